Background: an optimization exercise with open tools, aiming at small area, a short achievable clock period and few clock cycles. Do not read the settings as production practice. At most, simulation tests tie the RTL to the original design; equivalence was not proved. The runs stand in the order in which they began. Some may have run side by side, so a run need not build on the results above it, and the first need not be the original design. Not every run is shown, and edits may drop behaviour that the tests do not exercise. For run 2, only the layout was checked, not whether the RTL still works. Power is estimated from default activity; no workload was simulated.

<file path="flow/config.mk">
export PLATFORM = sky130hd
export DESIGN_NAME = SimpleCPU
export DESIGN_NICKNAME = SimpleCPU
export VERILOG_FILES = /design/flow/design.v
export SDC_FILE = /design/flow/constraint.sdc
export NUM_CORES = 4
export LEC_CHECK = 0
export CAP_MARGIN = 20
export CORE_MARGIN = 2
export CORE_UTILIZATION = 40
export PLACE_DENSITY = 0.6
export SLEW_MARGIN = 20
</file>
<file path="flow/constraint.sdc">
create_clock -name core_clock -period 10.0 [get_ports {clk}]
set_input_delay 2.0000 -clock core_clock [delete_from_list [all_inputs] [get_ports {clk}]]
set_output_delay 2.0000 -clock core_clock [all_outputs]
set_load 0.01 [all_outputs]
</file>
<file path="flow/design.v">
module ALU(Data1In,Data2In,OperatorIn,LessOut,ZeroOut,ResultOut);
  input[31:0] Data1In;         
  input[31:0] Data2In;         
  input[2:0] OperatorIn;       
  output LessOut;              
  output ZeroOut;              
  output reg[31:0] ResultOut;  
  always @(*) begin
    case (OperatorIn)
      3'b001: ResultOut<=Data1In+Data2In;  
      3'b010: ResultOut<=Data1In-Data2In;  
      3'b011: ResultOut<=Data1In&Data2In;  
      3'b100: ResultOut<=Data1In|Data2In;  
      3'b101: ResultOut<=Data1In^Data2In;  
      3'b110: if (Data2In>31) ResultOut<=32'h00000000;
              else if (Data2In>0) ResultOut<=Data1In<<Data2In;  
              else ResultOut<=Data1In;
      3'b111: if (Data2In>31) ResultOut<=32'h00000000;
              else if (Data2In>0) ResultOut<=Data1In>>Data2In;  
              else ResultOut<=Data1In;
     default: ResultOut<=32'h00000000;  
    endcase
  end  
  assign LessOut=(Data1In<Data2In)?1:0;
  assign ZeroOut=(ResultOut==0)?1:0;
endmodule
module ALUMUX(DataIn,Imm32In,SelectorIn,DataOut);
  input[31:0] DataIn;  
  input[31:0] Imm32In;     
  input SelectorIn;        
  output[31:0] DataOut;    
  assign DataOut=SelectorIn?DataIn:Imm32In;
endmodule
module AddrMUX(LessIn,ZeroIn,RegRelAddrIn,
               PCRelAddrIn,SeqAddrIn,SelectorIn,AddrOut);
  input LessIn;               
  input ZeroIn;               
  input[31:0] RegRelAddrIn;   
  input[31:0] PCRelAddrIn;    
  input[31:0] SeqAddrIn;      
  input[2:0] SelectorIn;      
  output reg[31:0] AddrOut;   
  always @(*) begin
    if (SelectorIn==0) AddrOut<=SeqAddrIn;
    else if (SelectorIn==1) begin              
      if (LessIn==1) AddrOut<=PCRelAddrIn; 
      else AddrOut<=SeqAddrIn;
    end
    else if (SelectorIn==2) begin              
      if (ZeroIn==1) AddrOut<=PCRelAddrIn; 
      else AddrOut<=SeqAddrIn;
    end
    else if (SelectorIn==3) AddrOut<=PCRelAddrIn;     
    else if (SelectorIn==4) AddrOut<=RegRelAddrIn;     
    else AddrOut<=0;   
  end
endmodule
module Controller(opcodeIn,ctrSignalsOut);
  input[4:0] opcodeIn;  
  output reg[11:0] ctrSignalsOut; 
  always @(*) begin
    case (opcodeIn)
      5'b00001: ctrSignalsOut<=12'b100000000011;  
      5'b00010: ctrSignalsOut<=12'b100000000010;  
      5'b00011: ctrSignalsOut<=12'b100000000101;  
      5'b00100: ctrSignalsOut<=12'b100000000111;  
      5'b00101: ctrSignalsOut<=12'b100000000110;  
      5'b00110: ctrSignalsOut<=12'b100000001001;  
      5'b00111: ctrSignalsOut<=12'b100000001000;  
      5'b01000: ctrSignalsOut<=12'b100000001011;  
      5'b01001: ctrSignalsOut<=12'b100000001010;  
      5'b01010: ctrSignalsOut<=12'b100000001101;  
      5'b01011: ctrSignalsOut<=12'b100000001100;  
      5'b01100: ctrSignalsOut<=12'b100000001111;  
      5'b01101: ctrSignalsOut<=12'b100000001110;  
      5'b01110: ctrSignalsOut<=12'b101000000000;  
      5'b01111: ctrSignalsOut<=12'b110100000010;  
      5'b10000: ctrSignalsOut<=12'b000010000010;  
      5'b10001: ctrSignalsOut<=12'b000000010101;  
      5'b10010: ctrSignalsOut<=12'b000000100101;  
      5'b10011: ctrSignalsOut<=12'b111000110000;  
      5'b10100: ctrSignalsOut<=12'b111001000010;  
       default: ctrSignalsOut<=12'b000000000000;  
    endcase
  end
endmodule
module DataMUX(ResultIn,Imm32In,DataIn,AddrIn,SelectorIn,DataOut);
  input[31:0] ResultIn;      
  input[31:0] Imm32In;       
  input[31:0] DataIn;        
  input[31:0] AddrIn;        
  input[1:0] SelectorIn;     
  output reg[31:0] DataOut;  
  always @(*) begin
    if (SelectorIn==0) DataOut<=ResultIn;
    else if (SelectorIn==1) DataOut<=Imm32In;
    else if (SelectorIn==2) DataOut<=DataIn;
    else DataOut<=AddrIn;
  end
endmodule
`timescale 1ns / 1ps
module EXMEMReg(clkIn,resetn,flushIn,rdIn,AddrIn,retAddrIn,ImmIn,Data2In,LessIn,ZeroIn,ResultIn,Ctrl_signalIn,rdOut,AddrOut,retAddrOut,ImmOut,Data2Out,LessOut,ZeroOut,ResultOut,ctrSignalsOut);
input clkIn;
input resetn;
input flushIn;
input[4:0] rdIn;
input[31:0] AddrIn;
input[31:0] retAddrIn;
input[31:0] ImmIn;
input[31:0] Data2In;
input LessIn;
input ZeroIn;
input[31:0] ResultIn;
input[11:0] Ctrl_signalIn;
output reg [4:0] rdOut;
output reg [31:0] AddrOut;
output reg [31:0] retAddrOut;
output reg [31:0] ImmOut;
output reg [31:0] Data2Out;
output reg LessOut;
output reg ZeroOut;
output reg [31:0] ResultOut;
output reg [11:0] ctrSignalsOut;
always @(posedge clkIn) begin
   if(~resetn)begin
      rdOut<=5'b0;
      AddrOut<=32'b0;
      retAddrOut<=32'b0;
      ImmOut<=32'b0;
      Data2Out<=32'b0;
      LessOut<=0;
      ZeroOut<=0;
      ResultOut<=32'b0;
      ctrSignalsOut<=12'b0;
   end
   else if(flushIn)begin
      rdOut<=5'b0;
      AddrOut<=32'b0;
      retAddrOut<=32'b0;
      ImmOut<=32'b0;
      Data2Out<=32'b0;
      LessOut<=0;
      ZeroOut<=0;
      ResultOut<=32'b0;
      ctrSignalsOut<=12'b0;
   end 
   else begin
      rdOut<=rdIn;
      AddrOut<=AddrIn;
      retAddrOut<=retAddrIn;
      ImmOut<=ImmIn;
      Data2Out<=Data2In;
      LessOut<=LessIn;
      ZeroOut<=ZeroIn;
      ResultOut<=ResultIn;
      ctrSignalsOut<=Ctrl_signalIn;
   end
end
endmodule
module FWD(
  input[4:0]      IDEXrs1In,     
  input[4:0]      IDEXrs2In,     
  input           EXMAwriteIn,   
  input[4:0]      EXMArdIn,      
  input[1:0]      EXMADataSelectorIn,      
  input           MAWBwriteIn,   
  input[4:0]      MAWBrdIn,      
  output reg[2:0] forward1Out,      
  output reg[2:0] forward2Out       
);
  always @(*) begin
    if ((EXMAwriteIn)&&(EXMArdIn==IDEXrs1In)) begin
      if      (EXMADataSelectorIn==0) forward1Out<=1;
      else if (EXMADataSelectorIn==1) forward1Out<=2;
      else if (EXMADataSelectorIn==3) forward1Out<=3;
      else                            forward1Out<=5;
    end
    else if ((MAWBwriteIn)&&(MAWBrdIn==IDEXrs1In)) forward1Out<=4;
    else forward1Out<=0;
  end
  always @(*) begin
    if ((EXMAwriteIn)&&(EXMArdIn==IDEXrs2In)) begin
      if      (EXMADataSelectorIn==0) forward2Out<=1;
      else if (EXMADataSelectorIn==1) forward2Out<=2;
      else if (EXMADataSelectorIn==3) forward2Out<=3;
      else                            forward2Out<=5;  
    end
    else if ((MAWBwriteIn)&&(MAWBrdIn==IDEXrs2In)) forward2Out<=4;
    else forward2Out<=0;
  end
endmodule
module FWDMUX(
  input[31:0]      IDEXdata1In,
  input[31:0]      IDEXdata2In,
  input[31:0]      EXMAresultIn,   
  input[31:0]      EXMAimm32In,
  input[31:0]      EXMAaddrIn,
  input[31:0]      MAWBdataIn,
  input[2:0]       forward1In,
  input[2:0]       forward2In,
  output reg[31:0] data1Out,
  output reg[31:0] data2Out
);
  always @(IDEXdata1In,EXMAresultIn,EXMAimm32In,EXMAaddrIn,MAWBdataIn,forward1In) begin
    if      (forward1In==0) data1Out<=IDEXdata1In;
    else if (forward1In==1) data1Out<=EXMAresultIn;
    else if (forward1In==2) data1Out<=EXMAimm32In;
    else if (forward1In==3) data1Out<=EXMAaddrIn;
    else if (forward1In==4) data1Out<=MAWBdataIn;
    else                    data1Out<=0;
  end                         
  always @(IDEXdata2In,EXMAresultIn,EXMAimm32In,EXMAaddrIn,MAWBdataIn,forward2In) begin
    if      (forward2In==0) data2Out<=IDEXdata2In;
    else if (forward2In==1) data2Out<=EXMAresultIn;
    else if (forward2In==2) data2Out<=EXMAimm32In;
    else if (forward2In==3) data2Out<=EXMAaddrIn;
    else if (forward2In==4) data2Out<=MAWBdataIn;
    else                    data2Out<=0;
  end
endmodule
module Flush(
  input lessIn,          
  input zeroIn,          
  input[2:0] AddrSelectorIn,   
  output reg flushOut    
);
  always @(*) begin
    if (AddrSelectorIn==1) begin   
      if (lessIn==1) flushOut<=1; 
      else flushOut<=0; 
    end
    else if (AddrSelectorIn==2) begin   
      if (zeroIn==1) flushOut<=1;
      else flushOut<=0;
    end
    else if (AddrSelectorIn==3) flushOut<=1;   
    else if (AddrSelectorIn==4) flushOut<=1;   
    else flushOut<=0;
  end
endmodule
`timescale 1ns / 1ps
module IDEXReg(clkIn,resetn,flushIn,stallIn,rs1In,rs2In,rdIn,AddrIn,ImmIn,
Data1In,Data2In,rdOut,rs1Out,rs2Out,AddrOut,ImmOut,Data1Out,Data2Out,ctrSignalsIn,ctrSignalsOut);
input clkIn;
input resetn;
input flushIn;       
input stallIn;
input[4:0] rs1In;
input[4:0] rs2In;        
input[4:0] rdIn;
input[31:0] AddrIn;
input[31:0] ImmIn;
input[31:0] Data1In;
input[31:0] Data2In;
input[11:0] ctrSignalsIn;
output reg [4:0] rdOut;
output reg [4:0] rs1Out;
output reg [4:0] rs2Out;
output reg [31:0] AddrOut;
output reg [31:0] ImmOut;
output reg [31:0] Data1Out;
output reg [31:0] Data2Out;
output reg [11:0] ctrSignalsOut;
always @(posedge clkIn) begin
   if(~resetn)begin
      rdOut<=5'b0;
      AddrOut<=32'b0;
      ImmOut<=32'b0;
      Data1Out<=32'b0;
      Data2Out<=32'b0;
      ctrSignalsOut<=12'b0;
      rs1Out<=5'b0;
      rs2Out<=5'b0;
   end
   else if(flushIn)begin
      rdOut<=5'b0;
      AddrOut<=32'b0;
      ImmOut<=32'b0;
      Data1Out<=32'b0;
      Data2Out<=32'b0;
      ctrSignalsOut<=12'b0;
      rs1Out<=5'b0;
      rs2Out<=5'b0;
   end
   else if(stallIn==0)begin
      rdOut<=rdIn;
      AddrOut<=AddrIn;
      ImmOut<=ImmIn;
      Data1Out<=Data1In;
      Data2Out<=Data2In;
      ctrSignalsOut<=ctrSignalsIn;
      rs1Out<=rs1In;
      rs2Out<=rs2In;
   end
   else begin
      rdOut<=5'b0;
      AddrOut<=32'b0;
      ImmOut<=32'b0;
      Data1Out<=32'b0;
      Data2Out<=32'b0;
      ctrSignalsOut<=12'b0;
      rs1Out<=5'b0;
      rs2Out<=5'b0;
   end
end
endmodule
`timescale 1ns / 1ps
module IFIDReg(clkIn,resetn,AddrIn,InsIn,flushIn,stallIn,AddrOut,InsOut);
input clkIn;
input resetn;
input [31:0]AddrIn;
input [31:0]InsIn;
input flushIn;
input stallIn;
output reg [31:0] AddrOut;
output reg [31:0] InsOut;
always @(posedge clkIn) begin
   if(~resetn)begin
      InsOut<=32'b0;
      AddrOut<=32'b0;
   end
   else if(flushIn) begin
       AddrOut<=32'b0;
       InsOut<=32'b0;
   end
   else if(stallIn==0)begin
      InsOut<=InsIn;
      AddrOut<=AddrIn;
   end
end
endmodule
module ImmGen(InsIn,Imm32Out);
  input[31:0] InsIn;          
  output reg[31:0] Imm32Out;  
  wire[4:0] opcode;
  assign opcode=InsIn[4:0];
  wire[4:0] imm5;
  assign imm5=InsIn[11:7];
  wire[5:0] imm6;
  assign imm6=InsIn[25:20];
  wire[6:0] imm7;
  assign imm7=InsIn[31:25];
  wire[11:0] imm12;
  assign imm12=InsIn[31:20];
  wire[19:0] imm20;
  assign imm20=InsIn[31:12];
  always @(InsIn) begin
    case (opcode)
      5'b00010: if (imm12[11]) Imm32Out<={20'hfffff,imm12[11:0]};
                else Imm32Out<={20'h00000,imm12[11:0]};
      5'b00101: Imm32Out<={20'h00000,imm12[11:0]};
      5'b00111: Imm32Out<={20'h00000,imm12[11:0]};
      5'b01001: Imm32Out<={20'h00000,imm12[11:0]};
      5'b01011: Imm32Out<={26'h0000000,imm6[5:0]};
      5'b01101: Imm32Out<={26'h0000000,imm6[5:0]};
      5'b01110: Imm32Out<={imm20,12'h000};
      5'b01111: if (imm12[11]) Imm32Out<={20'hfffff,imm12[11:0]};
                else Imm32Out<={20'h00000,imm12[11:0]};
      5'b10000: if (imm7[6]) Imm32Out<={20'hfffff,imm7[6:0],imm5[4:0]};
                else Imm32Out<={20'h00000,imm7[6:0],imm5[4:0]};
      5'b10001: if (imm7[6]) Imm32Out<={20'hfffff,imm7[6:0],imm5[4:0]};
                else Imm32Out<={20'h00000,imm7[6:0],imm5[4:0]};
      5'b10010: if (imm7[6]) Imm32Out<={20'hfffff,imm7[6:0],imm5[4:0]};
                else Imm32Out<={20'h00000,imm7[6:0],imm5[4:0]};
      5'b10011: if (imm20[19]) Imm32Out<={12'hfff,imm20[19:0]};
                else Imm32Out<={12'h000,imm20[19:0]};
      5'b10100: if (imm12[11]) Imm32Out<={20'hfffff,imm12[11:0]};
                else Imm32Out<={20'h00000,imm12[11:0]};
       default: Imm32Out<=32'h00000000;
    endcase
  end
endmodule
`timescale 1ns / 1ps
module MEMWBReg(clkIn,resetn,rdIn,retAddrIn,ImmIn,Data2In,ResultIn,Ctrl_signalIn,rdOut,retAddrOut,ImmOut,Data2Out,ResultOut,ctrSignalsOut);
input clkIn;
input resetn;
input[4:0] rdIn;
input[31:0] retAddrIn;
input[31:0] ImmIn;
input[31:0] Data2In;
input[31:0] ResultIn;
input[11:0] Ctrl_signalIn;
output reg [4:0] rdOut;
output reg [31:0] retAddrOut;
output reg [31:0] ImmOut;
output reg [31:0] Data2Out;
output reg [31:0] ResultOut;
output reg [11:0] ctrSignalsOut;
always @(posedge clkIn) begin
   if(~resetn)begin
      rdOut<=5'b0;
      retAddrOut<=32'b0;
      ImmOut<=32'b0;
      Data2Out<=32'b0;
      ResultOut<=32'b0;
      ctrSignalsOut<=12'b0;
   end
   else begin
      rdOut<=rdIn;
      retAddrOut<=retAddrIn;
      ImmOut<=ImmIn;
      Data2Out<=Data2In;
      ResultOut<=ResultIn;
      ctrSignalsOut<=Ctrl_signalIn;
   end
end
endmodule
module PC(clkIn,resetIn,AddrIn,flushIn,stallIn,AddrOut);
  input clkIn;
  input resetIn;
  input[31:0] AddrIn;
  input flushIn;
  input stallIn;
  output reg[31:0] AddrOut;
  always @(posedge clkIn) begin
    if (~resetIn) AddrOut<=0;
    else if (flushIn) AddrOut<=AddrIn;
    else if (stallIn==0) AddrOut<=AddrIn;
  end
endmodule
module PCRelAddrAdder(OffsetIn,AddrIn,AddrOut);
  input[31:0] OffsetIn;  
  input[31:0] AddrIn;    
  output[31:0] AddrOut;  
  assign AddrOut=AddrIn+OffsetIn;
endmodule
 module Reg(clkIn,resetIn,rs1In,rs2In,rdIn,DataIn,WriteIn,Data1Out,Data2Out,portOut);
  input clkIn;           
  input resetIn;
  input[4:0] rs1In;       
  input[4:0] rs2In;       
  input[4:0] rdIn;        
  input[31:0] DataIn;     
  input WriteIn;          
  output[31:0] Data1Out;  
  output[31:0] Data2Out;  
  output[15:0] portOut;   
  reg[31:0] RF[31:0];   
  integer k;
  assign Data1Out=RF[rs1In];
  assign Data2Out=RF[rs2In];
  assign portOut=RF[31][31:0];  
  always @(posedge clkIn) begin
    if (~resetIn) begin
      for (k=0;k<32;k=k+1) RF[k]<=0;
    end
    else if (WriteIn) RF[rdIn]<=DataIn;
  end
endmodule
module SeqAddrAdder(AddrIn,AddrOut);
  input[31:0] AddrIn;    
  output[31:0] AddrOut;  
  assign AddrOut=AddrIn+1;
endmodule
module Stall(
  input[4:0] IFIDrs1In,     
  input[4:0] IFIDrs2In,     
  input      IDEXIn,    
  input[4:0] IDEXrdIn,      
  input      MEMWBRegWriteIn,
  input[4:0] MEMWBrdIn,  
  output reg stallOut   
);
  always @(*) begin
    if ((IDEXIn)&&(IDEXrdIn==IFIDrs1In||IDEXrdIn==IFIDrs2In)) stallOut<=1;
    else if ((MEMWBRegWriteIn)&&(MEMWBrdIn==IFIDrs1In||MEMWBrdIn==IFIDrs2In)) stallOut<=1;
    else stallOut<=0;
  end
endmodule
`timescale 1ns / 1ps
module retAddrAdder(AddrIn,AddrOut);
  input[31:0] AddrIn;
  output[31:0] AddrOut;
  assign AddrOut=AddrIn+1;
endmodule
module SimpleCPU(clk,rstn,imem_addr,imem_data,dmem_addr,dmem_wdata,dmem_we,dmem_rdata);
  input clk;  
  input rstn;  
  output [31:0] imem_addr;   
  input  [31:0] imem_data;   
  output [31:0] dmem_addr;   
  output [31:0] dmem_wdata;  
  output        dmem_we;     
  input  [31:0] dmem_rdata;  
  wire clkIn;
  assign clkIn=clk;
  wire flush;
  wire stall;
  wire[31:0] AddrMUX_AddrOut; 
  wire[31:0] PC_AddrOut;
  PC myPC(clkIn,rstn,AddrMUX_AddrOut,flush,stall,PC_AddrOut);
  wire[31:0] IMem_InsOut;
  assign imem_addr=PC_AddrOut;
  assign IMem_InsOut=imem_data;
  wire [31:0] IFID_AddrOut;
  wire [31:0] IFID_InsOut;
  IFIDReg IFIDRegister(clkIn,rstn,PC_AddrOut,IMem_InsOut,flush,stall,IFID_AddrOut,IFID_InsOut);
  wire[31:0] SeqAddrAdder_AddrOut;
  SeqAddrAdder mySeqAddrAdder(PC_AddrOut,SeqAddrAdder_AddrOut);
  wire[11:0] Controller_ctrSignalsOut;
  Controller myController (IFID_InsOut[4:0],Controller_ctrSignalsOut);
  wire [11:0] MEMWB_ctrSignalsOut;
  wire [4:0] MEMWB_rdOut;
  wire [31:0] DataMUX_DataOut;
  wire [31:0] Reg_Data1Out;
  wire [31:0] Reg_Data2Out;
  wire [15:0] portOut;
  Reg myReg(clkIn,rstn,IFID_InsOut[19:15],IFID_InsOut[24:20],MEMWB_rdOut,DataMUX_DataOut,MEMWB_ctrSignalsOut[11],Reg_Data1Out,Reg_Data2Out,portOut);
  wire[31:0] ImmGen_Imm32Out;
  ImmGen myImmGen(IFID_InsOut,ImmGen_Imm32Out);
  wire[4:0] IDEX_rdOut;
  wire[11:0] IDEX_ctrSignalsOut;
  wire [4:0] EXMEM_rdOut;
  wire[11:0] EXMEM_ctrSignalsOut;
  Stall myStall(IFID_InsOut[19:15],IFID_InsOut[24:20],IDEX_ctrSignalsOut[8],IDEX_rdOut,MEMWB_ctrSignalsOut[11],MEMWB_rdOut,stall);
  wire[31:0] IDEX_AddrOut;
  wire[31:0] IDEX_Imm32Out;
  wire[31:0] IDEX_Data1Out;
  wire[31:0] IDEX_Data2Out;
  wire[4:0] IDEX_rs1Out;
  wire[4:0] IDEX_rs2Out;
  IDEXReg IDEXRegister(clkIn,rstn,flush,stall,IFID_InsOut[19:15],IFID_InsOut[24:20],IFID_InsOut[11:7],IFID_AddrOut,ImmGen_Imm32Out,Reg_Data1Out,
  Reg_Data2Out,IDEX_rdOut,IDEX_rs1Out,IDEX_rs2Out,IDEX_AddrOut,IDEX_Imm32Out,IDEX_Data1Out,IDEX_Data2Out,Controller_ctrSignalsOut,IDEX_ctrSignalsOut);
  wire [31:0] EXMEM_ResultOut;
  wire [31:0] EXMEM_Imm32Out;
  wire [31:0] EXMEM_AddrOut;
  wire [31:0] EXMEM_retAddrOut;
  wire[31:0] FWDMUX_Data1Out;
  wire[31:0] FWDMUX_Data2Out;
  wire [2:0]forward1;
  wire [2:0]forward2;
  FWDMUX myFWDMUX(IDEX_Data1Out,IDEX_Data2Out,EXMEM_ResultOut,EXMEM_Imm32Out,EXMEM_retAddrOut,
  DataMUX_DataOut,forward1,forward2,FWDMUX_Data1Out,FWDMUX_Data2Out);
  FWD myFWD(IDEX_rs1Out,IDEX_rs2Out,EXMEM_ctrSignalsOut[11],EXMEM_rdOut
  ,EXMEM_ctrSignalsOut[10:9],MEMWB_ctrSignalsOut[11],MEMWB_rdOut,forward1,forward2);
  wire[31:0] ALUMUX_DataOut; 
  ALUMUX myALUMUX(FWDMUX_Data2Out,IDEX_Imm32Out,IDEX_ctrSignalsOut[0],ALUMUX_DataOut);
  wire ALU_LessOut;
  wire ALU_ZeroOut;
  wire[31:0] ALU_ResultOut;
  ALU myALU(FWDMUX_Data1Out,ALUMUX_DataOut,IDEX_ctrSignalsOut[3:1],ALU_LessOut,ALU_ZeroOut,ALU_ResultOut);
  wire[31:0] PCRelAddrAdder_AddrOut;
  PCRelAddrAdder myPCRelAddrAdder(IDEX_Imm32Out,IDEX_AddrOut,PCRelAddrAdder_AddrOut);
  wire[31:0] retAddrAdder_retAddrOut;
  retAddrAdder myretAddrAdder(IDEX_AddrOut,retAddrAdder_retAddrOut);
  wire EXMEM_LessOut;
  wire EXMEM_ZeroOut;
  wire [31:0] EXMEM_Data2Out;
  EXMEMReg EXMEMRegister(clkIn,rstn,flush,IDEX_rdOut,PCRelAddrAdder_AddrOut,retAddrAdder_retAddrOut,IDEX_Imm32Out,FWDMUX_Data2Out,ALU_LessOut,ALU_ZeroOut,ALU_ResultOut,IDEX_ctrSignalsOut,
  EXMEM_rdOut,EXMEM_AddrOut,EXMEM_retAddrOut,EXMEM_Imm32Out,EXMEM_Data2Out,EXMEM_LessOut,EXMEM_ZeroOut,EXMEM_ResultOut,EXMEM_ctrSignalsOut);
  AddrMUX myAddrMUX(EXMEM_LessOut,EXMEM_ZeroOut,EXMEM_ResultOut,EXMEM_AddrOut,SeqAddrAdder_AddrOut,EXMEM_ctrSignalsOut[6:4],AddrMUX_AddrOut);
  Flush myFlush(EXMEM_LessOut,EXMEM_ZeroOut,EXMEM_ctrSignalsOut[6:4],flush);
  wire[31:0] DMem_DataOut;
  assign dmem_addr=EXMEM_ResultOut;
  assign dmem_wdata=EXMEM_Data2Out;
  assign dmem_we=EXMEM_ctrSignalsOut[7];
  assign DMem_DataOut=dmem_rdata;
  wire [31:0] MEMWB_ResultOut;
  wire [31:0] MEMWB_Data2Out;
  wire [31:0] MEMWB_Imm32Out;
  wire [31:0] MEMWB_retAddrOut;
  MEMWBReg MEMWBRegister(clkIn,rstn,EXMEM_rdOut,EXMEM_retAddrOut,EXMEM_Imm32Out,DMem_DataOut,EXMEM_ResultOut,EXMEM_ctrSignalsOut
  ,MEMWB_rdOut,MEMWB_retAddrOut,MEMWB_Imm32Out,MEMWB_Data2Out,MEMWB_ResultOut,MEMWB_ctrSignalsOut);
  DataMUX myDataMUX(MEMWB_ResultOut,MEMWB_Imm32Out,MEMWB_Data2Out,MEMWB_retAddrOut,MEMWB_ctrSignalsOut[10:9],DataMUX_DataOut);
endmodule
</file>
<file path="flow/run.sh">
#!/bin/bash
# synth_recipe.tcl (not shown) runs the flow's synth.tcl, then flattens the netlist and writes it again
# the make line also repeats each setting of config.mk as NAME=value (left out here)
make -C /OpenROAD-flow-scripts/flow DESIGN_CONFIG=/design/flow/config.mk WORK_HOME=/design/flow/orfs CLKGATE_MAP_FILE= SYNTH_SCRIPT=/design/flow/synth_recipe.tcl finish
</file>
==> results.py, run 1 <==
metrics = {
    "outcome": {
        "status": "finished clean",
    },
    "final_layout": {
        "drive_gt1_frac": 0.178,
        "fill_cells": 18900,
        "largest-register": "myReg.RF",
        "fin_nets": 7229,
        "area_growth_pct": 11.9,
        "largest_reg_flops": 1024,
        "layout_commonest_cell": "nor2_1",
        "layout_common_cells": "nor2_1 (1476), edfxtp_1 (1024), mux4_2 (641)",
    },
    "synthesis": {
        "syn_area_per_cell_um2": 11.7,
        "synth-main-ff-cell": "edfxtp_1",
        "async_reset_ff_frac": 0,
        "ys_seq_elements": 1583,
        "synth_edf_count": 1024,
        "syn_nets": 7352,
        "postSynthCellCount": 7147,
        "yosys.cell_types.count": 103,
        "yosysWarnings": 15,
        "syn_area_um2": 83700,
        "ys_seq_area_frac": 0.501,
    },
    "global_routing": {
        "grt_pass1_vias": 61400,
        "track_usage": 0.297,
        "grt_max_degree": 179,
        "antenna_found_initial": 16,
        "gr-total-overflow": 0,
        "grt_pass1_wl_um": 452000,
    },
    "routing": {
        "routed_via_density": 6.38,
        "finalWirelength_um": 322000,
        "ant_nets": 0,
        "drcViolationCount": 0,
        "dr_total_vias": 63400,
        "wl_per_cell_um": 32.3,
        "drt-pass1-iter-count": 7,
        "drt_iter0_drc": 9151,
    },
    "die": {
        "fp.dieW_um": 461,
        "io_pins": 163,
        "die_h_um": 461,
        "initial_core_util": 0.403,
        "die-area_um2": 213000,
        "fp-row-count": 167,
        "core_um2": 207000,
    },
    "clock_network": {
        "hold_buffers": 0,
        "clockBufferDepth": 3,
        "cts_buffers": 165,
        "cts_max_level": 4,
        "clkTransAtPathRegs_ps": 60,
        "clk_latency_ps": 840,
        "clkSinkCount": 1583,
        "cts_setup_buffers": 0,
        "cts_tree": "built",
        "ctsRootBufferMaster": "clkbuf_16",
        "postCtsResizedCells": 0,
    },
    "worst_setup_path": {
        "critPathTopFamily": "compound AO/OA/AOI/OAI gates",
        "rr_endpoint": "EXMEMRegister.ZeroOut$_SDFF_PP0_",
        "critical_path_class": "flip-flop to flip-flop",
        "startpoint": "MEMWBRegister.rdOut[4]$_SDFF_PN0_",
        "reg2reg_slack_ps": 1400,
        "crit_arrival_ps": 9350,
        "cp_cell_sequence": "xnor2_1 -> nand4_1 -> o22ai_1 -> o21ai_0 -> a31oi_1 -> a21oi_1 -> ha_1 -> a221oi_1 -> o211ai_1 -> a311oi_1 -> o41a_1 -> a221oi_1 -> a221oi_1 -> a21oi_1 -> a311o_1 -> a31oi_1 -> nand4_1 -> nor4_1 -> and4b_1 -> and4_1 -> and4_1",
        "startpoint_type": "flip-flop",
        "cp_num_buf_inv": 0,
        "slowest_stage": "o22ai_1",
        "crit_path_end_kind": "flip-flop",
        "max_stage_delay_ps": 930,
        "r2r-start": "MEMWBRegister.rdOut[4]$_SDFF_PN0_",
        "cpMostUsedCell": "a221oi_1",
        "crit_fanout": 13,
        "worstRegToRegCells": 21,
        "worstPathRequired_ps": 10750,
    },
    "worst_hold_path": {
        "min_from": "EXMEMRegister.ImmOut[4]$_SDFF_PP0_",
        "hold_path_class": "flip-flop to flip-flop",
        "hold_path_end": "MEMWBRegister.ImmOut[4]$_SDFF_PN0_",
        "worstHoldPathCells": 1,
    },
    "sta": {
        "slew_headroom": 0.139,
        "slew_violations": 0,
        "fin_skew_ps": 55.8,
        "finalHoldViolCount": 0,
        "tightest_slew_ps": 1290,
        "clock.fmax_ghz": 0.116,
        "grt_setup_unrepaired": "false",
        "fin_crit_sh": 0.860,
        "holdWs_ps": 445,
        "finalCriticalPeriod_ps": 8600,
        "tns_ps": 0,
        "setup_viol": 0,
    },
    "power": {
        "power.share.combinational": 0.175,
        "peakVddDrop_v": 0.000196,
        "power_frac_clock": 0.379,
        "powerDensity_nw_per_um2": 178,
        "p_sw_w": 0.00486,
        "sw_frac_of_total": 0.292,
        "power_leakage_nw": 32.0,
        "seqPwrFrac": 0.446,
        "p_int_w": 0.0118,
    },
    "placed_design": {
        "hpwl_um": 212000,
        "place_congestion": 1.01,
        "io_buffers": 160,
    },
    "job": {
        "maxCapViolations": 0,
    },
}
[through the flow]
step | util | power [W] | cells | worst slack, ps | cell area (um2)
after global placement | 0.425 | 0.0104 | 9645 | 1880 | 88100
after CTS | 0.451 | 0.0166 | 9941 | 1720 | 93600
after floorplan | - | 0.00916 | 7147 | 3700 | 83700
after detailed placement | 0.425 | 0.0104 | 9645 | 1750 | 88200
final | 0.451 | 0.0166 | 9949 | 1400 | 93600
after global routing | 0.451 | 0.0170 | 9944 | 955 | 93600
[power by group through the flow]
stage	registers, W	clock network (W)	logic [W]
global placement	0.00754	0	0.00283
global route	0.00744	0.00657	0.00302
detailed placement	0.00756	0	0.00282
finish	0.00742	0.00630	0.00292
CTS	0.00742	0.00633	0.00283
floorplan	0.00743	0	0.00173
[per-layer routing]
metal  vias to the layer above  share of wire  routed length, um  GRT usage
met5                         -        0.00023                 73          0
met4                        10          0.055              17700      0.145
met3                       817           0.11              35500     0.0708
met2                      4048           0.46             148000      0.470
met1                     32100           0.37             120000      0.383
li1                      26500              -                  -          -
[worst reg2reg max path, stage by stage, from the launching register on]
cell	delay (ps)
dfxtp_1	730
xnor2_1	230
nand4_1	490
o22ai_1	940
o21ai_0	180
a31oi_1	910
a21oi_1	470
ha_1	560
a221oi_1	500
o211ai_1	300
a311oi_1	510
o41a_1	340
a221oi_1	140
a221oi_1	250
a21oi_1	80
a311o_1	330
a31oi_1	260
nand4_1	160
nor4_1	470
and4b_1	260
and4_1	240
and4_1	190
[worst max-delay path by stage]
stage | end | slack, ps | depth (start not counted)
after floorplan | EXMEMRegister.ZeroOut$_SDFF_PP0_ | 3700 | 28
after global placement | EXMEMRegister.ZeroOut$_SDFF_PP0_ | 1880 | 22
after detailed placement | EXMEMRegister.ZeroOut$_SDFF_PP0_ | 1750 | 22
after CTS | EXMEMRegister.ZeroOut$_SDFF_PP0_ | 1720 | 22
after global routing | EXMEMRegister.ZeroOut$_SDFF_PP0_ | 960 | 22
final | EXMEMRegister.ZeroOut$_SDFF_PP0_ | 1400 | 21
[area by class of cell]
type | count | area [um2] | area share
Sequential cell | 1583 | 42000 | 0.448
Timing Repair Buffer | 356 | 3120 | 0.0334
Tap cell | 2788 | 3490 | 0.0373
Clock inverter | 77 | 945 | 0.0101
Clock buffer | 219 | 4480 | 0.0479
Multi-Input combinational cell | 4803 | 39100 | 0.418
Inverter | 115 | 432 | 0.00461
Antenna cell | 8 | 20.0 | 0.000214
[cells in the mapped netlist, types with 24 or more instances]
library cell	number	area [um2]
inv_1	109	409
nand2b_1	34	213
xnor2_1	56	490
and2_1	181	1130
mux2_2	36	405
or3_1	47	294
a221oi_1	42	368
a31oi_1	74	463
o21ai_0	212	1060
buf_2	41	205
o211ai_1	49	368
a21o_1	27	203
nor2_1	1483	5570
nand2_1	258	968
and3_1	126	788
o21ai_1	32	160
xor2_1	49	429
dfxtp_1	559	11200
edfxtp_1	1024	30700
clkbuf_1	523	1960
ha_1	136	1700
o31ai_1	24	180
a211oi_1	26	195
buf_1	70	263
mux4_2	641	14400
a22oi_1	42	315
o22ai_1	24	150
nor3_1	119	596
a21oi_1	260	1300
nand3_1	153	766
mux2i_1	268	2680
nor2b_1	33	206
[cell families (layout without fill, tap and decap cells)]
group	count (synthesis)	count (layout)	share of synthesized area
DFF	1583	1583	0.501
adders and majority gates	139	139	0.0211
buffers and inverters	761	767	0.0354
AOI/OAI and AO/OA	1079	1079	0.0864
xor gates and xnor gates	105	105	0.0110
and+or+nand+nor	2532	2532	0.135
muxes	948	948	0.210
other	0	8	0
Testbench counts, summed over its fixed seeds: cycles 83,322.
==> run 2: changes to the inputs <==
==> flow/design.v (replaced) <==
module SimpleCPU(clk,rstn,imem_addr,imem_data,dmem_addr,dmem_wdata,dmem_we,dmem_rdata);
  input clk;
  input rstn;
  output [31:0] imem_addr;
  input  [31:0] imem_data;
  output [31:0] dmem_addr;
  output [31:0] dmem_wdata;
  output        dmem_we;
  input  [31:0] dmem_rdata;
  reg  [31:0] pc;
  assign imem_addr = pc;
  reg  [31:0] ir;
  reg  [31:0] pcD;
  reg         vD;
  wire [4:0] op  = ir[4:0];
  wire [4:0] rd  = ir[11:7];
  wire [4:0] rs1 = ir[19:15];
  wire [4:0] rs2 = ir[24:20];
  wire opAdd  = op == 5'd1,  opAddi = op == 5'd2,  opSub  = op == 5'd3;
  wire opAnd  = op == 5'd4,  opAndi = op == 5'd5,  opOr   = op == 5'd6;
  wire opOri  = op == 5'd7,  opXor  = op == 5'd8,  opXori = op == 5'd9;
  wire opSll  = op == 5'd10, opSlli = op == 5'd11, opSrl  = op == 5'd12;
  wire opSrli = op == 5'd13, opLui  = op == 5'd14, opLw   = op == 5'd15;
  wire opSw   = op == 5'd16, opBlt  = op == 5'd17, opBeq  = op == 5'd18;
  wire opJal  = op == 5'd19, opJalr = op == 5'd20;
  wire isBr   = opBlt | opBeq;
  wire rType  = opAdd | opSub | opAnd | opOr | opXor | opSll | opSrl;
  wire iType  = opAddi | opAndi | opOri | opXori | opSlli | opSrli | opLw | opJalr;
  wire use1   = rType | iType | opSw | isBr;
  wire use2   = rType | opSw | isBr;
  wire wrD    = rType | iType | opLui | opJal;
  wire [31:0] immI  = {{20{ir[31]}}, ir[31:20]};
  wire [31:0] zimmI = {20'b0, ir[31:20]};
  wire [31:0] immSh = {26'b0, ir[25:20]};
  wire [31:0] immS  = {{20{ir[31]}}, ir[31:25], ir[11:7]};
  wire [31:0] immU  = {ir[31:12], 12'b0};
  wire [31:0] immJ  = {{12{ir[31]}}, ir[31:12]};
  wire predT  = isBr & ((opBeq & (rs1 == rs2)) | ir[31]);
  reg         vX;
  reg  [31:0] aX, bX, tX;
  reg  [4:0]  rdX;
  reg         wrX, ldX, stX, brX, bltX, jalrX, linkX, predX;
  reg  [2:0]  aluX;    
  reg  [31:0] resM, wdM;
  reg  [4:0]  rdM;
  reg         wrM, ldM, weM;
  assign dmem_addr  = resM;
  assign dmem_wdata = wdM;
  assign dmem_we    = weM;
  wire [31:0] wbM = ldM ? dmem_rdata : resM;
  reg  [31:0] RF [0:31];
  wire [31:0] rf1 = RF[rs1];
  wire [31:0] rf2 = RF[rs2];
  wire [31:0] sum   = aX + bX;
  wire [31:0] diff  = aX - bX;
  wire        big   = |bX[31:5];
  wire [31:0] shl   = big ? 32'b0 : aX << bX[4:0];
  wire [31:0] shr   = big ? 32'b0 : aX >> bX[4:0];
  reg  [31:0] alu;
  always @(*) begin
    case (aluX)
      3'd0: alu = sum;
      3'd1: alu = diff;
      3'd2: alu = aX & bX;
      3'd3: alu = aX | bX;
      3'd4: alu = aX ^ bX;
      3'd5: alu = shl;
      default: alu = shr;
    endcase
  end
  wire [31:0] resX  = linkX ? tX : alu;
  wire        taken = bltX ? (aX < bX) : (aX == bX);
  wire redirX = vX & ((brX & (taken != predX)) | jalrX);
  wire [31:0] tgtX = jalrX ? sum : tX;
  wire hitX1 = vX & wrX & (rdX == rs1);
  wire hitX2 = vX & wrX & (rdX == rs2);
  wire hitM1 = wrM & (rdM == rs1);
  wire hitM2 = wrM & (rdM == rs2);
  wire [31:0] r1 = hitX1 ? resX : hitM1 ? wbM : rf1;
  wire [31:0] r2 = hitX2 ? resX : hitM2 ? wbM : rf2;
  wire stall = vD & vX & ldX & ((hitX1 & use1) | (hitX2 & use2));
  wire off1 = opJal ? (ir[31:12] == 20'd1) : ({ir[31:25], ir[11:7]} == 12'd1);
  wire redirD = vD & ~stall & (opJal | predT) & ~off1;
  wire [31:0] brOff = opJal ? immJ : immS;
  wire [31:0] tgtD = pcD + brOff;
  wire [31:0] pcD1 = pcD + 32'd1;
  always @(posedge clk) begin
    if (!rstn) begin
      pc <= 32'b0;
      vD <= 1'b0;
    end else if (redirX) begin
      pc <= tgtX;
      vD <= 1'b0;
    end else if (!stall) begin
      if (redirD) begin
        pc <= tgtD;
        vD <= 1'b0;
      end else begin
        pc <= pc + 32'd1;
        vD <= 1'b1;
      end
    end
    if (!stall) begin
      ir  <= imem_data;
      pcD <= pc;
    end
  end
  always @(posedge clk) begin
    if (!rstn) vX <= 1'b0;
    else vX <= vD & ~stall & ~redirX;
    aX    <= r1;
    bX    <= (rType | isBr) ? r2 :
             (opSlli | opSrli) ? immSh :
             (opAndi | opOri | opXori) ? zimmI :
             opSw ? immS : immI;
    tX    <= opSw ? r2 : opLui ? immU : (opJal | opJalr | predT) ? pcD1 : tgtD;
    rdX   <= rd;
    wrX   <= wrD;
    ldX   <= opLw;
    stX   <= opSw;
    brX   <= isBr & ~off1;
    bltX  <= opBlt;
    jalrX <= opJalr;
    linkX <= opJal | opJalr | opLui;
    predX <= predT;
    aluX  <= (opSub | isBr) ? 3'd1 : (opAnd | opAndi) ? 3'd2 : (opOr | opOri) ? 3'd3 :
             (opXor | opXori) ? 3'd4 : (opSll | opSlli) ? 3'd5 : (opSrl | opSrli) ? 3'd6 : 3'd0;
  end
  always @(posedge clk) begin
    if (!rstn) begin
      wrM <= 1'b0;
      weM <= 1'b0;
    end else begin
      wrM <= vX & wrX;
      weM <= vX & stX;
    end
    ldM  <= ldX;
    rdM  <= rdX;
    resM <= resX;
    wdM  <= tX;
  end
  wire [31:0] wdata = rstn ? wbM : 32'b0;
  genvar g;
  generate for (g = 0; g < 32; g = g + 1) begin : rf
    always @(posedge clk)
      if (!rstn | (wrM & (rdM == g))) RF[g] <= wdata;
  end endgenerate
endmodule
==> flow/flow/run.sh (new file) <==
#!/bin/bash
# Standard ORFS layout, with repair_timing asked to leave extra setup slack
# (the clock and I/O constraints are the design's own; only the repair target moves).
set -euo pipefail
MARGIN=${MARGIN:-6.5}
bash standard.sh synth > synth.log 2>&1
bash standard.sh SETUP_SLACK_MARGIN=$MARGIN finish > layout.log 2>&1
==> flow/standard.sh (new file) <==
#!/bin/bash
# synth_recipe.tcl (not shown) runs the flow's synth.tcl, then flattens the netlist and writes it again
# the make line also repeats each setting of config.mk as NAME=value (left out here)
make -C /OpenROAD-flow-scripts/flow DESIGN_CONFIG=/design/flow/config.mk WORK_HOME=/design/flow/orfs CLKGATE_MAP_FILE= SYNTH_SCRIPT=/design/flow/synth_recipe.tcl "${@:-finish}"
removed: flow/run.sh
==> results.py, run 2 <==
metrics = {
    "worst_setup_path": {
        "worstPathRequired_ps": 10650,
        "cp_cell_sequence": "buf_6 -> nor3b_4 -> buf_6 -> nand3_4 -> nand2_2 -> nand2_2 -> ha_4 -> o211ai_1 -> o21a_2 -> a2111oi_4 -> o211ai_1 -> buf_4 -> o31ai_4 -> buf_6 -> a31oi_4 -> a21oi_2 -> xnor2_2 -> a21o_1 -> a22oi_1",
        "startpoint_type": "flip-flop",
        "crit_path_end_kind": "flip-flop",
        "critical_path_class": "flip-flop to flip-flop",
        "crit_fanout": 7,
        "max_stage_delay_ps": 430,
        "crit_arrival_ps": 4560,
        "slowest_stage": "edfxtp_1",
        "cpMostUsedCell": "buf_6",
    },
    "die": {
        "core_um2": 165000,
        "io_pins": 163,
        "die_h_um": 411,
        "initial_core_util": 0.402,
        "die-area_um2": 169000,
        "fp.dieW_um": 411,
        "fp-row-count": 149,
    },
    "outcome": {
        "status": "finished clean",
    },
    "clock_network": {
        "clockBufferDepth": 3,
        "cts_max_level": 4,
        "cts_tree": "built",
        "ctsRootBufferMaster": "clkbuf_16",
        "clk_latency_ps": 850,
        "cts_buffers": 144,
        "clkSinkCount": 1304,
        "hold_buffers": 0,
        "clkTransAtPathRegs_ps": 60,
    },
    "power": {
        "sw_frac_of_total": 0.357,
        "seqPwrFrac": 0.425,
        "power_frac_clock": 0.293,
        "peakVddDrop_v": 0.000176,
        "p_sw_w": 0.00668,
        "powerDensity_nw_per_um2": 226,
        "p_int_w": 0.0121,
        "power.share.combinational": 0.282,
        "power_leakage_nw": 29.9,
        "power.total_w": 0.0187,
    },
    "placed_design": {
        "hpwl_um": 210000,
        "place_area_um2": 71200,
        "place_congestion": 1.02,
        "io_buffers": 160,
    },
    "routing": {
        "ant_nets": 0,
        "drt-pass1-iter-count": 12,
        "finalWirelength_um": 358000,
        "dr_total_vias": 62500,
        "drt_iter0_drc": 12000,
        "drcViolationCount": 0,
        "routed_via_density": 7.32,
        "wl_per_cell_um": 42.0,
    },
    "synthesis": {
        "async_reset_ff_frac": 0,
        "synth_commonest_cells": "edfxtp_1 (1086), a22oi_1 (631), nand2_1 (465)",
        "yosys.cell_types.count": 97,
        "synth_largest_area_cell": "edfxtp_1",
        "yosysWarnings": 2,
        "synth.most_common_cell": "edfxtp_1",
        "postSynthCellCount": 5846,
        "ys_seq_area_frac": 0.559,
        "synth_top_area_frac": 0.493,
        "syn_area_um2": 66200,
        "syn_area_per_cell_um2": 11.3,
        "ys_seq_elements": 1304,
        "synth_edf_count": 1086,
        "syn_nets": 6045,
        "synth-main-ff-cell": "edfxtp_1",
        "synth_top_cells_by_area": "edfxtp_1 (49%), a22oi_1 (7.2%), dfxtp_1 (6.6%)",
    },
    "sta": {
        "clock.fmax_ghz": 0.256,
        "slew_headroom": 0.119,
        "fin_skew_ps": 55.8,
        "tightest_slew_ps": 1320,
        "holdWs_ps": 358,
        "finalCriticalPeriod_ps": 3910,
        "fin_crit_sh": 0.391,
        "grt_setup_unrepaired": "true",
        "tns_ps": 0,
        "slew_violations": 0,
        "finalHoldViolCount": 0,
        "setup_viol": 0,
    },
    "global_routing": {
        "track_usage": 0.409,
        "grt_pass1_wl_um": 478000,
        "grt_pass1_vias": 58300,
        "antenna_found_initial": 24,
        "grt_max_degree": 66,
        "grt-busiest-layer": "met2",
        "met1_usage": 0.471,
        "met3_usage": 0.182,
        "gr-total-overflow": 0,
        "use_met2": 0.590,
    },
    "final_layout": {
        "drive_gt1_frac": 0.236,
        "largest-register": "RF",
        "multi_input_area_um2": 31100,
        "layout_commonest_cell": "edfxtp_1",
        "fill_cells": 14300,
        "area_growth_pct": 25.2,
        "fin_nets": 6410,
        "final_area_um2": 82900,
        "seq_area_um2": 37200,
        "final_core_util": 0.503,
        "largest_reg_flops": 1024,
        "layout_common_cells": "edfxtp_1 (1086), a22oi_1 (629), nand2_1 (437)",
    },
    "job": {
        "maxCapViolations": 0,
    },
    "worst_hold_path": {
        "hold_path_class": "flip-flop to flip-flop",
    },
}
-- run 2: final timing paths --
| kind | slack (ps) | depth (start not counted) | endpoint | start |
|---|---|---|---|---|
| hold / removal | 360 | 0 | ldM$_DFF_P_ | ldX$_DFF_P_ |
| setup reg to reg | 6090 | 19 | tX[29]$_DFF_P_ | ir[3]$_DFFE_PN_ |
| setup / recovery | 6090 | 19 | tX[29]$_DFF_P_ | ir[3]$_DFFE_PN_ |
| hold reg to reg | 360 | 0 | ldM$_DFF_P_ | ldX$_DFF_P_ |
-- run 2: area by class of cell --
class,count,share of cell area
flip-flops and latches,1304,0.449
repair buffers,645,0.0756
inverters,166,0.00802
multi-input cells,3950,0.376
clock buffers,176,0.0454
diodes,19,0.000574
clock inverters,88,0.0127
well taps,2189,0.0331
-- run 2: power groups by stage --
stage | clock [W] | sequential, W | combinational, W
6_report | 0.00550 | 0.00795 | 0.00528
5_1_grt | 0.00568 | 0.00801 | 0.00537
4_1_cts | 0.00548 | 0.00792 | 0.00461
3_5_place_dp | 0 | 0.00801 | 0.00409
3_3_place_gp | 0 | 0.00800 | 0.00410
2_1_floorplan | 0 | 0.00767 | 0.00219
-- run 2: layer usage --
layer	up-vias	wire [um]
li1	23900	-
met1	30200	116000
met2	6306	147000
met3	2106	57000
met4	34	37200
met5	-	650
-- run 2: timing repair --
action,CTS,global route
resized for setup,759,334
setup buffers,170,112
setup endpoints to repair,1566,169
pin swaps,103,185
cloned,12,4
hold endpoints to repair,0,0
-- run 2: logic make-up (layout without fill, tap and decap cells) --
kind of cell    after synthesis  after routing  synth area share
simple gates               1413           1417             0.101
other cells                   0             19                 0
fa+ha+maj                   133            133            0.0255
mux                         189            189            0.0362
flops                      1304           1304             0.559
xor+xnor                    130            130            0.0172
compound gates             2080           2081             0.225
buf+inv                     597           1075            0.0369
-- run 2: stage by stage --
stage / setup WS [ps] / cells
3_3_place_gp: 3900 / 7954
3_5_place_dp: 3840 / 7955
4_1_cts: 6070 / 8401
2_1_floorplan: 6200 / 5846
5_1_grt: 5970 / 8518
6_report: 6090 / 8537
-- run 2: critical path: cells and delay by family (launching register included) --
| kind | cells | cell delay (ps) |
|---|---|---|
| DFF | 1 | 430 |
| adders and majority gates | 1 | 280 |
| and+or+nand+nor | 4 | 550 |
| AOI/OAI and AO/OA | 9 | 1670 |
| xor gates and xnor gates | 1 | 170 |
| buffers and inverters | 4 | 650 |
==> run 3: changes to the inputs <==
--- a/flow/design.v
+++ b/flow/design.v
@@ -79,5 +79,11 @@
   wire [31:0] r1 = hitX1 ? resX : hitM1 ? wbM : rf1;
   wire [31:0] r2 = hitX2 ? resX : hitM2 ? wbM : rf2;
-  wire stall = vD & vX & ldX & ((hitX1 & use1) | (hitX2 & use2));
+  reg  stall;
+  wire [4:0] fop = imem_data[4:0];
+  wire fUse1 = (fop >= 5'd1 && fop <= 5'd13) || (fop >= 5'd15 && fop <= 5'd18) || fop == 5'd20;
+  wire fUse2 = fop == 5'd1 || fop == 5'd3 || fop == 5'd4 || fop == 5'd6 || fop == 5'd8 ||
+               fop == 5'd10 || fop == 5'd12 || (fop >= 5'd16 && fop <= 5'd18);
+  wire stallN = vD & ~stall & ~redirX & opLw &
+                ((fUse1 & (imem_data[19:15] == rd)) | (fUse2 & (imem_data[24:20] == rd)));
   wire off1 = opJal ? (ir[31:12] == 20'd1) : ({ir[31:25], ir[11:7]} == 12'd1);
   wire redirD = vD & ~stall & (opJal | predT) & ~off1;
@@ -107,4 +113,6 @@
   end
   always @(posedge clk) begin
+    if (!rstn) stall <= 1'b0;
+    else stall <= stallN;
     if (!rstn) vX <= 1'b0;
     else vX <= vD & ~stall & ~redirX;
==> results.py, run 3 <==
metrics = {
    "outcome": {
        "status": "finished clean",
    },
    "sta": {
        "setup_viol": 0,
        "fin_skew_ps": 90.5,
        "grt_setup_unrepaired": "true",
        "slew_violations": 0,
        "finalCriticalPeriod_ps": 3850,
        "tightest_slew_ps": 1290,
        "fin_crit_sh": 0.385,
        "holdWs_ps": 330,
        "finalHoldViolCount": 0,
        "tns_ps": 0,
        "slew_headroom": 0.140,
        "clock.fmax_ghz": 0.260,
    },
    "worst_setup_path": {
        "slowest_stage": "edfxtp_1",
        "crit_arrival_ps": 4610,
        "max_stage_delay_ps": 440,
        "cp_cell_sequence": "nor3b_4 -> buf_4 -> and3_4 -> nand2_2 -> nand2_2 -> ha_4 -> inv_2 -> fa_2 -> nor2b_2 -> o2111ai_2 -> a21oi_2 -> o31a_1 -> o21ai_4 -> buf_6 -> o31ai_4 -> xor2_2 -> a211oi_2 -> o22ai_1",
        "reg2reg_slack_ps": 6150,
        "crit_fanout": 3,
        "cp_num_buf_inv": 3,
        "cpMostUsedCell": "nand2_2",
        "critical_path_class": "flip-flop to flip-flop",
        "crit_path_end_kind": "flip-flop",
        "worstPathRequired_ps": 10770,
        "startpoint_type": "flip-flop",
        "critPathTopFamily": "compound AO/OA/AOI/OAI gates",
    },
    "power": {
        "power_leakage_nw": 31.0,
        "power.total_w": 0.0191,
        "peakVddDrop_v": 0.000187,
        "powerDensity_nw_per_um2": 226,
    },
    "global_routing": {
        "antenna_found_initial": 27,
        "use_met2": 0.597,
        "track_usage": 0.412,
        "grt-busiest-layer": "met2",
        "met3_usage": 0.181,
        "met1_usage": 0.477,
        "grt_pass1_vias": 60600,
        "gr-total-overflow": 0,
        "grt_max_degree": 79,
        "grt_pass1_wl_um": 497000,
    },
    "job": {
        "maxCapViolations": 0,
    },
    "synthesis": {
        "synth_fa_ha_area_frac": 0.0269,
        "synth-simple-area-share": 0.126,
        "syn_area_per_cell_um2": 11.0,
        "async_reset_ff_frac": 0,
        "yosys.cell_types.count": 107,
        "ys_seq_area_frac": 0.543,
        "syn_nets": 6379,
        "synth_commonest_cells": "edfxtp_1 (1086), a22oi_1 (875), nand2_1 (512)",
        "synth-xor-area-share": 0.0165,
        "postSynthCellCount": 6169,
        "synth_largest_area_cell": "edfxtp_1",
        "synth_edf_count": 1086,
        "synth.most_common_cell": "edfxtp_1",
        "yosysWarnings": 2,
        "syn_area_um2": 68100,
        "synth_compound_gate_area_share": 0.212,
        "synth_top_area_frac": 0.479,
        "synth_top_cells_by_area": "edfxtp_1 (48%), a22oi_1 (9.6%), dfxtp_1 (6.4%)",
        "synth-main-ff-cell": "edfxtp_1",
        "ys_seq_elements": 1305,
        "muxShareOfSynthArea": 0.0398,
        "synth_top_family_by_area": "compound AO/OA/AOI/OAI gates",
    },
    "final_layout": {
        "largest-register": "RF",
        "fin_nets": 6702,
        "area_growth_pct": 24.0,
        "drive_gt1_frac": 0.226,
        "final_core_util": 0.499,
        "layout_commonest_cell": "edfxtp_1",
        "layout_common_cells": "edfxtp_1 (1086), a22oi_1 (873), nand2_1 (487)",
        "largest_reg_flops": 1024,
    },
    "clock_network": {
        "clkSinkCount": 1305,
        "clkTransAtPathRegs_ps": 60,
        "cts_max_level": 4,
        "ctsRootBufferMaster": "clkbuf_16",
        "cts_tree": "built",
        "clockBufferDepth": 3,
        "cts_buffers": 142,
        "clk_latency_ps": 870,
    },
    "routing": {
        "drt-pass1-iter-count": 10,
        "routed_via_density": 7.40,
        "drcViolationCount": 0,
        "drt_iter0_drc": 13100,
        "wl_per_cell_um": 42.0,
        "finalWirelength_um": 372000,
        "ant_nets": 0,
        "dr_total_vias": 65400,
    },
    "worst_hold_path": {
        "hold_path_class": "flip-flop to flip-flop",
    },
    "die": {
        "die_h_um": 417,
        "fp-row-count": 151,
        "initial_core_util": 0.402,
        "fp.dieW_um": 417,
        "core_um2": 169000,
        "die-area_um2": 174000,
        "io_pins": 163,
    },
    "placed_design": {
        "io_buffers": 160,
        "hpwl_um": 216000,
        "place_congestion": 1.03,
    },
}
-- run 3: changes by cell type after synthesis, moves of 31 or more --
cell | before | now
a22oi_1 | 631 | 875
a22o_1 | 182 | 25
a221oi_1 | 189 | 42
and3_1 | 33 | 106
o21ai_0 | 227 | 168
nand2_1 | 465 | 512
nor4_1 | 46 | 93
clkbuf_1 | 270 | 309
nor3_1 | 78 | 113
o32ai_1 | 44 | 9
nor2_1 | 355 | 388
nand3_1 | 122 | 153
-- run 3: cell families (layout without fill, tap and decap cells) --
group / after synthesis / count (layout)
flops: 1305 / 1305
buf+inv: 595 / 1029
fa+ha+maj: 145 / 145
simple gates: 1743 / 1744
mux: 202 / 202
other cells: 0 / 16
compound gates: 2051 / 2051
xor+xnor: 128 / 128
-- run 3: timing repair --
action	4_1_cts	5_1_grt
pin swaps	148	142
resized for setup	732	345
gates cloned	13	1
hold buffers	0	0
buffers inserted	166	84
setup endpoints to repair	770	242
-- run 3: path summary, 6_finish.rpt --
| kind | startpoint | end | depth (start not counted) |
|---|---|---|---|
| worst max-delay path | ir[3]$_DFFE_PN_ | tX[26]$_DFF_P_ | 18 |
| worst min-delay path | ldX$_DFF_P_ | ldM$_DFF_P_ | 0 |
| worst max register to register | ir[3]$_DFFE_PN_ | tX[26]$_DFF_P_ | 18 |
| worst min register to register | ldX$_DFF_P_ | ldM$_DFF_P_ | 0 |
-- run 3: per-layer routing --
layer	routed length [um]	vias up
met4	38300	26
met5	359	-
met1	120000	31600
met2	153000	6700
met3	59500	2134
li1	-	24900
-- run 3: area by class of cell --
cell class                 instances  area, um2
antenna                           16       40.0
clock buffer                     182       3840
clock inverter                    74        930
fill                           15000      84800
inverter                         141        553
multi-input combinational       4270      33000
sequential                      1305      37200
tap                             2218       2780
timing repair buffer             632       6090
-- run 3: power by group --
part / internal (W) / switching [W] / leakage [nW]
clock network: 0.00303 / 0.00243 / 2.30
logic: 0.00188 / 0.00383 / 15.7
registers: 0.00719 / 0.000725 / 13.0
total: 0.0121 / 0.00699 / 31.0
-- run 3: stage by stage --
step / setup slack [ps] / cell area (um2) / instances
global placement: 4570 / 73200 / 8301
detailed placement: 4540 / 73200 / 8301
floorplan: 6200 / 68300 / 6169
CTS: 6290 / 82200 / 8736
finish: 6150 / 84500 / 8838
global route: 6110 / 84400 / 8822
Testbench counts for the RTL of run 3, summed over its fixed seeds: cycles 68,763.
==> run 4: changes to the inputs <==
--- a/flow/design.v
+++ b/flow/design.v
@@ -10,6 +10,13 @@
   reg  [31:0] pc;
   assign imem_addr = pc;
+  wire        fJal  = imem_data[4:0] == 5'd19;
+  wire        fBr   = (imem_data[4:0] == 5'd17) | (imem_data[4:0] == 5'd18);
+  wire        fPred = fBr & (imem_data[31] | ((imem_data[4:0] == 5'd18) & (imem_data[19:15] == imem_data[24:20])));
+  wire [31:0] fTgtJ = pc + {{12{imem_data[31]}}, imem_data[31:12]};
+  wire [31:0] fTgtB = pc + {{20{imem_data[31]}}, imem_data[31:25], imem_data[11:7]};
+  wire [31:0] fSeq  = pc + 32'd1;
   reg  [31:0] ir;
-  reg  [31:0] pcD;
+  reg  [31:0] altD;
+  reg         predD;
   reg         vD;
   wire [4:0] op  = ir[4:0];
@@ -35,6 +42,5 @@
   wire [31:0] immS  = {{20{ir[31]}}, ir[31:25], ir[11:7]};
   wire [31:0] immU  = {ir[31:12], 12'b0};
-  wire [31:0] immJ  = {{12{ir[31]}}, ir[31:12]};
-  wire predT  = isBr & ((opBeq & (rs1 == rs2)) | ir[31]);
+  wire predT  = predD;
   reg         vX;
   reg  [31:0] aX, bX, tX;
@@ -86,28 +92,22 @@
   wire stallN = vD & ~stall & ~redirX & opLw &
                 ((fUse1 & (imem_data[19:15] == rd)) | (fUse2 & (imem_data[24:20] == rd)));
-  wire off1 = opJal ? (ir[31:12] == 20'd1) : ({ir[31:25], ir[11:7]} == 12'd1);
-  wire redirD = vD & ~stall & (opJal | predT) & ~off1;
-  wire [31:0] brOff = opJal ? immJ : immS;
-  wire [31:0] tgtD = pcD + brOff;
-  wire [31:0] pcD1 = pcD + 32'd1;
+  wire off1 = {ir[31:25], ir[11:7]} == 12'd1;
+  wire        goF   = rstn & ~redirX & ~stall;
+  wire        selJ  = goF & fJal;
+  wire        selB  = goF & ~fJal & fPred;
+  wire        selS  = goF & ~fJal & ~fPred;
+  wire        selX  = rstn & redirX;
+  wire        selH  = rstn & ~redirX & stall;
+  wire [31:0] pcN   = ({32{selJ}} & fTgtJ) | ({32{selB}} & fTgtB) | ({32{selS}} & fSeq) |
+                      ({32{selX}} & tgtX) | ({32{selH}} & pc);
   always @(posedge clk) begin
-    if (!rstn) begin
-      pc <= 32'b0;
-      vD <= 1'b0;
-    end else if (redirX) begin
-      pc <= tgtX;
-      vD <= 1'b0;
-    end else if (!stall) begin
-      if (redirD) begin
-        pc <= tgtD;
-        vD <= 1'b0;
-      end else begin
-        pc <= pc + 32'd1;
-        vD <= 1'b1;
-      end
-    end
+    pc <= pcN;
+    if (!rstn) vD <= 1'b0;
+    else if (redirX) vD <= 1'b0;
+    else if (!stall) vD <= 1'b1;
     if (!stall) begin
       ir  <= imem_data;
-      pcD <= pc;
+      altD <= (fBr & ~fPred) ? fTgtB : fSeq;
+      predD <= fPred;
     end
   end
@@ -122,5 +122,5 @@
              (opAndi | opOri | opXori) ? zimmI :
              opSw ? immS : immI;
-    tX    <= opSw ? r2 : opLui ? immU : (opJal | opJalr | predT) ? pcD1 : tgtD;
+    tX    <= opSw ? r2 : opLui ? immU : altD;
     rdX   <= rd;
     wrX   <= wrD;
==> flow/flow/run.sh (replaced) <==
#!/bin/bash
# Standard ORFS layout with two changes to how it is made (the clock and I/O
# constraints stay the design's own):
#  - repair_timing is asked to leave extra setup slack (SETUP_SLACK_MARGIN),
#  - the port buffers that buffer_ports inserts are buf_4 cells rather than the
#    delay cell it picks by default (every port still gets its own buffer).
set -euo pipefail
MARGIN=${MARGIN:-6.0}
bash standard.sh synth > synth.log 2>&1
bash standard.sh SETUP_SLACK_MARGIN=$MARGIN "BUFFER_PORTS_ARGS=-buffer_cell sky130_fd_sc_hd__buf_4" finish > layout.log 2>&1
==> results.py, run 4 <==
metrics = {
    "outcome": {
        "status": "finished clean",
    },
    "worst_setup_path": {
        "crit_fanout": 26,
        "crit_arrival_ps": 4890,
        "slowest_stage": "buf_4",
        "critical_path_class": "flip-flop to flip-flop",
        "crit_path_end_kind": "flip-flop",
        "cp_cell_sequence": "buf_4 -> and3b_2 -> and2_2 -> buf_4 -> a22oi_1 -> nand3_1 -> nor4_1 -> o221ai_2 -> a21boi_0 -> nor2_1 -> a31oi_2",
        "cpMostUsedCell": "buf_4",
        "worstPathRequired_ps": 10610,
        "max_stage_delay_ps": 710,
        "startpoint_type": "flip-flop",
    },
    "placed_design": {
        "place_ws_ps": 4800,
        "place_congestion": 1.03,
        "io_buffers": 160,
        "hpwl_um": 217000,
    },
    "routing": {
        "finalWirelength_um": 362000,
        "routed_via_density": 7.36,
        "drt_iter0_drc": 14000,
        "dr_total_vias": 63700,
        "wl_per_cell_um": 41.8,
        "drcViolationCount": 0,
        "drt-pass1-iter-count": 13,
        "ant_nets": 0,
    },
    "synthesis": {
        "synth_largest_area_cell": "edfxtp_1",
        "postSynthCellCount": 6160,
        "yosys.cell_types.count": 100,
        "ys_seq_area_frac": 0.544,
        "yosysWarnings": 2,
        "synth.most_common_cell": "edfxtp_1",
        "synth-main-ff-cell": "edfxtp_1",
        "syn_area_per_cell_um2": 11.1,
        "synth_commonest_cells": "edfxtp_1 (1087), a22oi_1 (877), nand2_1 (523)",
        "synth_top_area_frac": 0.479,
        "async_reset_ff_frac": 0,
        "synth_top_cells_by_area": "edfxtp_1 (48%), a22oi_1 (9.7%), dfxtp_1 (6.4%)",
        "synth_edf_count": 1087,
        "ys_seq_elements": 1306,
        "syn_nets": 6378,
        "syn_area_um2": 68100,
    },
    "global_routing": {
        "grt_pass1_vias": 58100,
        "track_usage": 0.401,
        "antenna_found_initial": 23,
        "grt_pass1_wl_um": 483000,
        "gr-total-overflow": 0,
        "grt_max_degree": 65,
    },
    "sta": {
        "finalHoldViolCount": 0,
        "slew_headroom": 0.202,
        "setup_viol": 0,
        "slew_violations": 0,
        "tns_ps": 0,
        "clock.fmax_ghz": 0.233,
        "grt_setup_unrepaired": "true",
        "fin_skew_ps": 91.1,
        "finalCriticalPeriod_ps": 4280,
        "fin_crit_sh": 0.428,
        "tightest_slew_ps": 1200,
        "timing.final.ws_setup_ps": 5720,
    },
    "final_layout": {
        "largest_reg_flops": 1024,
        "layout_commonest_cell": "edfxtp_1",
        "fill_cells": 15400,
        "largest-register": "RF",
        "area_growth_pct": 17.0,
        "layout_common_cells": "edfxtp_1 (1087), a22oi_1 (877), nand2_1 (520)",
        "drive_gt1_frac": 0.176,
        "fin_nets": 6530,
    },
    "die": {
        "fp.dieW_um": 417,
        "io_pins": 163,
        "die-area_um2": 174000,
        "core_um2": 169000,
        "initial_core_util": 0.402,
        "die_h_um": 417,
        "fp-row-count": 151,
    },
    "job": {
        "maxCapViolations": 0,
    },
    "clock_network": {
        "clkSinkCount": 1306,
        "cts_tree": "built",
        "ctsRootBufferMaster": "clkbuf_16",
        "hold_buffers": 0,
        "cts_buffers": 141,
        "cts_max_level": 4,
        "clkTransAtPathRegs_ps": 60,
        "clockBufferDepth": 3,
        "clk_latency_ps": 850,
    },
    "power": {
        "power_leakage_nw": 29.6,
        "powerDensity_nw_per_um2": 229,
        "peakVddDrop_v": 0.000176,
    },
    "worst_hold_path": {
        "hold_path_class": "flip-flop to flip-flop",
    },
}
run 4: cell types whose count changed after synthesis, moves of 15 or more:
cell      previous run  this run
clkbuf_1           309       341
mux2_2              42        67
inv_1              133       161
o21ai_1             34         9
a21oi_1            341       356
nor2b_1             42        57
a31oi_1             45        28
o21ai_0            168       205
a22o_1              25        50
nand3_1            153       128
and3_1             106        83
buf_2               85        28
or3_1               37        21
run 4: worst paths after layout:
path,startpoint,to,slack (ps),depth (start not counted)
worst max-delay path,ir[22]$_DFFE_PN_,bX[4]$_DFF_P_,5720,11
worst min-delay path,ldX$_DFF_P_,ldM$_DFF_P_,340,0
worst max register to register,ir[22]$_DFFE_PN_,bX[4]$_DFF_P_,5720,11
worst min register to register,ldX$_DFF_P_,ldM$_DFF_P_,340,0
run 4: cells by family (layout without fill, tap and decap cells):
logic type / Yosys count / in the layout / share of synthesized area
AO/OA/AOI/OAI: 2065 / 2065 / 0.213
XOR/XNOR: 146 / 146 / 0.0188
adder cells (fa/ha/maj): 153 / 153 / 0.0285
buffers and inverters: 594 / 854 / 0.0342
flip-flops: 1306 / 1306 / 0.544
multiplexers: 227 / 228 / 0.0435
other: 0 / 15 / 0
AND/OR/NAND/NOR: 1669 / 1670 / 0.118
run 4: through the flow:
step	util	instance area [um2]	hold WS (ps)	cells	power (W)
2_1_floorplan	-	68500	310	6160	0.0100
3_3_place_gp	0.431	73000	314	8308	0.0123
3_5_place_dp	0.431	73000	316	8308	0.0124
4_1_cts	0.465	78700	345	8604	0.0177
5_1_grt	0.471	79700	360	8641	0.0186
6_report	0.471	79700	341	8655	0.0183
run 4: final cells by class:
type                            count  area, um2  area share
Antenna cell                       15       37.5    0.000471
Clock buffer                      175       3730      0.0467
Clock inverter                     78        908      0.0114
Inverter                          165        623     0.00782
Multi-Input combinational cell   4262      30900       0.388
Sequential cell                  1306      37100       0.465
Tap cell                         2218       2780      0.0348
Timing Repair Buffer              436       3630      0.0455
run 4: critical path: cells and delay by family (launching register included):
kind	cells	cell delay (ps)
buf+inv	2	950
simple gates	5	1270
compound gates	4	1470
flops	1	350
run 4: where the power goes:
group | switching, W | internal [W] | total, W
registers | 0.000732 | 0.00716 | 0.00789
clock network | 0.00238 | 0.00297 | 0.00535
logic | 0.00351 | 0.00152 | 0.00503
total | 0.00662 | 0.0117 | 0.0183
run 4: repair_timing:
item / in CTS / in global routing
setup buffers: 37 / 34
endpoints found under the setup margin: 146 / 116
pin swaps: 23 / 17
resized for setup: 146 / 128
cloned: 6 / 1
run 4: per-layer routing:
| layer | vias up | share of wire | global-route usage |
|---|---|---|---|
| met4 | 23 | 0.085 | 0.254 |
| met5 | - | 0.00051 | 0.00278 |
| met1 | 30800 | 0.36 | 0.531 |
| met2 | 6653 | 0.39 | 0.542 |
| met3 | 1670 | 0.17 | 0.161 |
| li1 | 24500 | - | - |
Testbench counts for the RTL of run 4, summed over its fixed seeds: cycles 65,348.
==> run 5: changes to the inputs <==
--- a/flow/config.mk
+++ b/flow/config.mk
@@ -8,5 +8,5 @@
 export CAP_MARGIN = 20
 export CORE_MARGIN = 2
-export CORE_UTILIZATION = 40
-export PLACE_DENSITY = 0.6
+export CORE_UTILIZATION = 50
+export PLACE_DENSITY = 0.65
 export SLEW_MARGIN = 20
==> results.py, run 5 <==
metrics = {
    "die": {
        "io_pins": 163,
        "core_um2": 135000,
        "fp-row-count": 135,
        "fp.dieW_um": 373,
        "initial_core_util": 0.503,
        "die-area_um2": 139000,
        "die_h_um": 373,
    },
    "worst_setup_path": {
        "cp_cell_sequence": "buf_4 -> nor2_1 -> buf_4 -> and2_4 -> buf_4 -> a22oi_1 -> nand2_1 -> nor3_1 -> nand2_1 -> o211ai_1 -> a31oi_2 -> a21o_1",
        "startpoint_type": "flip-flop",
        "cp_num_buf_inv": 3,
        "rr_endpoint": "bX[2]$_DFF_P_",
        "crit_arrival_ps": 5140,
        "critical_path_class": "flip-flop to flip-flop",
        "worstPathRequired_ps": 10700,
        "slowest_stage": "a31oi_2",
        "cpMostUsedCell": "buf_4",
        "crit_fanout": 19,
        "reg2reg_slack_ps": 5560,
        "critPathTopFamily": "compound AO/OA/AOI/OAI gates",
        "max_stage_delay_ps": 660,
        "crit_path_end_kind": "flip-flop",
        "r2r-start": "ir[20]$_DFFE_PN_",
        "worstRegToRegCells": 12,
    },
    "routing": {
        "dr_total_vias": 64700,
        "wl_met1_um": 121000,
        "met2_length_um": 134000,
        "drt-pass1-iter-count": 10,
        "routed_via_density": 7.87,
        "wl_met3_um": 67700,
        "drt_iter0_drc": 14700,
        "ant_nets": 0,
        "finalWirelength_um": 352000,
        "routed.top_layer": "met5",
        "wl_per_cell_um": 42.9,
        "drcViolationCount": 0,
    },
    "synthesis": {
        "syn_nets": 6378,
        "syn_area_per_cell_um2": 11.1,
        "postSynthCellCount": 6160,
        "synth.most_common_cell": "edfxtp_1",
        "yosys.cell_types.count": 100,
        "syn_area_um2": 68100,
        "synth-main-ff-cell": "edfxtp_1",
        "synth_commonest_cells": "edfxtp_1 (1087), a22oi_1 (877), nand2_1 (523)",
        "synth_top_cells_by_area": "edfxtp_1 (48%), a22oi_1 (9.7%), dfxtp_1 (6.4%)",
        "ys_seq_area_frac": 0.544,
        "synth_largest_area_cell": "edfxtp_1",
        "synth_top_area_frac": 0.479,
        "yosysWarnings": 2,
        "ys_seq_elements": 1306,
        "async_reset_ff_frac": 0,
        "synth_edf_count": 1087,
    },
    "worst_hold_path": {
        "worstHoldPathCells": 0,
        "hold_path_class": "flip-flop to flip-flop",
        "min_from": "ldX$_DFF_P_",
        "hold_path_end": "ldM$_DFF_P_",
    },
    "sta": {
        "tightest_slew_ps": 1270,
        "grt_setup_unrepaired": "true",
        "fin_crit_sh": 0.444,
        "fin_skew_ps": 51.3,
        "setup_viol": 0,
        "finalHoldViolCount": 0,
        "finalCriticalPeriod_ps": 4440,
        "tns_ps": 0,
        "slew_violations": 0,
        "timing.final.ws_setup_ps": 5560,
        "slew_headroom": 0.126,
        "clock.fmax_ghz": 0.225,
    },
    "final_layout": {
        "finalNonFillerCells": 8217,
        "area_growth_pct": 16.0,
        "final_area_um2": 79000,
        "largest_reg_flops": 1024,
        "layout_commonest_cell": "edfxtp_1",
        "largest-register": "RF",
        "drive_gt1_frac": 0.173,
        "layout_common_cells": "edfxtp_1 (1087), a22oi_1 (877), nand2_1 (520)",
        "fin_nets": 6525,
    },
    "power": {
        "peakVddDrop_v": 0.000168,
        "sw_frac_of_total": 0.358,
        "power_frac_clock": 0.297,
        "powerDensity_nw_per_um2": 231,
        "p_sw_w": 0.00652,
        "p_int_w": 0.0117,
        "power.share.combinational": 0.268,
        "seqPwrFrac": 0.435,
        "power_leakage_nw": 29.5,
    },
    "job": {
        "maxCapViolations": 0,
    },
    "clock_network": {
        "clkSinkCount": 1306,
        "cts_buffers": 140,
        "cts_max_level": 4,
        "clkTransAtPathRegs_ps": 60,
        "clockBufferDepth": 3,
        "clk_latency_ps": 840,
        "cts_tree": "built",
        "ctsRootBufferMaster": "clkbuf_16",
    },
    "global_routing": {
        "grt_pass1_vias": 58900,
        "track_usage": 0.489,
        "grt_max_degree": 62,
        "grt_pass1_wl_um": 474000,
        "gr-total-overflow": 0,
        "antenna_found_initial": 15,
    },
    "placed_design": {
        "io_buffers": 160,
        "place_area_um2": 72500,
        "place_congestion": 1.04,
        "hpwl_um": 209000,
        "place_ws_ps": 4800,
        "dp.cells": 7871,
    },
    "outcome": {
        "status": "finished clean",
    },
}
[run 5: changes by cell type in the layout (fill, tap and decap cells not counted), sizes merged]
cell and change:
clkinv +6, bufinv +3, clkinvlp +4, or2 +1
diode -1, inv -5, bufbuf -3, buf -3
clkbuf -3
[run 5: cell type report]
cell class	instances	area, um2
repair buffers	431	3510
clock buffers	171	3720
flip-flops and latches	1306	37100
multi-input cells	4263	30800
diodes	14	35.0
inverters	165	623
clock inverters	86	993
fillers	11100	56300
well taps	1781	2230
[run 5: worst register-to-register path: stages, from the launching register on]
cell	delay, ps
edfxtp_1	370
buf_4	260
nor2_1	280
buf_4	340
and2_4	610
buf_4	620
a22oi_1	200
nand2_1	140
nor3_1	70
nand2_1	70
o211ai_1	370
a31oi_2	660
a21o_1	340
[run 5: power groups by stage]
stage                     clock (W)  sequential [W]  combinational [W]
after global routing        0.00558         0.00798            0.00492
after floorplan                   0         0.00768            0.00232
after detailed placement          0         0.00796            0.00428
after CTS                   0.00536         0.00786            0.00443
after global placement            0         0.00795            0.00427
final                       0.00541         0.00793            0.00488
[run 5: routing by layer]
| metal | GRT usage | up-vias |
|---|---|---|
| li1 | - | 24500 |
| met1 | 0.649 | 30800 |
| met2 | 0.644 | 7516 |
| met3 | 0.217 | 1810 |
| met4 | 0.309 | 8 |
| met5 | 0.00454 | - |
[run 5: what timing repair did]
action / 4_1_cts / 5_1_grt
cloned: 3 / 4
hold buffers: 0 / 0
pin swaps: 21 / 26
setup buffers: 39 / 29
endpoints found under the setup margin: 176 / 150
resized for setup: 150 / 110
[run 5: worst max path at each step]
stage	to	cells after the start	from	slack [ps]
floorplan	RF[1][0]$_DFFE_PP_	4	rstn	5610
global placement	tX[22]$_DFF_P_	13	bX[0]$_DFF_P_	4840
detailed placement	tX[22]$_DFF_P_	13	bX[0]$_DFF_P_	4800
CTS	tX[23]$_DFF_P_	11	aX[13]$_DFF_P_	5970
global route	aX[30]$_DFF_P_	14	aX[15]$_DFF_P_	5910
finish	bX[2]$_DFF_P_	12	ir[20]$_DFFE_PN_	5560
[run 5: metrics by stage]
step	hold WS (ps)	utilization	total power, W
floorplan	310	-	0.0100
global placement	310	0.536	0.0122
detailed placement	313	0.536	0.0122
CTS	326	0.578	0.0177
global route	330	0.584	0.0185
finish	328	0.584	0.0182
[run 5: cell families after synthesis]
| family | share of synthesized area |
|---|---|
| compound gates | 0.213 |
| simple gates | 0.118 |
| fa+ha+maj | 0.0285 |
| mux | 0.0435 |
| xor+xnor | 0.0188 |
| buf+inv | 0.0342 |
| flops | 0.544 |
==> run 6: changes to the inputs <==
==> flow/design.v: back to that of run 3 <==
--- a/flow/flow/run.sh
+++ b/flow/flow/run.sh
@@ -6,5 +6,5 @@
 #    delay cell it picks by default (every port still gets its own buffer).
 set -euo pipefail
-MARGIN=${MARGIN:-6.0}
+MARGIN=${MARGIN:-6.5}
 bash standard.sh synth > synth.log 2>&1
 bash standard.sh SETUP_SLACK_MARGIN=$MARGIN "BUFFER_PORTS_ARGS=-buffer_cell sky130_fd_sc_hd__buf_4" finish > layout.log 2>&1
==> results.py, run 6 <==
metrics = {
    "outcome": {
        "status": "finished with violations",
        "so_faults": "capacitance limit, slew limit",
    },
    "synthesis": {
        "ys_seq_area_frac": 0.543,
        "syn_nets": 6379,
        "postSynthCellCount": 6169,
        "synth_largest_area_cell": "edfxtp_1",
        "yosysWarnings": 2,
        "synth.most_common_cell": "edfxtp_1",
        "synth_edf_count": 1086,
        "ys_seq_elements": 1305,
        "async_reset_ff_frac": 0,
        "synth_top_area_frac": 0.479,
        "syn_area_per_cell_um2": 11.0,
        "synth_top_cells_by_area": "edfxtp_1 (48%), a22oi_1 (9.6%), dfxtp_1 (6.4%)",
        "synth_commonest_cells": "edfxtp_1 (1086), a22oi_1 (875), nand2_1 (512)",
        "syn_area_um2": 68100,
        "yosys.cell_types.count": 107,
        "synth-main-ff-cell": "edfxtp_1",
    },
    "global_routing": {
        "gr-total-overflow": 0,
        "grt_pass1_wl_um": 485000,
        "track_usage": 0.501,
        "grt_max_degree": 71,
        "antenna_found_initial": 23,
        "grt_pass1_vias": 60300,
    },
    "worst_setup_path": {
        "startpoint_type": "flip-flop",
        "worstPathRequired_ps": 10640,
        "critical_path_class": "flip-flop to flip-flop",
        "crit_path_end_kind": "flip-flop",
        "crit_fanout": 19,
        "crit_arrival_ps": 4510,
    },
    "power": {
        "p_int_w": 0.0120,
        "sw_frac_of_total": 0.367,
        "power_leakage_nw": 31.2,
        "powerDensity_nw_per_um2": 227,
        "p_sw_w": 0.00699,
        "power.share.combinational": 0.297,
        "power_frac_clock": 0.284,
        "seqPwrFrac": 0.419,
        "peakVddDrop_v": 0.000196,
    },
    "final_layout": {
        "largest-register": "RF",
        "seq_area_um2": 37100,
        "multi_input_area_um2": 32700,
        "largest_reg_flops": 1024,
        "drive_gt1_frac": 0.249,
        "fin_nets": 6745,
        "area_growth_pct": 23.0,
        "fill_cells": 10700,
        "layout_common_cells": "edfxtp_1 (1086), a22oi_1 (863), buf_4 (523)",
        "final_area_um2": 83700,
        "layout_commonest_cell": "edfxtp_1",
    },
    "clock_network": {
        "cts_buffers": 140,
        "clkTransAtPathRegs_ps": 60,
        "cts_max_level": 4,
        "clk_latency_ps": 810,
        "clockBufferDepth": 3,
        "cts_tree": "built",
        "clkSinkCount": 1305,
        "ctsRootBufferMaster": "clkbuf_16",
    },
    "placed_design": {
        "io_buffers": 160,
        "place_congestion": 1.04,
        "place_area_um2": 72000,
        "hpwl_um": 212000,
        "place_ws_ps": 4550,
    },
    "routing": {
        "ant_nets": 0,
        "routed_via_density": 7.81,
        "drt-pass1-iter-count": 10,
        "wl_per_cell_um": 43.7,
        "dr_total_vias": 65900,
        "drcViolationCount": 0,
        "drt_iter0_drc": 13300,
        "finalWirelength_um": 369000,
    },
    "sta": {
        "fin_crit_sh": 0.387,
        "clock.fmax_ghz": 0.259,
        "holdWs_ps": 338,
        "slew_headroom": -0.221,
        "setup_viol": 0,
        "fin_skew_ps": 63.8,
        "finalHoldViolCount": 0,
        "grt_setup_unrepaired": "true",
        "timing.final.ws_setup_ps": 6130,
        "tightest_slew_ps": 1780,
        "slew_violations": 16,
        "finalCriticalPeriod_ps": 3870,
        "tns_ps": 0,
    },
    "die": {
        "core_um2": 135000,
        "fp-row-count": 135,
        "initial_core_util": 0.503,
        "fp.dieW_um": 373,
        "die-area_um2": 139000,
        "die_h_um": 373,
        "io_pins": 163,
    },
    "job": {
        "maxCapViolations": 4,
    },
    "worst_hold_path": {
        "hold_path_class": "flip-flop to flip-flop",
    },
}
==> run 6: cell count changes after synthesis, sizes merged, moves of 15 or more <==
| cell | delta |
|---|---|
| and3 | +23 |
| clkbuf | -32 |
| a31oi | +17 |
| inv | -28 |
| buf | +57 |
| a22o | -25 |
| nor2b | -15 |
| a21oi | -16 |
| nand3 | +25 |
| or3 | +15 |
==> run 6: metal layers <==
metal / vias up / wire length [um] / global-route usage
li1: 25000 / - / -
met1: 31300 / 116000 / 0.581
met2: 7100 / 149000 / 0.718
met3: 2406 / 60500 / 0.208
met4: 16 / 43200 / 0.428
met5: - / 177 / 0
==> run 6: power groups by stage <==
| stage | clock network, W | registers, W | logic, W |
|---|---|---|---|
| 2_1_floorplan | 0 | 0.00770 | 0.00241 |
| 3_3_place_gp | 0 | 0.00802 | 0.00438 |
| 3_5_place_dp | 0 | 0.00803 | 0.00438 |
| 4_1_cts | 0.00537 | 0.00791 | 0.00502 |
| 5_1_grt | 0.00558 | 0.00802 | 0.00570 |
| 6_report | 0.00540 | 0.00797 | 0.00566 |
==> run 6: metrics by stage <==
step	instances	total power (W)	util
2_1_floorplan	6169	0.0101	-
3_3_place_gp	7839	0.0124	0.532
3_5_place_dp	7839	0.0124	0.532
4_1_cts	8278	0.0183	0.597
5_1_grt	8429	0.0193	0.619
6_report	8440	0.0190	0.619
==> run 6: worst paths after layout <==
| kind | start | endpoint | slack [ps] | depth (start not counted) |
|---|---|---|---|---|
| worst max-delay path | ldM$_DFF_P_ | aX[30]$_DFF_P_ | 6130 | 4 |
| worst min-delay path | ldX$_DFF_P_ | ldM$_DFF_P_ | 340 | 0 |
| worst max register to register | ldM$_DFF_P_ | aX[30]$_DFF_P_ | 6130 | 4 |
| worst min register to register | ldX$_DFF_P_ | ldM$_DFF_P_ | 340 | 0 |
==> run 6: final cells by class <==
class,count,area share
flip-flops and latches,1305,0.444
multi-input cells,4279,0.391
repair buffers,668,0.0759
clock buffers,163,0.0439
well taps,1781,0.0266
clock inverters,91,0.0126
inverters,141,0.00653
diodes,12,0.000359
==> run 6: cells by family after synthesis <==
group	synth area share
multiplexers	0.0398
XOR/XNOR	0.0165
buffers and inverters	0.0355
AO/OA/AOI/OAI	0.212
flip-flops	0.543
AND/OR/NAND/NOR	0.126
adder cells (fa/ha/maj)	0.0269
==> run 6: critical path, cell delays in order, from the launching register on <==
cell	delay, ps
dfxtp_2	900
buf_4	420
mux2i_1	1420
o211ai_1	650
o21a_1	280
==> run 6: what timing repair did <==
action	CTS	global route
pin swaps	136	132
endpoints found under the hold margin	0	0
resized for setup	548	338
buffers inserted	175	129
setup endpoints to repair	803	420
hold buffers	0	0
gates cloned	10	20
Testbench counts for the RTL of run 6, summed over its fixed seeds: cycles 68,763.

[separate check: timing with driven ports]
The results above use ideal ports. As a check the final layouts listed here were re-extracted and re-timed, cells and wires unchanged.
Step 1, drivers: a clkbuf_16 drives clk and a buf_2 each remaining input, both assumed.
Step 2 times the ports against the registers' clock, not the clock port: input delays grow and output delays shrink by t, the midpoint of the rising clock arrivals with the driver on.
Three values: ideal ports, drivers, drivers and shift; two values: the first two.
run | t (ns) | setup slack, ns | slew at the worst register clock pin (ns)
run 1 | 0.895 | 1.400 / 1.400 / 1.400 | 0.07 / 0.07
run 2 | 0.908 | 6.093 / 6.093 / 5.519 | 0.07 / 0.07
run 3 | 0.919 | 6.154 / 6.154 / 5.576 | 0.07 / 0.07
run 4 | 0.885 | 5.715 / 5.715 / 5.062 | 0.07 / 0.07
run 5 | 0.907 | 5.556 / 5.556 / 5.271 | 0.07 / 0.07
run 6 | 0.866 | 6.133 / 6.133 / 5.449 | 0.07 / 0.07
The setup slack of run 6, which loses most, moves by 0.000 ns with the drivers and by -0.684 ns with both steps.
